Background: an optimization exercise with open tools, aiming at small area. Do not read the settings as production practice. RTL that was checked went through simulation tests only; none was proved equivalent to the original. The runs stand in the order in which they began. Some may have run side by side, so a run need not build on the results above it, and the first need not be the original design. Not every run is shown, and edits may drop behaviour that the tests do not exercise. Function not checked in runs 3 and 4: the RTL went through the layout flow alone. No driver is modelled on the clock port, so clock power and skew are understated where the tree is cut down; a real chip needs a root buffer or a tree. Power figures rest on the tool's default switching activity, not on a simulated workload.

--- run.sh ---
#!/bin/bash
# synth_recipe.tcl (not shown) runs the flow's synth.tcl, then flattens the netlist and writes it again
# the make line also repeats each setting of config.mk as NAME=value (left out here)
make -C /OpenROAD-flow-scripts/flow DESIGN_CONFIG=/design/flow/config.mk WORK_HOME=/design/flow/orfs CLKGATE_MAP_FILE= SYNTH_SCRIPT=/design/flow/synth_recipe.tcl finish
--- config.mk ---
export PLATFORM = sky130hd
export DESIGN_NAME = smg_display
export DESIGN_NICKNAME = smg_display
export VERILOG_FILES = /design/flow/design.v
export SDC_FILE = /design/flow/constraint.sdc
export NUM_CORES = 4
export LEC_CHECK = 0
export CAP_MARGIN = 20
export CORE_MARGIN = 2
export CORE_UTILIZATION = 40
export SLEW_MARGIN = 20
--- constraint.sdc ---
create_clock -name core_clock -period 10.0 [get_ports {clk}]
set_input_delay 2.0000 -clock core_clock [delete_from_list [all_inputs] [get_ports {clk}]]
set_output_delay 2.0000 -clock core_clock [all_outputs]
set_load 0.01 [all_outputs]
--- design.v ---
`timescale 1ns / 1ps
module smg_display(
input clk,
input rst_n,
input number_en, 
input [19:0] number,
output reg [5:0] an,
output reg [7:0] sseg,
output reg warning
    );
reg [19:0] number_r;
reg [23:0] num;
reg [3:0] num_an;
reg finish;
reg [19:0] count1;
always @(posedge clk or negedge rst_n) begin
    if(!rst_n) begin
            number_r <= 0;
            num <= 0;
            warning <= 0;
            finish <= 0;  
    end
    else begin
        if(number_en == 1) begin
            number_r <= number;
            num <= 0;
            warning <= 0;
            finish <= 0;
        end
        else if(~finish) begin
            if(number_r > 20'b1111_0100_0010_0011_1111) begin 
                number_r <= number_r - 20'b1111_0100_0010_0100_0000;
                warning <= 1;
            end
            else begin
                if(number_r > 20'b0001_1000_0110_1001_1111) begin 
                    number_r <= number_r - 20'b0001_1000_0110_1010_0000; 
                    num[23:20] <= num[23:20] + 4'b1;
                end
                else begin
                    if(number_r > 20'b0000_0010_0111_0000_1111) begin 
                        number_r <= number_r - 20'b0000_0010_0111_0001_0000;
                        num[19:16] <= num[19:16] + 4'b1;
                    end
                    else begin
                        if(number_r > 20'b0000_0000_0011_1110_0111) begin 
                            number_r <= number_r - 20'b0000_0000_0011_1110_1000;
                            num[15:12] <= num[15:12] + 4'b1;
                        end
                        else begin
                            if(number_r > 20'b0000_0000_0000_0110_0011) begin 
                                number_r <= number_r - 20'b0000_0000_0000_0110_0100;
                                num[11:8] <= num[11:8] + 4'b1;
                            end
                            else begin
                                if(number_r > 20'b0000_0000_0000_0000_1001) begin 
                                    number_r <= number_r - 20'b0000_0000_0000_0000_1010;
                                    num[7:4] <= num[7:4] + 4'b1;
                                end
                                else begin
                                    num[3:0] <= number_r[3:0]; 
                                    finish <= 1;
                                end
                            end
                        end
                    end
                end
            end
        end
        else begin
            number_r <= number_r;
            num <= num;
            warning <= warning;
            finish <= finish;
        end
    end
end
always @(posedge clk or negedge rst_n) begin
    if(!rst_n) begin
        an <= 0; 
        count1 <= 0;
        num_an <= 0;
    end
    else begin
        if(count1 == 20'd9_9999) begin 
            an <= 6'b111110;
            num_an <= num[3:0];
            count1 <= count1 + 1;
        end
        else if(count1 == 20'd19_9999) begin
            an <= 6'b111101;
            num_an <= num[7:4];
            count1 <= count1 + 1;
        end
        else if(count1 == 20'd29_9999) begin
            an <= 6'b111011;
            num_an <= num[11:8];
            count1 <= count1 + 1;
        end
        else if(count1 == 20'd39_9999) begin
            an <= 6'b110111;
            num_an <= num[15:12];
            count1 <= count1 + 1;
        end
        else if(count1 == 20'd49_9999) begin
            an <= 6'b101111;
            num_an <= num[19:16];
            count1 <= count1 + 1;
        end
        else if(count1 == 20'd59_9999) begin
            an <= 6'b011111;
            num_an <= num[23:20];
            count1 <= 0;
        end
        else begin
            an <= an;
            num_an <= num_an;
            count1 <= count1 + 1;
        end
    end
end
always @(*) begin
    case(num_an) 
	4'b0000:
	    sseg <= 8'b1100_0000;
	4'b0001:
	    sseg <= 8'b1111_1001;
	4'b0010:
	    sseg <= 8'b1010_0100;				
	4'b0011:
	    sseg <= 8'b1011_0000;
	4'b0100:
	    sseg <= 8'b1001_1001;
	4'b0101:
	    sseg <= 8'b1001_0010;			
	4'b0110:
	    sseg <= 8'b1000_0010;
	4'b0111:
	    sseg <= 8'b1111_1000;
	4'b1000:
	    sseg <= 8'b1000_0000;
	4'b1001:
	    sseg <= 8'b1001_0000;
        default:
            sseg <= 8'b0000_0000; 
    endcase
end
endmodule
==> impl_metrics.json, run 1 <==
{
  "ctsHtreeMaxLevel": 3,
  "synth-adder-area-share_pct": 7.19,
  "insertion_delay_ns": 0.35,
  "antenna_found_initial": 0,
  "r2r-end": "number_r[9]",
  "fin_crit_sh_pct": 39.5,
  "reg2reg_slack_ns": 6.36,
  "dpl-instance-area_um2": 6020,
  "fp.dieArea_um2": 14900,
  "maxCapViolCount": 0,
  "fin_setup_tns_ns": 0,
  "async_flop_share_pct": 100,
  "vias": 5083,
  "cts_setup_buffers": 0,
  "synth_top_flop_cell": "dfrtp_1",
  "hp-class": "flip-flop to flip-flop",
  "synth_xor_area_share_pct": 6.45,
  "num_io_pins": 38,
  "grt_pass1_wl_mm": 25.2,
  "rows": 43,
  "fillers": 1360,
  "p_per_area_nw_per_um2": 213,
  "drt-initial-drc-count": 494,
  "routedWlPerCell_um": 18.1,
  "reg2reg_depth": 10,
  "synth_top_family_by_area": "simple AND/OR/NAND/NOR gates",
  "fin_util_pct": 46.4,
  "ant_nets": 0,
  "critPathBufInv": 2,
  "crit_arrival_ns": 1.95,
  "synth_top_area_share_pct": 34.2,
  "ys_top_cells_by_count": "86 x nor2_1, 76 x dfrtp_1, 51 x nand2_1, 39 x o21ai_0, 37 x a21oi_1",
  "worst_path_max_delay_cell": "clkdlybuf4s50_1",
  "syn_area_per_cell_um2": 8.52,
  "wl_mm": 15.5,
  "crit_path_end": "sseg[3]",
  "ys_seq_area_share_pct": 34.2,
  "leakagePower_nw": 2.66,
  "track_usage_pct": 21.6,
  "ctsRootBufferMaster": "clkbuf_16",
  "diodes": 0,
  "synthMuxAreaShare_pct": 2.83,
  "max_stage_delay_ns": 0.54,
  "clkTransAtPathRegs_ns": 0.06,
  "synth_edf_count": 0,
  "netlist_instances": 653,
  "grt_use_met1_pct": 27.5,
  "multi_input_comb_area_um2": 3440,
  "grt_overflow": 0,
  "areaGrowthSynthToFinish_pct": 14.3,
  "crit_path_start": "num_an[1]",
  "layout.area.seq_um2": 1900,
  "finish.net_count": 726,
  "yosys.area_share.simple_pct": 24.9,
  "final_cells": 856,
  "status": "finished clean",
  "setup_violations": 0,
  "cts_hold_buf": 0,
  "rsz0062_at_grt": "false",
  "ys_ff_latch": 76,
  "port_buffers": 37,
  "ir_worst_vdd_mv": 0.125,
  "synth_area_leaders": "dfrtp_1 34%, ha_1 7.2%, nor2_1 5.8%",
  "syn_nets": 708,
  "syn_area_um2": 5570,
  "die_w_um": 122,
  "start_kind": "flip-flop",
  "crit_cells": 6,
  "design_area_um2": 6360,
  "dp_hpwl_mm": 10.9,
  "holdWs_ns": 0.489,
  "hold_viol_final": 0,
  "cts_sinks": 76,
  "synth_top_cell_by_area": "dfrtp_1",
  "cts_tree": "built",
  "crit_required_ns": 8.00,
  "synth_warnings": 1,
  "routed_via_density": 5.94,
  "r2r_start": "number_r[6]",
  "crit_fanout": 6,
  "drtPass1Iterations": 5,
  "grt_use_met2_pct": 36.6,
  "drive_above_1_share_pct": 7.84,
  "synth_most_common_cell": "nor2_1",
  "fp.dieH_um": 122,
  "critPathKind": "flip-flop to output port",
  "fmax_mhz": 253,
  "grt_max_degree": 77,
  "coreArea_um2": 13700,
  "crit_family": "buffers and inverters",
  "min_period_ns": 3.95,
  "post_cts_resized": 0,
  "clock_path_buffers": 2,
  "report.final.slew_viol_count": 0,
  "grt_pass1_vias": 4995,
  "synth_compound_area_share_pct": 20.3,
  "placedCellCount": 840,
  "busiest_layer": "met2",
  "place_congestion": 0.928,
  "use_met3_pct": 3.32,
  "cts_inserted_buffers": 9,
  "synth_cell_types": 72,
  "worstMarginPinSlew_ns": 1.09,
  "initial_core_util_pct": 40.6,
  "crit_chain": "inv_1, ha_1, nand2_1, o21ai_0, nor2_1, clkdlybuf4s50_1",
  "drc_errors": 0,
  "crit_path_end_kind": "output port",
  "max_slew_margin_pct": 26.9,
  "skew_ns": 0.00673
}
[where the power goes]
| part | total [W] | internal [W] | switching [W] |
|---|---|---|---|
| logic | 0.000526 | 0.000211 | 0.000315 |
| clock network | 0.000370 | 0.000228 | 0.000143 |
| registers | 0.000457 | 0.000349 | 0.000109 |
[routing by layer]
layer | wire length [µm] | vias to the layer above
met5 | 0 | -
met4 | 454 | 0
met3 | 780 | 36
met2 | 7500 | 174
met1 | 6740 | 2439
li1 | - | 2434
[worst min-delay path by stage]
stage,from,end,slack (ns),depth (start not counted)
2_1_floorplan,num[1],num[1],0.45,2
3_3_place_gp,an[2],an[2],0.47,1
3_5_place_dp,count1[4],count1[4],0.49,1
4_1_cts,count1[4],count1[4],0.50,1
5_1_grt,an[2],an[2],0.52,1
6_report,num[2],num[2],0.49,2
[sequential cells by signal (all words and copies together) (netlist names)]
signal / cells
num: 24
count1: 20
number_r: 20
an: 6
num_an: 4
finish: 1
warning: 1
[layout by cell type (no fill, tap or decap), drive strengths merged, types with 6 or more instances in the layout]
cell type / n
a2111oi: 6
clkdlybuf4s50: 35
and3: 9
dfrtp: 76
nor3: 22
a21o: 9
nand3: 30
a31oi: 11
xnor2: 15
xor2: 26
a211oi: 7
buf: 6
a21oi: 37
nand2: 51
nand2b: 6
clkbuf: 10
o21ai: 43
o31ai: 7
ha: 32
nor4: 13
mux2: 6
o211ai: 9
a22oi: 8
or3: 8
nand4: 12
inv: 20
nor2: 86
mux2i: 9
[through the flow]
stage / power (W) / setup WS [ns]
global route: 0.00143 / 5.88
CTS: 0.00135 / 6.04
detailed placement: 0.000973 / 6.22
global placement: 0.000973 / 6.26
finish: 0.00135 / 6.05
floorplan: 0.000836 / 6.84
[tightest hold or removal path, delay by kind of cell (launching register included)]
family	cells	cell delay, ns
simple gates	1	0.05
compound gates	1	0.06
flops	1	0.35
[final cells by class]
class / instances / area share (%)
clock buffer: 10 / 3.76
clock inverter: 6 / 1.48
inverter: 18 / 1.06
multi-input combinational: 525 / 54.0
sequential: 76 / 29.9
tap: 180 / 3.54
timing repair buffer: 41 / 6.24
[kinds of logic after synthesis]
family,count (synthesis)
adders and majority gates,32
buffers and inverters,52
DFF,76
muxes,15
and+or+nand+nor,268
xor gates and xnor gates,41
AOI/OAI and AO/OA,169
==> run 2: changes to the inputs <==
==> design.v (replaced) <==
module smg_display(
input clk,
input rst_n,
input number_en,
input [19:0] number,
output reg [5:0] an,
output reg [7:0] sseg,
output warning
    );
localparam [16:0] SCAN_T = 17'h01a32;
localparam [16:0] SCAN_R = 17'h03464;
reg [24:0] r;
reg [4:0]  c;             
wire busy = ~(c[4] & c[2]);
function [3:0] fix;
    input [3:0] d;
    input       en;
    fix = (en && d >= 4'd5) ? d + 4'd3 : d;
endfunction
wire [24:0] cr;
assign cr[3:0]   = fix(r[3:0],   1'b1);
assign cr[7:4]   = fix(r[7:4],   c[4] | c[3] | c[2]);
assign cr[11:8]  = fix(r[11:8],  c[4] | c[3]);
assign cr[15:12] = fix(r[15:12], c[4] | (c[3] & c[2]));
assign cr[19:16] = fix(r[19:16], c[4]);
assign cr[23:20] = fix(r[23:20], c[4] & c[1] & c[0]);
assign cr[24]    = r[24];
always @(posedge clk or negedge rst_n) begin
    if (!rst_n) begin
        r <= 25'd0;
        c <= 5'd20;
    end else if (number_en) begin
        r <= {number, 5'd0};
        c <= 5'd0;
    end else if (busy) begin
        r <= {cr[23:0], cr[24]};
        c <= c + 5'd1;
    end
end
assign warning = r[24];
reg [16:0] lfsr;
wire step = (lfsr == SCAN_T);
always @(posedge clk or negedge rst_n) begin
    if (!rst_n)
        lfsr <= SCAN_R;
    else
        lfsr <= {lfsr[15:0], lfsr[16] ^ lfsr[11] ^ step};
end
reg [2:0] idx;            
reg [3:0] num_an;
wire [2:0] nidx = (idx == 3'd5 || idx == 3'd7) ? 3'd0 : idx + 3'd1;
reg [3:0] dsel;
always @(*) begin
    case (nidx)
        3'd0: dsel = r[3:0];
        3'd1: dsel = r[7:4];
        3'd2: dsel = r[11:8];
        3'd3: dsel = r[15:12];
        3'd4: dsel = r[19:16];
        default: dsel = r[23:20];
    endcase
end
always @(posedge clk or negedge rst_n) begin
    if (!rst_n) begin
        idx <= 3'd7;
        num_an <= 4'd0;
    end else if (step) begin
        idx <= nidx;
        num_an <= dsel;
    end
end
always @(*) begin
    case (idx)
        3'd0: an = 6'b111110;
        3'd1: an = 6'b111101;
        3'd2: an = 6'b111011;
        3'd3: an = 6'b110111;
        3'd4: an = 6'b101111;
        3'd5: an = 6'b011111;
        default: an = 6'b000000;
    endcase
end
always @(*) begin
    case (num_an)
        4'd0: sseg = 8'hC0;
        4'd1: sseg = 8'hF9;
        4'd2: sseg = 8'hA4;
        4'd3: sseg = 8'hB0;
        4'd4: sseg = 8'h99;
        4'd5: sseg = 8'h92;
        4'd6: sseg = 8'h82;
        4'd7: sseg = 8'hF8;
        4'd8: sseg = 8'h80;
        4'd9: sseg = 8'h90;
        default: sseg = 8'h80;
    endcase
end
endmodule
==> run 2 against run 1 <==
  * Fmax down 6.1%
  * Largest power group is now sequential cells
  * Clock power down 64%
  * Still clean on timing, DRC and antenna
  * Synthesized cell count down 46%
  * Worst hold slack worse by 0.12 ns
  * Total power down 67%
  * Critical path type unchanged
  * Design area down 40%
  * Cell count down 44%
  * Global-route usage down 3.5 points
  * Critical path depth down 2
  * Die area down 40%
  * Via count down 47%
  * Worst setup slack worse by 0.26 ns
==> impl_metrics.json, run 2 <==
{
  "status": "finished clean",
  "routed_via_density": 5.55,
  "routedWlPerCell_um": 15.7,
  "r2r-end": "num_an[1]",
  "finish.net_count": 423,
  "synth_most_common_cell": "dfrtp_1",
  "cts_inserted_buffers": 5,
  "pre_cts_slack_ns": 5.69,
  "min_path_cells": 0,
  "worstMarginPinSlew_ns": 0.701,
  "netlist_instances": 350,
  "regMostFlops": "r",
  "dp_hpwl_mm": 5.37,
  "antenna_found_initial": 0,
  "reg2reg_slack_ns": 7.67,
  "layout.area.seq_um2": 1370,
  "ctsRootBufferMaster": "clkbuf_8",
  "layout_common_cells": "43 x dfrtp_1, 35 x clkdlybuf4s50_1, 28 x nor2_1",
  "max_slew_margin_pct": 53.3,
  "hold_start": "lfsr[3]",
  "crit_path_start": "idx[0]",
  "grt_pass1_vias": 2653,
  "swShare_pct": 29.5,
  "fp.dieArea_um2": 8990,
  "ctsHtreeMaxLevel": 2,
  "maxCapViolCount": 0,
  "hold_viol_final": 0,
  "power_switching_w": 0.000131,
  "grt_max_degree": 55,
  "ant_nets": 0,
  "port_buffers": 36,
  "drc_errors": 0,
  "diodes": 0,
  "syn_area_per_cell_um2": 9.42,
  "cts_sinks": 54,
  "ys_ff_latch": 54,
  "cts_hold_buf": 0,
  "comb_power_share_pct": 14.4,
  "synth_xor_area_share_pct": 1.86,
  "layout_commonest_cell": "dfrtp_1",
  "power.total_w": 0.000443,
  "synth_area_leaders": "dfrtp_1 33%, dfstp_2 8.8%, ha_1 8.7%",
  "crit_fanout": 10,
  "synth-adder-area-share_pct": 8.73,
  "syn_nets": 396,
  "drtPass1Iterations": 4,
  "whs_endpoint": "lfsr[4]",
  "synth_warnings": 1,
  "num_io_pins": 38,
  "cts_tree": "built",
  "areaGrowthSynthToFinish_pct": 15.8,
  "r2r_start": "idx[0]",
  "coreArea_um2": 8090,
  "start_kind": "flip-flop",
  "ir_worst_vdd_mv": 0.0558,
  "crit_arrival_ns": 2.21,
  "ys_seq_area_share_pct": 41.4,
  "synth_compound_area_share_pct": 18.5,
  "leakagePower_nw": 1.57,
  "synth_top_area_share_pct": 32.6,
  "vias": 2680,
  "rsz0062_at_grt": "false",
  "async_flop_share_pct": 100,
  "wl_mm": 7.59,
  "p_seq_share_pct": 55.3,
  "largest_reg_flops": 25,
  "initial_core_util_pct": 40.8,
  "insertion_delay_ns": 0.32,
  "synth_cell_types": 58,
  "reg2reg_depth": 6,
  "setup_ws_ns": 5.79,
  "p_clk_share_pct": 30.4,
  "fin_crit_sh_pct": 42.1,
  "fin_setup_tns_ns": 0,
  "clkTransAtPathRegs_ns": 0.12,
  "fillers": 821,
  "place_congestion": 0.824,
  "setup_violations": 0,
  "synth_edf_count": 0,
  "grt_overflow": 0,
  "synth_top_family_by_area": "compound AO/OA/AOI/OAI gates",
  "skew_ns": 0.0139,
  "die_w_um": 94.8,
  "fmax_mhz": 238,
  "yosys.area_share.simple_pct": 18.4,
  "crit_path_end_kind": "output port",
  "drt-initial-drc-count": 141,
  "drive_above_1_share_pct": 12.2,
  "track_usage_pct": 18.1,
  "p_int_w": 0.000312,
  "ys_top_cells_by_count": "43 x dfrtp_1, 28 x nor2_1, 23 x ha_1, 23 x inv_1, 23 x nand2_1",
  "min_period_ns": 4.21,
  "synthMuxAreaShare_pct": 5.99,
  "top_regs": "r: 25 flops, lfsr: 17 flops, c: 5 flops",
  "rows": 33,
  "multi_input_comb_area_um2": 1770,
  "grt_pass1_wl_mm": 13.0,
  "clock_path_buffers": 2,
  "synth_top_cell_by_area": "dfrtp_1",
  "hp-class": "flip-flop to flip-flop",
  "p_per_area_nw_per_um2": 116,
  "report.final.slew_viol_count": 0,
  "fp.dieH_um": 94.8,
  "crit_required_ns": 8.00,
  "critPathKind": "flip-flop to output port",
  "post_cts_resized": 0,
  "synth_top_flop_cell": "dfrtp_1",
  "syn_area_um2": 3300,
  "cts_setup_buffers": 0
}
## run 2: critical path: stages (launching register included)
cell             delay [ns]
dfstp_2                0.65
inv_1                  0.13
ha_1                   0.27
or3_1                  0.37
clkdlybuf4s50_1        0.48
## run 2: through the flow
stage	std cells	hold slack [ns]	util, %	instance area, µm²
6_report	483	0.364	47.2	3820
5_1_grt	483	0.378	47.2	3820
4_1_cts	483	0.373	47.2	3820
3_5_place_dp	475	0.360	46.0	3720
3_3_place_gp	475	0.358	46.0	3720
2_1_floorplan	350	0.347	-	3300
## run 2: power groups by stage
stage / logic [W] / registers [W] / clock network [W]
2_1_floorplan: 0.0000412 / 0.000242 / 0
3_3_place_gp: 0.0000621 / 0.000248 / 0
3_5_place_dp: 0.0000641 / 0.000249 / 0
4_1_cts: 0.0000645 / 0.000244 / 0.000137
5_1_grt: 0.0000725 / 0.000247 / 0.000147
6_report: 0.0000637 / 0.000245 / 0.000134
## run 2: worst max path at each step
stage                 end  slack, ns
floorplan           an[2]       6.42
global placement    r[14]       5.73
detailed placement   r[6]       5.69
CTS                 an[2]       5.78
finish              an[2]       5.79
global route        an[2]       5.65
## run 2: cell type report
type / count / share of cell area (%)
Inverter: 23 / 2.26
Tap cell: 105 / 3.44
Clock buffer: 5 / 1.80
Sequential cell: 54 / 35.7
Clock inverter: 3 / 0.753
Multi-Input combinational cell: 255 / 46.3
Timing Repair Buffer: 38 / 9.70
## run 2: kinds of logic (layout without fill, tap and decap cells)
family,count (synthesis),in the layout
AND/OR/NAND/NOR,112,112
AO/OA/AOI/OAI,94,94
flip-flops,54,54
buffers and inverters,41,69
adder cells (fa/ha/maj),23,23
multiplexers,18,18
XOR/XNOR,7,7
other,1,1
## run 2: routing by layer
layer	track usage, %	routed length (µm)
met4	3.38	70
met3	2.79	233
met1	25.0	3580
met5	0	0
met2	30.4	3710
==> run 3: changes to the inputs <==
--- a/design.v
+++ b/design.v
@@ -17,3 +17,10 @@
     input       en;
-    fix = (en && d >= 4'd5) ? d + 4'd3 : d;
+    reg         g;
+    begin
+        g = en & (d[3] | d[2] & (d[1] | d[0]));
+        fix[3] = d[3] | g;
+        fix[2] = g ? (d[3] & d[0]) : d[2];
+        fix[1] = g ? (d[1] & d[0] | d[3] & ~d[0]) : d[1];
+        fix[0] = d[0] ^ g;
+    end
 endfunction
==> flow/run.sh (new file) <==
#!/bin/bash
# Standard ORFS layout, but the port buffers are the smallest buffer (buf_1)
# instead of the cell buffer_ports picks by default.
set -euo pipefail
export BUFFER_PORTS_ARGS="-buffer_cell sky130_fd_sc_hd__buf_1"
bash standard.sh > standard.log 2>&1
==> standard.sh (new file) <==
#!/bin/bash
# synth_recipe.tcl (not shown) runs the flow's synth.tcl, then flattens the netlist and writes it again
# the make line also repeats each setting of config.mk as NAME=value (left out here)
make -C /OpenROAD-flow-scripts/flow DESIGN_CONFIG=/design/flow/config.mk WORK_HOME=/design/flow/orfs CLKGATE_MAP_FILE= SYNTH_SCRIPT=/design/flow/synth_recipe.tcl "${@:-finish}"
removed: run.sh
==> run 3 against run 2 <==
  * Sequential cell count unchanged
  * Synthesized cell count is 2.6% higher
  * Clock power grew 7%
  * Sequential share of layout area grew 4.8 points
  * Critical path depth is the same
  * Wire length down 15%
  * Design area is 12% lower
  * Highest routed layer unchanged
==> impl_metrics.json, run 3 <==
{
  "status": "finished clean",
  "top_regs": "r: 25 flops, lfsr: 17 flops, c: 5 flops",
  "whs_endpoint": "lfsr[6]",
  "routed_via_density": 5.32,
  "hold_start": "lfsr[5]",
  "synth_most_common_cell": "nand2_1",
  "antenna_found_initial": 0,
  "syn_area_um2": 3110,
  "synth_edf_count": 0,
  "cts_hold_buf": 0,
  "clkTransAtPathRegs_ns": 0.09,
  "fin_setup_tns_ns": 0,
  "max_slew_margin_pct": 36.2,
  "coreArea_um2": 7650,
  "synth_top_cell_by_area": "dfrtp_1",
  "grt_overflow": 0,
  "areaGrowthSynthToFinish_pct": 8.32,
  "multi_input_comb_area_um2": 1550,
  "skew_ns": 0.00449,
  "grt_use_met2_pct": 25.4,
  "worstMarginPinSlew_ns": 0.954,
  "report.final.slew_viol_count": 0,
  "num_io_pins": 38,
  "regMostFlops": "r",
  "fp.dieArea_um2": 8500,
  "post_cts_resized": 0,
  "wl_mm": 6.49,
  "routedWlPerCell_um": 13.6,
  "reg2reg_slack_ns": 7.56,
  "crit_arrival_ns": 1.85,
  "drt-initial-drc-count": 169,
  "grt_pass1_vias": 2397,
  "hp-class": "flip-flop to flip-flop",
  "ctsHtreeMaxLevel": 2,
  "fin_util_pct": 44.1,
  "layout.area.seq_um2": 1370,
  "synth_top_area_share_pct": 34.6,
  "rsz0062_at_grt": "false",
  "netlist_instances": 359,
  "fin_crit_sh_pct": 38.5,
  "critPathKind": "flip-flop to output port",
  "die_w_um": 92.2,
  "ant_nets": 0,
  "async_flop_share_pct": 100,
  "fmax_mhz": 259,
  "port_buffers": 36,
  "start_kind": "flip-flop",
  "crit_path_start": "idx[0]",
  "leakagePower_nw": 1.39,
  "r2r_start": "idx[1]",
  "use_met3_pct": 3.12,
  "fillers": 788,
  "syn_nets": 394,
  "vias": 2542,
  "place_congestion": 0.752,
  "ctsRootBufferMaster": "clkbuf_8",
  "synth_cell_types": 51,
  "crit_required_ns": 8.00,
  "busiest_layer": "met2",
  "syn_area_per_cell_um2": 8.67,
  "layout_common_cells": "47 x nand2_1, 43 x dfrtp_1, 34 x nor2_1, 34 x o21ai_0, 34 x buf_1",
  "ir_worst_vdd_mv": 0.0550,
  "grt_pass1_wl_mm": 11.2,
  "grt_max_degree": 55,
  "crit_fanout": 10,
  "synth_warnings": 1,
  "min_period_ns": 3.85,
  "setup_violations": 0,
  "fp.dieH_um": 92.2,
  "clock_path_buffers": 2,
  "rows": 32,
  "ys_ff_latch": 54,
  "initial_core_util_pct": 40.7,
  "synth_area_leaders": "dfrtp_1 35%, dfstp_2 9.3%, nand2_1 5.7%",
  "drc_errors": 0,
  "reg2reg_depth": 7,
  "p_per_area_nw_per_um2": 127,
  "ys_seq_area_share_pct": 43.9,
  "power.total_w": 0.000429,
  "track_usage_pct": 16.2,
  "r2r-end": "num_an[3]",
  "largest_reg_flops": 25,
  "cts_inserted_buffers": 5,
  "ys_top_cells_by_count": "47 x nand2_1, 43 x dfrtp_1, 34 x nor2_1, 34 x o21ai_0, 25 x a21oi_1",
  "drtPass1Iterations": 4,
  "cts_setup_buffers": 0,
  "insertion_delay_ns": 0.30,
  "cts_tree": "built",
  "finish.net_count": 410,
  "crit_path_end_kind": "output port",
  "synth_top_flop_cell": "dfrtp_1",
  "dp_hpwl_mm": 4.47,
  "hold_viol_final": 0,
  "grt_use_met1_pct": 22.6,
  "maxCapViolCount": 0,
  "diodes": 0,
  "layout_commonest_cell": "nand2_1",
  "min_path_cells": 0,
  "drive_above_1_share_pct": 8.78,
  "cts_sinks": 54
}
[run 3: cell count changes in the layout (fill, tap and decap cells not counted), moves of 5 or more]
cell             before  now
o21ai_0              21   34
a311oi_1              0    6
nor3_1                9    1
clkdlybuf4s50_1      35    0
nor2b_1               2    9
ha_1                 23   12
nand2_1              23   47
nor2_1               28   34
buf_1                 0   34
nand3_1              13    6
o2bb2ai_1             0    5
mux2_2               14    1
[run 3: cell type report]
| cell class | instances | share of cell area, % |
|---|---|---|
| Multi-Input combinational cell | 258 | 46.1 |
| Sequential cell | 54 | 40.5 |
| Timing Repair Buffer | 37 | 4.31 |
| Tap cell | 102 | 3.79 |
| Inverter | 19 | 2.12 |
| Clock buffer | 5 | 2.04 |
| Clock inverter | 3 | 1.19 |
[run 3: metrics by stage]
| stage | hold WS (ns) | cells | cell area, µm² | setup slack, ns |
|---|---|---|---|---|
| finish | 0.374 | 478 | 3370 | 6.15 |
| floorplan | 0.346 | 359 | 3110 | 6.58 |
| detailed placement | 0.355 | 470 | 3260 | 6.48 |
| CTS | 0.373 | 478 | 3370 | 6.14 |
| global route | 0.378 | 478 | 3370 | 6.04 |
| global placement | 0.355 | 470 | 3260 | 6.53 |
[run 3: how the worst max path moves through the flow]
stage / endpoint / slack, ns / cells after the start
global placement: an[2] / 6.53 / 4
global route: an[2] / 6.04 / 4
floorplan: an[2] / 6.58 / 4
detailed placement: an[2] / 6.48 / 4
CTS: an[2] / 6.14 / 4
finish: an[2] / 6.15 / 4
[run 3: layer usage]
layer	wire length (µm)	vias up	part of all wire [%]
li1	-	1294	-
met1	3200	1189	49
met2	2950	50	45
met3	235	9	3.6
met4	103	0	1.6
met5	0	-	0
[run 3: power by group]
| part | internal (W) | switching [W] |
|---|---|---|
| combinational | 0.0000175 | 0.0000214 |
| clock | 0.0000737 | 0.0000691 |
| sequential | 0.000228 | 0.0000185 |
[run 3: cell families (layout without fill, tap and decap cells)]
group                    Yosys count  in the layout  synth area share [%]
buffers and inverters             47             64                  6.23
other                              1              1                 0.121
AO/OA/AOI/OAI                    119            119                  24.4
AND/OR/NAND/NOR                  119            119                  18.2
flip-flops                        54             54                  43.9
XOR/XNOR                           4              4                  1.13
adder cells (fa/ha/maj)           12             12                  4.82
multiplexers                       3              3                  1.17
[run 3: critical path, cell delays in order (launching register included)]
cell and delay [ns]:
dfstp_2 0.62, inv_1 0.08, ha_1 0.32, or3_1 0.40
buf_1 0.13
==> run 4: changes to the inputs <==
--- a/design.v
+++ b/design.v
@@ -55,35 +55,16 @@
 end
-reg [2:0] idx;            
 reg [3:0] num_an;
-wire [2:0] nidx = (idx == 3'd5 || idx == 3'd7) ? 3'd0 : idx + 3'd1;
-reg [3:0] dsel;
-always @(*) begin
-    case (nidx)
-        3'd0: dsel = r[3:0];
-        3'd1: dsel = r[7:4];
-        3'd2: dsel = r[11:8];
-        3'd3: dsel = r[15:12];
-        3'd4: dsel = r[19:16];
-        default: dsel = r[23:20];
-    endcase
-end
+wire pre = ~(an[0] | an[1]);
+wire [5:0] nan = {an[4:0] | {5{pre}}, an[5]};
+wire [3:0] dsel = ({4{~nan[0]}} & r[3:0])   | ({4{~nan[1]}} & r[7:4])
+                | ({4{~nan[2]}} & r[11:8])  | ({4{~nan[3]}} & r[15:12])
+                | ({4{~nan[4]}} & r[19:16]) | ({4{~nan[5]}} & r[23:20]);
 always @(posedge clk or negedge rst_n) begin
     if (!rst_n) begin
-        idx <= 3'd7;
+        an <= 6'b000000;
         num_an <= 4'd0;
     end else if (step) begin
-        idx <= nidx;
+        an <= nan;
         num_an <= dsel;
     end
-end
-always @(*) begin
-    case (idx)
-        3'd0: an = 6'b111110;
-        3'd1: an = 6'b111101;
-        3'd2: an = 6'b111011;
-        3'd3: an = 6'b110111;
-        3'd4: an = 6'b101111;
-        3'd5: an = 6'b011111;
-        default: an = 6'b000000;
-    endcase
 end
==> flow/run.sh (replaced) <==
#!/bin/bash
# The standard ORFS layout (standard.sh) with two changes:
#  - synthesis maps the logic with an area-oriented ABC script (flow/abc_area.script)
#    in place of ORFS's delay-oriented one; the clock period has ample slack;
#  - the port buffers are the smallest buffer (buf_1).
set -euo pipefail
here=$(pwd)
rm -rf "$here/scripts_own"
cp -r "$FLOW_HOME/scripts" "$here/scripts_own"
cp "$here/flow/abc_area.script" "$here/scripts_own/abc_speed.script"
export BUFFER_PORTS_ARGS="-buffer_cell sky130_fd_sc_hd__buf_1"
bash standard.sh SCRIPTS_DIR="$here/scripts_own" finish > standard.log 2>&1
==> flow/abc_area.script (new file) <==
strash
&get -n
&fraig -x
&put
scorr
dc2
dretime
strash
dch -f
amap
topo
==> run 4 against run 3 <==
  * Sequential power grew 3%
  * Die area fell by 15%
  * Total power up 26%
  * Worst hold slack got worse by 0.0049 ns
  * Global-route usage increased by 3.2 points
  * Largest cell class is now sequential cells
==> impl_metrics.json, run 4 <==
{
  "crit_chain": "buf_1, clkinv_1, nand2_1, clkinv_1, o32a_1",
  "top_regs": "r: 25 flops, lfsr: 17 flops, an: 6 flops",
  "coreArea_um2": 6350,
  "finish.net_count": 356,
  "rows": 29,
  "cts_hold_buf": 0,
  "synth_warnings": 1,
  "post_cts_resized": 0,
  "cts_sinks": 57,
  "ctsHtreeMaxLevel": 3,
  "die_w_um": 85.1,
  "cts_inserted_buffers": 9,
  "synth-adder-area-share_pct": 2.86,
  "max_stage_delay_ns": 0.88,
  "track_usage_pct": 19.4,
  "dp_hpwl_mm": 4.50,
  "place_congestion": 0.876,
  "insertion_delay_ns": 0.34,
  "r2r_start": "lfsr[10]",
  "regMostFlops": "r",
  "worstMarginPinSlew_ns": 0.879,
  "layout_commonest_cell": "dfrtp_1",
  "synth_most_common_cell": "dfrtp_1",
  "fin_crit_sh_pct": 44.1,
  "crit_fanout": 27,
  "crit_path_start": "number_en",
  "synth_top_family_by_area": "compound AO/OA/AOI/OAI gates",
  "largest_reg_flops": 25,
  "yosys.area_share.simple_pct": 13.0,
  "clkTransAtPathRegs_ns": 0.07,
  "syn_area_um2": 2630,
  "async_flop_share_pct": 100,
  "ys_ff_latch": 57,
  "crit_required_ns": 10.22,
  "port_buffers": 36,
  "maxCapViolCount": 0,
  "skew_ns": 0.00794,
  "synth_top_cell_by_area": "dfrtp_1",
  "setup_ws_ns": 5.59,
  "fp.dieArea_um2": 7240,
  "crit_arrival_ns": 4.63,
  "fin_setup_tns_ns": 0,
  "grt_max_degree": 58,
  "synth_cell_types": 32,
  "vias": 2236,
  "synth_xor_area_share_pct": 0,
  "fmax_mhz": 227,
  "grt_pass1_wl_mm": 10.9,
  "ctsRootBufferMaster": "clkbuf_8",
  "ys_seq_area_share_pct": 54.6,
  "syn_nets": 309,
  "synth_top_area_share_pct": 46.6,
  "syn_area_per_cell_um2": 9.39,
  "routedWlPerCell_um": 15.5,
  "status": "finished clean",
  "antenna_found_initial": 0,
  "synth_area_leaders": "dfrtp_1 47%, dfstp_2 8.0%, nor2_1 6.9%",
  "crit_path_end_kind": "flip-flop",
  "max_slew_margin_pct": 41.3,
  "diodes": 0,
  "reg2reg_depth": 5,
  "start_kind": "input port",
  "power.total_w": 0.000538,
  "fillers": 617,
  "drtPass1Iterations": 4,
  "areaGrowthSynthToFinish_pct": 17.6,
  "ant_nets": 0,
  "report.final.slew_viol_count": 0,
  "hold_viol_final": 0,
  "netlist_instances": 280,
  "worst_path_max_delay_cell": "nand2_1",
  "routed_via_density": 5.47,
  "critPathKind": "input port to flip-flop",
  "initial_core_util_pct": 41.4,
  "drive_above_1_share_pct": 8.13,
  "cts_setup_buffers": 0,
  "num_io_pins": 38,
  "grt_pass1_vias": 2201,
  "crit_path_end": "r[23]",
  "drt-initial-drc-count": 198,
  "layout_common_cells": "49 x dfrtp_1, 48 x nor2_1, 35 x buf_1",
  "r2r-end": "num_an[2]",
  "synth_edf_count": 0,
  "synth_top_flop_cell": "dfrtp_1",
  "min_period_ns": 4.41,
  "leakagePower_nw": 1.26,
  "grt_overflow": 0,
  "cts_tree": "built",
  "setup_violations": 0,
  "synthMuxAreaShare_pct": 0,
  "p_per_area_nw_per_um2": 174,
  "wl_mm": 6.33,
  "rsz0062_at_grt": "false",
  "drc_errors": 0,
  "clock_path_buffers": 2,
  "reg2reg_slack_ns": 7.83,
  "crit_top_cell": "clkinv_1",
  "hp-class": "flip-flop to flip-flop",
  "ir_worst_vdd_mv": 0.0871,
  "fp.dieH_um": 85.1,
  "ys_top_cells_by_count": "49 x dfrtp_1, 48 x nor2_1, 34 x clkinv_1, 26 x o21ai_0, 22 x a21oi_1",
  "pre_cts_slack_ns": 5.24,
  "synth_compound_area_share_pct": 23.9
}
## run 4: worst max-delay path: cells and delay by family
| family | cells | cell delay, ns |
|---|---|---|
| AO/OA/AOI/OAI | 1 | 0.43 |
| buffers and inverters | 3 | 1.32 |
| AND/OR/NAND/NOR | 1 | 0.88 |
## run 4: cell families after synthesis
group | after synthesis
fa+ha+maj | 6
other cells | 1
simple gates | 80
flops | 57
buf+inv | 36
compound gates | 100
## run 4: worst min-delay path by stage
stage                  start  slack, ns       end  cells past startpoint
finish              lfsr[12]       0.37  lfsr[13]                      0
global route        lfsr[12]       0.38  lfsr[13]                      0
CTS                 lfsr[12]       0.37  lfsr[13]                      0
detailed placement   lfsr[0]       0.35   lfsr[1]                      0
global placement     lfsr[9]       0.35  lfsr[10]                      0
floorplan            lfsr[0]       0.35   lfsr[1]                      0
## run 4: per-stage QoR
stage	hold slack (ns)	std cells	util, %	area, µm²
floorplan	0.346	280	-	2630
global placement	0.349	393	45.1	2860
detailed placement	0.355	393	45.1	2860
CTS	0.370	409	48.7	3090
global route	0.378	409	48.7	3090
finish	0.369	409	48.7	3090
## run 4: cell type report
cell class,count,area [µm²],area share [%]
tap,77,96.3,3.12
clock inverter,6,91.3,2.96
sequential,57,1440,46.5
multi-input combinational,187,1050,34.0
timing repair buffer,38,151,4.90
inverter,34,128,4.13
clock buffer,10,138,4.45
## run 4: where the power goes
group | leakage [nW] | switching (W) | internal (W) | total, W
Clock | 0.105 | 0.0000981 | 0.000147 | 0.000245
Sequential | 0.711 | 0.0000128 | 0.000241 | 0.000254
Combinational | 0.440 | 0.0000241 | 0.0000150 | 0.0000391
Total | 1.26 | 0.000135 | 0.000403 | 0.000538
## run 4: per-layer routing
layer | global-route usage [%] | wire length, µm | vias to the layer above | part of all wire (%)
met4 | 4.47 | 48 | 0 | 0.76
met1 | 27.5 | 3010 | 1050 | 48
li1 | - | - | 1108 | -
met2 | 28.8 | 2870 | 73 | 45
met3 | 6.81 | 403 | 5 | 6.4
met5 | 0 | 0 | - | 0
==> run 5: changes to the inputs <==
--- a/design.v
+++ b/design.v
@@ -70,16 +70,12 @@
 end
+wire [3:0] d = num_an;
 always @(*) begin
-    case (num_an)
-        4'd0: sseg = 8'hC0;
-        4'd1: sseg = 8'hF9;
-        4'd2: sseg = 8'hA4;
-        4'd3: sseg = 8'hB0;
-        4'd4: sseg = 8'h99;
-        4'd5: sseg = 8'h92;
-        4'd6: sseg = 8'h82;
-        4'd7: sseg = 8'hF8;
-        4'd8: sseg = 8'h80;
-        4'd9: sseg = 8'h90;
-        default: sseg = 8'h80;
-    endcase
+    sseg[7] = 1'b1;
+    sseg[6] = ~d[3] & ~d[2] & ~d[1] | d[2] & d[1] & d[0];
+    sseg[5] = ~d[3] & ~d[2] & d[0] | ~d[2] & d[1] | d[1] & d[0];
+    sseg[4] = d[2] & ~d[1] | d[0];
+    sseg[3] = ~d[3] & ~d[2] & ~d[1] & d[0] | d[2] & ~d[1] & ~d[0] | d[2] & d[1] & d[0];
+    sseg[2] = ~d[2] & d[1] & ~d[0];
+    sseg[1] = d[2] & ~d[1] & d[0] | d[2] & d[1] & ~d[0];
+    sseg[0] = ~d[3] & ~d[2] & ~d[1] & d[0] | d[2] & ~d[1] & ~d[0];
 end
==> flow/run.sh (replaced) <==
#!/bin/bash
# The standard ORFS layout (standard.sh) with these changes:
#  - synthesis maps the logic with an area-oriented ABC script (flow/abc_area.script)
#    in place of ORFS's delay-oriented one; the clock period has ample slack;
#  - the port buffers are the smallest buffer (buf_1);
#  - clock tree synthesis inserts no dummy load cells (CTS_ARGS below).
set -euo pipefail
here=$(pwd)
rm -rf "$here/scripts_own"
cp -r "$FLOW_HOME/scripts" "$here/scripts_own"
cp "$here/flow/abc_area.script" "$here/scripts_own/abc_speed.script"
export BUFFER_PORTS_ARGS="-buffer_cell sky130_fd_sc_hd__buf_1"
export CTS_ARGS="-sink_clustering_enable -repair_clock_nets -dont_use_dummy_load"
bash standard.sh SCRIPTS_DIR="$here/scripts_own" finish > standard.log 2>&1
==> run 5 against run 4 <==
  * Critical path depth unchanged
  * Still clean
  * Highest routed layer unchanged
  * Sequential cell count unchanged
  * Worst setup slack improved by 0.75 ns
  * Count of clock-buffer cells in the layout decreased by 1
  * Largest cell class unchanged
  * Critical path type unchanged
==> impl_metrics.json, run 5 <==
{
  "status": "finished clean",
  "synth_edf_count": 0,
  "hp-class": "flip-flop to flip-flop",
  "skew_ns": 0.0205,
  "ys_ff_latch": 57,
  "finish.net_count": 333,
  "areaGrowthSynthToFinish_pct": 14.0,
  "cts_setup_buffers": 0,
  "dp_hpwl_mm": 4.24,
  "fp.dieH_um": 83.4,
  "r2r_start": "c[2]",
  "drtPass1Iterations": 6,
  "maxCapViolCount": 0,
  "routedWlPerCell_um": 15.6,
  "synth_top_cell_by_area": "dfrtp_1",
  "reg2reg_slack_ns": 7.30,
  "async_flop_share_pct": 100,
  "setup_violations": 0,
  "p_per_area_nw_per_um2": 165,
  "hold_viol_final": 0,
  "synth_warnings": 1,
  "critPathKind": "input port to flip-flop",
  "whs_endpoint": "lfsr[13]",
  "ctsRootBufferMaster": "clkbuf_8",
  "worstMarginPinSlew_ns": 0.702,
  "rows": 28,
  "drive_above_1_share_pct": 6.51,
  "ys_seq_area_share_pct": 56.9,
  "grt_pass1_wl_mm": 9.89,
  "max_slew_margin_pct": 53.2,
  "coreArea_um2": 6030,
  "crit_required_ns": 10.19,
  "synth_top_flop_cell": "dfrtp_1",
  "fin_setup_tns_ns": 0,
  "synth_area_leaders": "dfrtp_1 49%, dfstp_2 8.3%, nor2_1 6.2%",
  "placedCellCount": 373,
  "synth_top_area_share_pct": 48.6,
  "post_cts_resized": 0,
  "drt-initial-drc-count": 161,
  "hold_start": "lfsr[12]",
  "grt_max_degree": 58,
  "port_buffers": 36,
  "r2r-end": "r[24]",
  "insertion_delay_ns": 0.34,
  "cts_sinks": 57,
  "netlist_instances": 262,
  "final_cells": 382,
  "initial_core_util_pct": 41.9,
  "diodes": 0,
  "vias": 2133,
  "largest_reg_flops": 25,
  "antenna_found_initial": 0,
  "crit_arrival_ns": 3.86,
  "top_regs": "r: 25 flops, lfsr: 17 flops, an: 6 flops",
  "multi_input_comb_area_um2": 960,
  "die_w_um": 83.4,
  "fp.dieArea_um2": 6960,
  "grt_overflow": 0,
  "start_kind": "input port",
  "layout_common_cells": "49 x dfrtp_1, 42 x nor2_1, 35 x buf_1",
  "min_period_ns": 3.66,
  "num_io_pins": 38,
  "leakagePower_nw": 1.18,
  "cts_tree": "built",
  "wl_mm": 5.95,
  "syn_area_um2": 2520,
  "synth_cell_types": 35,
  "layout_commonest_cell": "dfrtp_1",
  "fillers": 614,
  "rsz0062_at_grt": "false",
  "crit_path_end_kind": "flip-flop",
  "fmax_mhz": 273,
  "ant_nets": 0,
  "ir_worst_vdd_mv": 0.0873,
  "reg2reg_depth": 7,
  "syn_nets": 286,
  "routed_via_density": 5.58,
  "clock_path_buffers": 2,
  "place_congestion": 0.844,
  "syn_area_per_cell_um2": 9.63,
  "min_path_cells": 0,
  "regMostFlops": "r",
  "layout.area.seq_um2": 1440,
  "grt_pass1_vias": 2022,
  "crit_fanout": 20,
  "cts_hold_buf": 0,
  "synth_most_common_cell": "dfrtp_1",
  "track_usage_pct": 18.0,
  "drc_errors": 0,
  "ctsHtreeMaxLevel": 3,
  "report.final.slew_viol_count": 0,
  "fin_crit_sh_pct": 36.6,
  "cts_inserted_buffers": 9,
  "ys_top_cells_by_count": "49 x dfrtp_1, 42 x nor2_1, 30 x clkinv_1, 22 x o22ai_1",
  "clkTransAtPathRegs_ns": 0.07
}
run 5: worst max-delay path by stage:
stage / slack, ns / end / startpoint
after floorplan: 6.52 / r[18] / number_en
final: 6.34 / r[24] / number_en
after global routing: 6.19 / r[24] / number_en
after global placement: 6.14 / r[18] / number_en
after CTS: 6.37 / r[24] / number_en
after detailed placement: 6.03 / r[24] / number_en
run 5: worst max-delay path, stage by stage:
cell	delay [ns]
buf_1	0.20
nor2_1	0.48
clkinv_1	0.68
o22ai_1	0.42
a21oi_1	0.07
run 5: report_power, final:
part           switching (W)  leakage [nW]  internal [W]  total [W]
registers          0.0000201         0.713      0.000248   0.000268
clock network      0.0000753        0.0647     0.0000795   0.000155
logic              0.0000310         0.405     0.0000226  0.0000536
total               0.000126          1.18      0.000350   0.000476
run 5: logic make-up after synthesis:
kind of cell / count (synthesis) / synth area share [%]
AOI/OAI and AO/OA: 90 / 23.8
adders and majority gates: 1 / 0.496
buffers and inverters: 32 / 5.06
DFF: 57 / 56.9
other: 1 / 0.149
and+or+nand+nor: 81 / 13.6
run 5: per-layer routing:
| layer | track usage [%] | vias to the layer above | wire [µm] |
|---|---|---|---|
| li1 | - | 1050 | - |
| met1 | 27.0 | 999 | 2840 |
| met2 | 24.7 | 76 | 2580 |
| met3 | 6.06 | 8 | 456 |
| met4 | 5.43 | 0 | 70 |
| met5 | 0 | - | 0 |
run 5: final cells by class:
type | instances | share of cell area, %
repair buffers | 38 | 5.26
well taps | 75 | 3.26
clock buffers | 9 | 4.30
inverters | 30 | 3.91
multi-input cells | 173 | 33.3
flip-flops and latches | 57 | 49.9
run 5: per-stage QoR:
step | area (µm²) | worst slack [ns] | utilization, % | hold slack (ns) | total power [W]
global placement | 2750 | 6.14 | 45.7 | 0.351 | 0.000324
detailed placement | 2750 | 6.03 | 45.7 | 0.354 | 0.000325
global route | 2880 | 6.19 | 47.8 | 0.356 | 0.000503
CTS | 2880 | 6.37 | 47.8 | 0.353 | 0.000481
finish | 2880 | 6.34 | 47.8 | 0.351 | 0.000476
floorplan | 2520 | 6.52 | - | 0.346 | 0.000301
==> run 6: changes to the inputs <==
--- a/flow/run.sh
+++ b/flow/run.sh
@@ -12,3 +12,3 @@
 export BUFFER_PORTS_ARGS="-buffer_cell sky130_fd_sc_hd__buf_1"
-export CTS_ARGS="-sink_clustering_enable -repair_clock_nets -dont_use_dummy_load"
+export CTS_ARGS="-sink_clustering_enable -repair_clock_nets -dont_use_dummy_load -buf_list {sky130_fd_sc_hd__clkbuf_2 sky130_fd_sc_hd__clkbuf_4} -sink_clustering_size 20"
 bash standard.sh SCRIPTS_DIR="$here/scripts_own" finish > standard.log 2>&1
==> run 6 against run 5 <==
  * Clock skew grew 0.0076 ns
  * First-iteration DRC count down 2.5%
  * Wire length grew 0.10%
  * Global-route usage rose by 0.084 points
  * Area after synthesis stayed put
  * Register-to-register slack gained 0.02 ns
  * Critical path type unchanged
==> impl_metrics.json, run 6 <==
{
  "drive_above_1_share_pct": 6.51,
  "p_seq_share_pct": 61.7,
  "start_kind": "input port",
  "syn_area_um2": 2520,
  "hold_viol_final": 0,
  "synth_compound_area_share_pct": 23.8,
  "ys_ff_latch": 57,
  "wl_mm": 5.96,
  "ys_seq_area_share_pct": 56.9,
  "critPathKind": "input port to flip-flop",
  "p_clk_share_pct": 25.9,
  "cts_setup_buffers": 0,
  "coreArea_um2": 6030,
  "synth-adder-area-share_pct": 0.496,
  "place_congestion": 0.844,
  "routedWlPerCell_um": 15.6,
  "synth_top_cell_by_area": "dfrtp_1",
  "synth_warnings": 1,
  "drc_errors": 0,
  "num_io_pins": 38,
  "synth_edf_count": 0,
  "leakagePower_nw": 1.16,
  "synth_most_common_cell": "dfrtp_1",
  "setup_violations": 0,
  "synth_top_family_by_area": "compound AO/OA/AOI/OAI gates",
  "finish.net_count": 333,
  "cts_tree": "built",
  "report.final.slew_viol_count": 0,
  "maxCapViolCount": 0,
  "yosys.area_share.simple_pct": 13.6,
  "track_usage_pct": 18.1,
  "synth_cell_types": 35,
  "crit_fanout": 20,
  "layout_common_cells": "49 x dfrtp_1, 42 x nor2_1, 35 x buf_1",
  "grt_pass1_wl_mm": 9.87,
  "regMostFlops": "r",
  "fin_util_pct": 46.8,
  "antenna_found_initial": 0,
  "port_buffers": 36,
  "synth_top_flop_cell": "dfrtp_1",
  "diodes": 0,
  "drt-initial-drc-count": 157,
  "syn_area_per_cell_um2": 9.63,
  "synth_area_leaders": "dfrtp_1 49%, dfstp_2 8.3%, nor2_1 6.2%",
  "hp-class": "flip-flop to flip-flop",
  "async_flop_share_pct": 100,
  "cts_hold_buf": 0,
  "max_slew_margin_pct": 53.4,
  "min_period_ns": 3.55,
  "initial_core_util_pct": 41.9,
  "crit_arrival_ns": 3.81,
  "fp.dieH_um": 83.4,
  "p_int_w": 0.000311,
  "p_per_area_nw_per_um2": 154,
  "drtPass1Iterations": 5,
  "dp_hpwl_mm": 4.24,
  "vias": 2152,
  "top_regs": "r: 25 flops, lfsr: 17 flops, an: 6 flops",
  "insertion_delay_ns": 0.39,
  "cts_inserted_buffers": 9,
  "rsz0062_at_grt": "false",
  "comb_power_share_pct": 12.4,
  "grt_overflow": 0,
  "grt_pass1_vias": 2014,
  "worstMarginPinSlew_ns": 0.700,
  "crit_required_ns": 10.26,
  "fin_setup_tns_ns": 0,
  "ctsRootBufferMaster": "clkbuf_4",
  "post_cts_resized": 0,
  "ir_worst_vdd_mv": 0.0706,
  "netlist_instances": 262,
  "synthMuxAreaShare_pct": 0,
  "ctsHtreeMaxLevel": 3,
  "fmax_mhz": 282,
  "skew_ns": 0.0281,
  "holdWs_ns": 0.349,
  "power.total_w": 0.000433,
  "die_w_um": 83.4,
  "areaGrowthSynthToFinish_pct": 11.8,
  "grt_max_degree": 58,
  "clock_path_buffers": 2,
  "swShare_pct": 28.2,
  "power_switching_w": 0.000122,
  "synth_xor_area_share_pct": 0,
  "fp.dieArea_um2": 6960,
  "cts_sinks": 57,
  "largest_reg_flops": 25,
  "rows": 28,
  "routed_via_density": 5.63,
  "fillers": 617,
  "clkTransAtPathRegs_ns": 0.10,
  "fin_crit_sh_pct": 35.5,
  "ant_nets": 0,
  "ys_top_cells_by_count": "49 x dfrtp_1, 42 x nor2_1, 30 x clkinv_1, 22 x o22ai_1",
  "layout_commonest_cell": "dfrtp_1",
  "synth_top_area_share_pct": 48.6,
  "status": "finished clean",
  "syn_nets": 286,
  "crit_path_end_kind": "flip-flop"
}
## run 6: cell counts after synthesis
Identical to the previous run, type by type.
## run 6: kinds of logic (layout without fill, tap and decap cells)
| logic type | Yosys count | after routing |
|---|---|---|
| other | 1 | 1 |
| AO/OA/AOI/OAI | 90 | 90 |
| buffers and inverters | 32 | 77 |
| AND/OR/NAND/NOR | 81 | 81 |
| flip-flops | 57 | 57 |
| adder cells (fa/ha/maj) | 1 | 1 |
## run 6: per-layer routing
layer | share of wire [%] | track usage, % | up-vias
li1 | - | - | 1056
met2 | 43 | 24.6 | 82
met5 | 0 | 0 | -
met1 | 47 | 26.7 | 1006
met4 | 1.5 | 5.87 | 0
met3 | 9.0 | 6.76 | 8
## run 6: final cells by class
class	instances	area, µm²	share of cell area (%)
multi-input combinational	173	960	34.0
sequential	57	1440	50.9
clock buffer	9	67.6	2.39
timing repair buffer	38	151	5.37
tap	75	93.8	3.33
inverter	30	113	3.99
## run 6: final timing paths
kind	start	endpoint	slack, ns	cells after the start
setup / recovery	number_en	r[24]	6.45	5
hold / removal	lfsr[12]	lfsr[13]	0.35	0
setup reg to reg	c[2]	r[24]	7.32	7
hold reg to reg	lfsr[12]	lfsr[13]	0.35	0
max in group asynchronous	rst_n	r[23]	7.79	2
min in group asynchronous	rst_n	lfsr[8]	1.71	2
## run 6: per-stage QoR
step | std cells | instance area (µm²) | worst slack, ns
floorplan | 262 | 2520 | 6.52
finish | 382 | 2820 | 6.45
detailed placement | 373 | 2750 | 6.03
global route | 382 | 2820 | 6.28
CTS | 382 | 2820 | 6.45
global placement | 373 | 2750 | 6.14
## run 6: power by group through the flow
stage	combinational, W	clock (W)	sequential, W
finish	0.0000536	0.000112	0.000267
global route	0.0000623	0.000128	0.000270
CTS	0.0000544	0.000117	0.000267
detailed placement	0.0000542	0	0.000271
global placement	0.0000530	0	0.000271
floorplan	0.0000371	0	0.000264
## run 6: worst max-delay path: stages
cell      delay [ns]
buf_1           0.20
nor2_1          0.47
clkinv_1        0.66
o22ai_1         0.40
a21oi_1         0.07
==> run 7: changes to the inputs <==
--- a/flow/run.sh
+++ b/flow/run.sh
@@ -12,3 +12,3 @@
 export BUFFER_PORTS_ARGS="-buffer_cell sky130_fd_sc_hd__buf_1"
-export CTS_ARGS="-sink_clustering_enable -repair_clock_nets -dont_use_dummy_load -buf_list {sky130_fd_sc_hd__clkbuf_2 sky130_fd_sc_hd__clkbuf_4} -sink_clustering_size 20"
+export CTS_ARGS="-sink_clustering_enable -repair_clock_nets -dont_use_dummy_load -buf_list {sky130_fd_sc_hd__clkbuf_8 sky130_fd_sc_hd__clkbuf_16} -sink_clustering_size 60 -sink_clustering_max_diameter 300"
 bash standard.sh SCRIPTS_DIR="$here/scripts_own" finish > standard.log 2>&1
==> run 7 against run 6 <==
  * Critical path depth unchanged
  * Worst hold slack improved by 0.0027 ns
  * Clock skew shrank 0.0076 ns
  * Fmax down 3.1%
  * Clock power grew 38%
  * Sequential share of layout area fell by 1.0 points
  * Design area rose by 2.0%
  * Synthesized cell count stayed put
  * Count of clock-buffer cells in the layout is the same
  * Wire length down 0.10%
  * Area after synthesis stayed put
  * Core utilization is 0.93 points higher
  * Critical endpoint unchanged
  * Largest power group unchanged
  * Highest routed layer unchanged
==> impl_metrics.json, run 7 <==
{
  "status": "finished clean",
  "drive_above_1_share_pct": 6.51,
  "cts_hold_buf": 0,
  "synth_top_area_share_pct": 48.6,
  "initial_core_util_pct": 41.9,
  "routedWlPerCell_um": 15.6,
  "rows": 28,
  "worstMarginPinSlew_ns": 0.702,
  "synth_top_cell_by_area": "dfrtp_1",
  "diodes": 0,
  "crit_path_end_kind": "flip-flop",
  "syn_area_per_cell_um2": 9.63,
  "crit_required_ns": 10.19,
  "syn_area_um2": 2520,
  "synth-adder-area-share_pct": 0.496,
  "crit_fanout": 20,
  "synth_edf_count": 0,
  "largest_reg_flops": 25,
  "place_congestion": 0.844,
  "synth_area_leaders": "dfrtp_1 49%, dfstp_2 8.3%, nor2_1 6.2%",
  "synth_xor_area_share_pct": 0,
  "ctsHtreeMaxLevel": 3,
  "ctsRootBufferMaster": "clkbuf_8",
  "clock_path_buffers": 2,
  "setup_violations": 0,
  "drt-initial-drc-count": 161,
  "grt_overflow": 0,
  "ant_nets": 0,
  "hp-class": "flip-flop to flip-flop",
  "critPathKind": "input port to flip-flop",
  "min_period_ns": 3.66,
  "fp.dieArea_um2": 6960,
  "finish.net_count": 333,
  "synth_most_common_cell": "dfrtp_1",
  "ys_top_cells_by_count": "49 x dfrtp_1, 42 x nor2_1, 30 x clkinv_1, 22 x o22ai_1",
  "clkTransAtPathRegs_ns": 0.07,
  "yosys.area_share.simple_pct": 13.6,
  "coreArea_um2": 6030,
  "r2r_start": "c[2]",
  "multi_input_comb_area_um2": 960,
  "start_kind": "input port",
  "routed_via_density": 5.58,
  "fp.dieH_um": 83.4,
  "post_cts_resized": 0,
  "drtPass1Iterations": 6,
  "cts_setup_buffers": 0,
  "skew_ns": 0.0205,
  "leakagePower_nw": 1.18,
  "die_w_um": 83.4,
  "dp_hpwl_mm": 4.24,
  "layout_commonest_cell": "dfrtp_1",
  "regMostFlops": "r",
  "synth_top_flop_cell": "dfrtp_1",
  "max_slew_margin_pct": 53.2,
  "wl_mm": 5.95,
  "synthMuxAreaShare_pct": 0,
  "port_buffers": 36,
  "grt_pass1_vias": 2022,
  "ys_seq_area_share_pct": 56.9,
  "synth_compound_area_share_pct": 23.8,
  "top_regs": "r: 25 flops, lfsr: 17 flops, an: 6 flops",
  "cts_tree": "built",
  "cts_inserted_buffers": 9,
  "insertion_delay_ns": 0.34,
  "synth_top_family_by_area": "compound AO/OA/AOI/OAI gates",
  "track_usage_pct": 18.0,
  "drc_errors": 0,
  "fin_crit_sh_pct": 36.6,
  "ys_ff_latch": 57,
  "num_io_pins": 38,
  "report.final.slew_viol_count": 0,
  "async_flop_share_pct": 100,
  "ir_worst_vdd_mv": 0.0873,
  "synth_warnings": 1,
  "rsz0062_at_grt": "false",
  "p_per_area_nw_per_um2": 165,
  "cts_sinks": 57,
  "maxCapViolCount": 0,
  "synth_cell_types": 35,
  "grt_max_degree": 58,
  "min_path_cells": 0,
  "grt_pass1_wl_mm": 9.89,
  "netlist_instances": 262,
  "layout_common_cells": "49 x dfrtp_1, 42 x nor2_1, 35 x buf_1",
  "fin_util_pct": 47.8,
  "vias": 2133,
  "reg2reg_depth": 7,
  "hold_viol_final": 0,
  "layout.area.seq_um2": 1440,
  "antenna_found_initial": 0,
  "areaGrowthSynthToFinish_pct": 14.0,
  "fmax_mhz": 273,
  "hold_start": "lfsr[12]",
  "syn_nets": 286,
  "holdWs_ns": 0.351,
  "crit_path_start": "number_en",
  "fillers": 614,
  "fin_setup_tns_ns": 0,
  "crit_arrival_ns": 3.86
}
[run 7: layout make-up]
class / count / area share, %
Tap cell: 75 / 3.26
Sequential cell: 57 / 49.9
Multi-Input combinational cell: 173 / 33.3
Inverter: 30 / 3.91
Clock buffer: 9 / 4.30
Timing Repair Buffer: 38 / 5.26
[run 7: where the power goes]
| part | total (W) | switching [W] | internal, W |
|---|---|---|---|
| Combinational | 0.0000536 | 0.0000310 | 0.0000226 |
| Sequential | 0.000268 | 0.0000201 | 0.000248 |
| Clock | 0.000155 | 0.0000753 | 0.0000795 |
| Total | 0.000476 | 0.000126 | 0.000350 |
[run 7: path summary, 6_finish.rpt]
path,endpoint,slack (ns)
setup reg to reg,r[24],7.30
max in group asynchronous,r[2],7.72
hold reg to reg,lfsr[13],0.35
hold / removal,lfsr[13],0.35
min in group asynchronous,lfsr[8],1.79
setup / recovery,r[24],6.34
[run 7: critical path, stage by stage]
cell      delay (ns)
buf_1           0.20
nor2_1          0.48
clkinv_1        0.68
o22ai_1         0.42
a21oi_1         0.07
[run 7: per-stage QoR]
step                      setup WS, ns  cell area (µm²)  instances  power [W]
after detailed placement          6.03             2750        373   0.000325
after CTS                         6.37             2880        382   0.000481
after floorplan                   6.52             2520        262   0.000301
after global placement            6.14             2750        373   0.000324
final                             6.34             2880        382   0.000476
after global routing              6.19             2880        382   0.000503
[run 7: routing by layer]
layer  GRT usage, %  up-vias  part of all wire [%]
met5              0        -                     0
met4           5.43        0                   1.2
met3           6.06        8                   7.7
met2           24.7       76                    43
met1           27.0      999                    48
li1               -     1050                     -
[run 7: kinds of logic (layout without fill, tap and decap cells)]
family                     count (synthesis)  after routing
AOI/OAI and AO/OA                         90             90
adders and majority gates                  1              1
DFF                                       57             57
other                                      1              1
buffers and inverters                     32             77
and+or+nand+nor                           81             81
==> run 8: changes to the inputs <==
--- a/flow/run.sh
+++ b/flow/run.sh
@@ -12,3 +12,3 @@
 export BUFFER_PORTS_ARGS="-buffer_cell sky130_fd_sc_hd__buf_1"
-export CTS_ARGS="-sink_clustering_enable -repair_clock_nets -dont_use_dummy_load -buf_list {sky130_fd_sc_hd__clkbuf_8 sky130_fd_sc_hd__clkbuf_16} -sink_clustering_size 60 -sink_clustering_max_diameter 300"
+export CTS_ARGS="-sink_clustering_enable -repair_clock_nets -dont_use_dummy_load -buf_list {sky130_fd_sc_hd__clkbuf_4 sky130_fd_sc_hd__clkbuf_8} -sink_clustering_size 30 -sink_clustering_max_diameter 200"
 bash standard.sh SCRIPTS_DIR="$here/scripts_own" finish > standard.log 2>&1
==> run 8 against run 7 <==
  * Largest power group unchanged
  * Total power did not move
  * Core utilization did not move
  * Highest routed layer unchanged
  * Sequential cell count did not move
  * Critical path depth did not move
  * Wire length did not move
==> impl_metrics.json, run 8 <==
{
  "layout_commonest_cell": "dfrtp_1",
  "maxCapViolCount": 0,
  "hp-class": "flip-flop to flip-flop",
  "syn_area_um2": 2520,
  "grt_overflow": 0,
  "drc_errors": 0,
  "yosys.area_share.simple_pct": 13.6,
  "routedWlPerCell_um": 15.6,
  "rsz0062_at_grt": "false",
  "fin_crit_sh_pct": 36.6,
  "synth_top_cell_by_area": "dfrtp_1",
  "vias": 2133,
  "synth_top_flop_cell": "dfrtp_1",
  "areaGrowthSynthToFinish_pct": 14.0,
  "post_cts_resized": 0,
  "drt-initial-drc-count": 161,
  "drtPass1Iterations": 6,
  "netlist_instances": 262,
  "synth_xor_area_share_pct": 0,
  "drive_above_1_share_pct": 6.51,
  "synth_warnings": 1,
  "cts_hold_buf": 0,
  "setup_violations": 0,
  "clock_path_buffers": 2,
  "coreArea_um2": 6030,
  "ys_seq_area_share_pct": 56.9,
  "wl_mm": 5.95,
  "design_area_um2": 2880,
  "port_buffers": 36,
  "finish.net_count": 333,
  "cts_sinks": 57,
  "track_usage_pct": 18.0,
  "synth_compound_area_share_pct": 23.8,
  "ys_ff_latch": 57,
  "num_io_pins": 38,
  "ant_nets": 0,
  "dpl-instance-area_um2": 2750,
  "diodes": 0,
  "grt_pass1_wl_mm": 9.89,
  "initial_core_util_pct": 41.9,
  "max_slew_margin_pct": 53.2,
  "crit_required_ns": 10.19,
  "syn_area_per_cell_um2": 9.63,
  "leakagePower_nw": 1.18,
  "antenna_found_initial": 0,
  "top_regs": "r: 25 flops, lfsr: 17 flops, an: 6 flops",
  "skew_ns": 0.0205,
  "critPathKind": "input port to flip-flop",
  "clkTransAtPathRegs_ns": 0.07,
  "synth_area_leaders": "dfrtp_1 49%, dfstp_2 8.3%, nor2_1 6.2%",
  "ir_worst_vdd_mv": 0.0873,
  "start_kind": "input port",
  "syn_nets": 286,
  "dp_hpwl_mm": 4.24,
  "cts_inserted_buffers": 9,
  "crit_path_end_kind": "flip-flop",
  "hold_viol_final": 0,
  "largest_reg_flops": 25,
  "cts_setup_buffers": 0,
  "p_per_area_nw_per_um2": 165,
  "synth_top_family_by_area": "compound AO/OA/AOI/OAI gates",
  "synthMuxAreaShare_pct": 0,
  "fmax_mhz": 273,
  "ys_top_cells_by_count": "49 x dfrtp_1, 42 x nor2_1, 30 x clkinv_1, 22 x o22ai_1",
  "grt_pass1_vias": 2022,
  "async_flop_share_pct": 100,
  "placedCellCount": 373,
  "status": "finished clean",
  "fp.dieArea_um2": 6960,
  "synth_most_common_cell": "dfrtp_1",
  "insertion_delay_ns": 0.34,
  "synth_cell_types": 35,
  "crit_fanout": 20,
  "layout_common_cells": "49 x dfrtp_1, 42 x nor2_1, 35 x buf_1",
  "report.final.slew_viol_count": 0,
  "rows": 28,
  "die_w_um": 83.4,
  "crit_arrival_ns": 3.86,
  "synth_edf_count": 0,
  "regMostFlops": "r",
  "ctsHtreeMaxLevel": 3,
  "final_cells": 382,
  "fp.dieH_um": 83.4,
  "place_congestion": 0.844,
  "synth_top_area_share_pct": 48.6,
  "routed_via_density": 5.58,
  "ctsRootBufferMaster": "clkbuf_8",
  "fin_setup_tns_ns": 0,
  "worstMarginPinSlew_ns": 0.702,
  "synth-adder-area-share_pct": 0.496,
  "min_period_ns": 3.66,
  "grt_max_degree": 58,
  "cts_tree": "built"
}
[run 8: area by class of cell]
cell class	instances	area, µm²
inverters	30	113
clock buffers	9	124
fillers	614	3150
well taps	75	93.8
multi-input cells	173	960
flip-flops and latches	57	1440
repair buffers	38	151
[run 8: per-stage QoR]
stage          util (%)  setup slack [ns]  power [W]  hold WS (ns)
6_report           47.8              6.34   0.000476         0.351
5_1_grt            47.8              6.19   0.000503         0.356
4_1_cts            47.8              6.37   0.000481         0.353
3_5_place_dp       45.7              6.03   0.000325         0.354
3_3_place_gp       45.7              6.14   0.000324         0.351
2_1_floorplan         -              6.52   0.000301         0.346
[run 8: cells by family (layout without fill, tap and decap cells)]
logic type / Yosys count / in the layout
buffers and inverters: 32 / 77
other: 1 / 1
AND/OR/NAND/NOR: 81 / 81
adder cells (fa/ha/maj): 1 / 1
AO/OA/AOI/OAI: 90 / 90
flip-flops: 57 / 57
[run 8: path summary, 6_finish.rpt]
check / startpoint / to / slack, ns / depth (start not counted)
worst max-delay path: number_en / r[24] / 6.34 / 5
worst min-delay path: lfsr[12] / lfsr[13] / 0.35 / 0
worst max register to register: c[2] / r[24] / 7.30 / 7
worst min register to register: lfsr[12] / lfsr[13] / 0.35 / 0
max in group asynchronous: rst_n / r[2] / 7.72 / 2
min in group asynchronous: rst_n / lfsr[8] / 1.79 / 2
[run 8: power breakdown]
group	switching, W	internal (W)	total [W]
clock	0.0000753	0.0000795	0.000155
combinational	0.0000310	0.0000226	0.0000536
sequential	0.0000201	0.000248	0.000268
[run 8: critical path, stage by stage]
cell      delay, ns
buf_1          0.20
nor2_1         0.48
clkinv_1       0.68
o22ai_1        0.42
a21oi_1        0.07
[run 8: metal layers]
metal | vias to the layer above | share of wire (%) | GRT usage, %
li1 | 1050 | - | -
met1 | 999 | 48 | 27.0
met2 | 76 | 43 | 24.7
met3 | 8 | 7.7 | 6.06
met4 | 0 | 1.2 | 5.43
met5 | - | 0 | 0
==> run 9: changes to the inputs <==
==> design.v (replaced) <==
module smg_display(
input clk,
input rst_n,
input number_en,
input [19:0] number,
output reg [5:0] an,
output reg [7:0] sseg,
output warning
    );
localparam [11:0] H_T = 12'h11a;
localparam [11:0] H_R = 12'h235;
localparam [11:0] H_M = 12'h7ff;
reg [24:0] r;
reg        pend;          
reg        conv;          
reg [4:0]  q;
reg [11:0] h;
wire q31 = &q;
wire hcut = ((h & H_M) == (H_T & H_M));
function [3:0] fix;
    input [3:0] d;
    input       en;
    reg         g;
    begin
        g = en & (d[3] | d[2] & (d[1] | d[0]));
        fix[3] = d[3] | g;
        fix[2] = g ? (d[3] & d[0]) : d[2];
        fix[1] = g ? (d[1] & d[0] | d[3] & ~d[0]) : d[1];
        fix[0] = d[0] ^ g;
    end
endfunction
wire [24:0] cr;
assign cr[3:0]   = fix(r[3:0],   1'b1);
assign cr[7:4]   = fix(r[7:4],   q[4] | q[3] | q[2]);
assign cr[11:8]  = fix(r[11:8],  q[4] | q[3]);
assign cr[15:12] = fix(r[15:12], q[4] | (q[3] & q[2]));
assign cr[19:16] = fix(r[19:16], q[4]);
wire g5 = q[4] & q[1] & q[0] & r[22] & r[20];
assign cr[23:20] = {r[23] | g5, r[22] & ~g5, r[21], r[20] & ~g5};
assign cr[24]    = r[24];
always @(posedge clk or negedge rst_n) begin
    if (!rst_n) begin
        r <= 25'd0;
        pend <= 1'b0;
        conv <= 1'b0;
    end else if (number_en) begin
        r <= {number, 5'd0};
        pend <= 1'b1;
        conv <= 1'b0;
    end else begin
        if (q31) begin
            pend <= 1'b0;
            conv <= pend;
        end else if (q == 5'd19) begin
            conv <= 1'b0;
        end
        if (conv)
            r <= {cr[23:0], cr[24]};
    end
end
assign warning = r[24];
always @(posedge clk or negedge rst_n) begin
    if (!rst_n) begin
        q <= 5'd0;
        h <= H_R;
    end else begin
        q <= q + 5'd1;
        h <= {h[10:0], h[11] ^ h[0] ^ hcut};
    end
end
wire step = q31 & hcut;
reg [2:0] jc;
reg       started;
reg [3:0] num_an;
wire s0 = ~jc[2] & ~jc[0];
wire s1 =  jc[0] & ~jc[1];
wire s2 =  jc[1] & ~jc[2];
wire s3 =  jc[2] &  jc[0];
wire s4 =  jc[1] & ~jc[0];
wire s5 =  jc[2] & ~jc[1];
wire [3:0] dsel = ({4{s5}} & r[3:0])   | ({4{s0}} & r[7:4])
                | ({4{s1}} & r[11:8])  | ({4{s2}} & r[15:12])
                | ({4{s3}} & r[19:16]) | ({4{s4}} & r[23:20]);
always @(posedge clk or negedge rst_n) begin
    if (!rst_n) begin
        jc <= 3'b100;
        started <= 1'b0;
        num_an <= 4'd0;
    end else if (step) begin
        jc <= {jc[1:0], ~jc[2]};
        started <= 1'b1;
        num_an <= dsel;
    end
end
always @(*) begin
    an[0] = started & ~s0;
    an[1] = started & ~s1;
    an[2] = started & ~s2;
    an[3] = started & ~s3;
    an[4] = started & ~s4;
    an[5] = started & ~s5;
end
wire [3:0] d = num_an;
always @(*) begin
    sseg[7] = 1'b1;
    sseg[6] = ~d[3] & ~d[2] & ~d[1] | d[2] & d[1] & d[0];
    sseg[5] = ~d[3] & ~d[2] & d[0] | ~d[2] & d[1] | d[1] & d[0];
    sseg[4] = d[2] & ~d[1] | d[0];
    sseg[3] = ~d[3] & ~d[2] & ~d[1] & d[0] | d[2] & ~d[1] & ~d[0] | d[2] & d[1] & d[0];
    sseg[2] = ~d[2] & d[1] & ~d[0];
    sseg[1] = d[2] & ~d[1] & d[0] | d[2] & d[1] & ~d[0];
    sseg[0] = ~d[3] & ~d[2] & ~d[1] & d[0] | d[2] & ~d[1] & ~d[0];
end
endmodule
--- a/flow/run.sh
+++ b/flow/run.sh
@@ -12,3 +12,3 @@
 export BUFFER_PORTS_ARGS="-buffer_cell sky130_fd_sc_hd__buf_1"
-export CTS_ARGS="-sink_clustering_enable -repair_clock_nets -dont_use_dummy_load -buf_list {sky130_fd_sc_hd__clkbuf_4 sky130_fd_sc_hd__clkbuf_8} -sink_clustering_size 30 -sink_clustering_max_diameter 200"
+export CTS_ARGS="-sink_clustering_enable -repair_clock_nets -dont_use_dummy_load -buf_list {sky130_fd_sc_hd__clkbuf_4 sky130_fd_sc_hd__clkbuf_8} -sink_clustering_size 16"
 bash standard.sh SCRIPTS_DIR="$here/scripts_own" finish > standard.log 2>&1
==> run 9 against run 8 <==
  * Die area down 4.4%
  * Critical path depth unchanged
  * Synthesized cell count down 0.38%
  * Worst setup slack worse by 0.55 ns
  * Critical path type unchanged
==> impl_metrics.json, run 9 <==
{
  "status": "finished clean",
  "critPathKind": "input port to flip-flop",
  "grt_pass1_wl_mm": 9.29,
  "crit_required_ns": 10.20,
  "synth_cell_types": 33,
  "placedCellCount": 372,
  "crit_arrival_ns": 4.41,
  "synth_most_common_cell": "dfrtp_1",
  "top_regs": "r: 25 flops, h: 12 flops, q: 5 flops",
  "drtPass1Iterations": 4,
  "max_slew_margin_pct": 37.3,
  "largest_reg_flops": 25,
  "syn_area_um2": 2410,
  "post_cts_resized": 0,
  "clock_path_buffers": 2,
  "regMostFlops": "r",
  "diodes": 0,
  "route.met3.wl_um": 393,
  "ys_ff_latch": 52,
  "p_seq_share_pct": 58.2,
  "rsz0062_at_grt": "false",
  "start_kind": "input port",
  "place_congestion": 0.972,
  "synth_top_area_share_pct": 47.8,
  "min_period_ns": 4.22,
  "top_layer": "met4",
  "synth_top_flop_cell": "dfrtp_1",
  "grt_max_degree": 53,
  "rows": 28,
  "grt_pass1_vias": 1870,
  "synth_edf_count": 0,
  "routed-wl-met2_mm": 2.60,
  "drt-initial-drc-count": 223,
  "p_int_w": 0.000298,
  "routedWlPerCell_um": 15.7,
  "report.final.slew_viol_count": 0,
  "synth_area_leaders": "dfrtp_1 48%, dfstp_2 6.5%, clkinv_1 6.4%",
  "insertion_delay_ns": 0.31,
  "routed_via_density": 5.50,
  "wl_mm": 5.90,
  "grt_overflow": 0,
  "hp-class": "flip-flop to flip-flop",
  "netlist_instances": 261,
  "wl_met1_mm": 2.82,
  "coreArea_um2": 5850,
  "antenna_found_initial": 0,
  "cts_tree": "built",
  "swShare_pct": 29.2,
  "finish.net_count": 329,
  "synth_top_cell_by_area": "dfrtp_1",
  "cts_setup_buffers": 0,
  "hold_viol_final": 0,
  "skew_ns": 0.0176,
  "layout_commonest_cell": "dfrtp_1",
  "leakagePower_nw": 1.08,
  "cts_inserted_buffers": 5,
  "ir_worst_vdd_mv": 0.0661,
  "p_clk_share_pct": 25.5,
  "comb_power_share_pct": 16.3,
  "setup_violations": 0,
  "vias": 2072,
  "power_switching_w": 0.000123,
  "ys_top_cells_by_count": "46 x dfrtp_1, 41 x clkinv_1, 34 x nor2_1, 24 x nand2_1, 24 x o21ai_0",
  "ctsHtreeMaxLevel": 2,
  "num_io_pins": 38,
  "clkTransAtPathRegs_ns": 0.10,
  "ys_seq_area_share_pct": 54.4,
  "crit_path_end_kind": "flip-flop",
  "crit_fanout": 14,
  "final_cells": 377,
  "maxCapViolCount": 0,
  "track_usage_pct": 18.9,
  "fp.dieH_um": 81.6,
  "cts_hold_buf": 0,
  "ctsRootBufferMaster": "clkbuf_8",
  "areaGrowthSynthToFinish_pct": 12.4,
  "layout_common_cells": "46 x dfrtp_1, 41 x clkinv_1, 35 x buf_1",
  "async_flop_share_pct": 100,
  "synth_warnings": 1,
  "drc_errors": 0,
  "syn_area_per_cell_um2": 9.22,
  "die_w_um": 81.6,
  "p_per_area_nw_per_um2": 155,
  "initial_core_util_pct": 41.1,
  "fin_crit_sh_pct": 42.2,
  "syn_nets": 286,
  "fp.dieArea_um2": 6650,
  "cts_sinks": 52,
  "drive_above_1_share_pct": 4.30,
  "fmax_mhz": 237,
  "ant_nets": 0,
  "fin_setup_tns_ns": 0,
  "dp_hpwl_mm": 4.34,
  "worstMarginPinSlew_ns": 0.937,
  "port_buffers": 36
}
==> run 9: area by class of cell <==
class	instances	area, µm²
Sequential cell	52	1310
Clock buffer	5	68.8
Inverter	41	154
Multi-Input combinational cell	167	937
Timing Repair Buffer	37	144
Tap cell	75	93.8
Fill cell	571	3140
==> run 9: routing by layer <==
layer / GRT usage (%) / vias up
li1: - / 1026
met1: 26.8 / 972
met2: 28.5 / 65
met3: 3.96 / 9
met4: 7.17 / 0
met5: 0 / -
==> run 9: power by group through the flow <==
stage | combinational (W) | clock [W] | sequential (W)
after global routing | 0.0000786 | 0.000120 | 0.000246
after global placement | 0.0000680 | 0 | 0.000248
after detailed placement | 0.0000683 | 0 | 0.000248
final | 0.0000687 | 0.000107 | 0.000244
after floorplan | 0.0000484 | 0 | 0.000241
after CTS | 0.0000686 | 0.000112 | 0.000244
==> run 9: critical path, cell delays in order <==
cell and delay, ns:
buf_1 0.48, nor2_1 0.37, nor2_1 0.80, clkinv_1 0.41, o32ai_1 0.35
==> run 9: worst paths after layout <==
kind / from / to / slack, ns / depth (start not counted)
min: h[6] / h[7] / 0.37 / 0
min reg2reg: h[6] / h[7] / 0.37 / 0
max in group asynchronous: rst_n / r[8] / 7.75 / 2
min in group asynchronous: rst_n / h[8] / 1.80 / 2
max reg2reg: conv / r[24] / 7.62 / 4
max: number_en / conv / 5.78 / 5
==> run 9: kinds of logic after synthesis <==
logic type | share of synthesized area [%]
and+or+nand+nor | 12.4
DFF | 54.4
buffers and inverters | 6.70
adders and majority gates | 1.04
AOI/OAI and AO/OA | 25.4
other | 0.156
==> run 9: metrics by stage <==
stage	power (W)	setup slack, ns	util, %	area [µm²]	hold WS, ns
4_1_cts	0.000424	5.79	46.3	2710	0.372
6_report	0.000420	5.78	46.3	2710	0.368
3_3_place_gp	0.000316	5.68	45.1	2640	0.353
3_5_place_dp	0.000316	5.48	45.1	2640	0.356
5_1_grt	0.000445	5.46	46.3	2710	0.387
2_1_floorplan	0.000290	6.59	-	2410	0.345
==> run 10: changes to the inputs <==
==> flow/abc_area.script (replaced) <==
strash
&get -n
&fraig -x
&put
scorr
dc2
dretime
strash
dch -f
amap -m -F 3 -A 20
topo
==> run 10 against run 9 <==
  * Non-clock buffer count increased by 1
  * Wire length fell by 1.2%
  * Clock skew increased by 0.0051 ns
  * Total power hardly changed
  * Fmax grew 6.8%
  * Cell count is 2.7% lower
  * Via count shrank 2.1%
  * Combinational power is 4.7% lower
  * Critical path type unchanged
  * Largest power group unchanged
==> impl_metrics.json, run 10 <==
{
  "worst_path_max_delay_cell": "nor2_1",
  "top_regs": "r: 25 flops, h: 12 flops, q: 5 flops",
  "busiest_layer": "met2",
  "fmax_mhz": 253,
  "use_met3_pct": 3.89,
  "fin_crit_sh_pct": 39.5,
  "vias": 2029,
  "layout.area.seq_um2": 1310,
  "fillers": 598,
  "max_stage_delay_ns": 0.72,
  "netlist_instances": 250,
  "crit_required_ns": 10.21,
  "clock_path_buffers": 2,
  "synth_top_cell_by_area": "dfrtp_1",
  "coreArea_um2": 5820,
  "ir_worst_vdd_mv": 0.0667,
  "drtPass1Iterations": 5,
  "antenna_found_initial": 0,
  "grt_use_met2_pct": 28.3,
  "reg2reg_depth": 6,
  "insertion_delay_ns": 0.31,
  "syn_area_per_cell_um2": 9.51,
  "place_congestion": 0.838,
  "ys_top_cells_by_count": "46 x dfrtp_1, 33 x clkinv_1, 33 x nor2_1, 21 x a21oi_1, 19 x o22ai_1",
  "port_buffers": 36,
  "num_io_pins": 38,
  "fp.dieH_um": 81.1,
  "maxCapViolCount": 0,
  "cts_setup_buffers": 0,
  "crit_cells": 5,
  "p_per_area_nw_per_um2": 157,
  "finish.net_count": 319,
  "fin_setup_tns_ns": 0,
  "grt_use_met1_pct": 28.3,
  "dpl-instance-area_um2": 2620,
  "design_area_um2": 2690,
  "worstMarginPinSlew_ns": 0.902,
  "cts_sinks": 52,
  "ctsRootBufferMaster": "clkbuf_8",
  "synth_top_flop_cell": "dfrtp_1",
  "cts_tree": "built",
  "setup_violations": 0,
  "holdWs_ns": 0.380,
  "fp.dieArea_um2": 6580,
  "hp-class": "flip-flop to flip-flop",
  "synth_most_common_cell": "dfrtp_1",
  "syn_area_um2": 2380,
  "status": "finished clean",
  "synth_edf_count": 0,
  "ys_ff_latch": 52,
  "grt_pass1_wl_mm": 9.43,
  "leakagePower_nw": 1.09,
  "ctsHtreeMaxLevel": 2,
  "ys_seq_area_share_pct": 55.0,
  "routedWlPerCell_um": 15.9,
  "min_period_ns": 3.95,
  "largest_reg_flops": 25,
  "grt_overflow": 0,
  "critPathBufInv": 2,
  "regMostFlops": "r",
  "crit_arrival_ns": 4.16,
  "drt-initial-drc-count": 230,
  "syn_nets": 275,
  "crit_family": "buffers and inverters",
  "drc_errors": 0,
  "rsz0062_at_grt": "false",
  "reg2reg_slack_ns": 7.61,
  "areaGrowthSynthToFinish_pct": 12.9,
  "dp_hpwl_mm": 4.23,
  "synth_top_area_share_pct": 48.4,
  "report.final.slew_viol_count": 0,
  "async_flop_share_pct": 100,
  "rows": 28,
  "drive_above_1_share_pct": 4.79,
  "crit_chain": "buf_1, nor2_1, nor2_1, clkinv_1, o31ai_1",
  "clkTransAtPathRegs_ns": 0.09,
  "die_w_um": 81.1,
  "crit_path_end_kind": "flip-flop",
  "synth_area_leaders": "dfrtp_1 48%, dfstp_2 6.6%, clkinv_1 5.2%",
  "cts_inserted_buffers": 5,
  "track_usage_pct": 19.1,
  "ant_nets": 0,
  "crit_top_cell": "nor2_1",
  "initial_core_util_pct": 40.9,
  "cts_hold_buf": 0,
  "hold_viol_final": 0,
  "routed_via_density": 5.53,
  "wl_mm": 5.83,
  "layout_common_cells": "46 x dfrtp_1, 35 x buf_1, 33 x clkinv_1, 33 x nor2_1, 21 x a21oi_1",
  "min_path_cells": 0,
  "grt_max_degree": 53,
  "layout_commonest_cell": "dfrtp_1",
  "multi_input_comb_area_um2": 938,
  "synth_cell_types": 35,
  "crit_fanout": 15,
  "grt_pass1_vias": 1864,
  "start_kind": "input port",
  "diodes": 0,
  "skew_ns": 0.0227,
  "synth_warnings": 1,
  "critPathKind": "input port to flip-flop",
  "post_cts_resized": 0,
  "max_slew_margin_pct": 39.7
}
run 10: cells by family after synthesis:
family,share of synthesized area [%]
compound gates,26.1
xor+xnor,0.368
fa+ha+maj,1.05
buf+inv,5.52
flops,55.0
other cells,0.158
simple gates,11.8
run 10: power breakdown:
| group | internal (W) | switching, W |
|---|---|---|
| clock | 0.0000453 | 0.0000625 |
| combinational | 0.0000264 | 0.0000390 |
| sequential | 0.000226 | 0.0000215 |
run 10: path summary, 6_finish.rpt:
check	start	end
worst max-delay path	number_en	conv
worst min-delay path	h[2]	h[3]
worst max register to register	h[4]	num_an[0]
worst min register to register	h[2]	h[3]
max in group asynchronous	rst_n	q[4]
min in group asynchronous	rst_n	num_an[1]
run 10: through the flow:
stage / instances / total power (W) / setup slack (ns) / util [%]
after CTS: 367 / 0.000423 / 6.08 / 46.2
final: 367 / 0.000421 / 6.05 / 46.2
after floorplan: 250 / 0.000289 / 6.52 / -
after detailed placement: 362 / 0.000316 / 5.74 / 45.0
after global routing: 367 / 0.000442 / 5.81 / 46.2
after global placement: 362 / 0.000316 / 5.87 / 45.0
run 10: cell type report:
type | instances | share of cell area [%]
repair buffers | 38 | 5.64
multi-input cells | 164 | 34.9
well taps | 75 | 3.49
clock buffers | 5 | 2.56
flip-flops and latches | 52 | 48.7
inverters | 33 | 4.61
run 10: layer usage:
layer	vias to the layer above	wire length, µm
met1	950	2630
met2	70	2700
met5	-	0
li1	1003	-
met4	0	58
met3	6	436
==> run 11: changes to the inputs <==
==> flow/abc_area.script (replaced) <==
strash
&get -n
&fraig -x
&put
scorr
dc2
dretime
strash
dch -f
amap -m
topo
==> run 11 against run 10 <==
  * Sequential cell count did not move
  * Die area grew 0.95%
  * Area after synthesis up 1.0%
  * Worst setup slack got worse by 0.36 ns
  * Register-to-register slack worse by 0.11 ns
  * Design area up 0.61%
  * Count of clock-buffer cells in the layout unchanged
  * Sequential share of layout area is 0.29 points lower
  * Largest power group unchanged
==> impl_metrics.json, run 11 <==
{
  "route.met3.wl_um": 380,
  "crit_required_ns": 10.25,
  "comb_power_share_pct": 16.2,
  "grt_pass1_vias": 2072,
  "routed-wl-met2_mm": 2.86,
  "syn_area_um2": 2400,
  "layout_common_cells": "46 x dfrtp_1, 42 x clkinv_1, 35 x buf_1",
  "wl_met1_mm": 2.69,
  "cts_hold_buf": 0,
  "grt_overflow": 0,
  "clkTransAtPathRegs_ns": 0.10,
  "crit_chain": "buf_1, nor2_1, nor2_1, clkinv_1, nor3_1, a221o_1",
  "largest_reg_flops": 25,
  "top_regs": "r: 25 flops, h: 12 flops, q: 5 flops",
  "swShare_pct": 29.2,
  "fin_setup_tns_ns": 0,
  "cts_sinks": 52,
  "fillers": 593,
  "critPathBufInv": 2,
  "synth_top_area_share_pct": 47.9,
  "ys_seq_area_share_pct": 54.5,
  "routed_via_density": 5.58,
  "worstMarginPinSlew_ns": 0.940,
  "final_cells": 375,
  "ys_top_cells_by_count": "46 x dfrtp_1, 42 x clkinv_1, 33 x nor2_1, 24 x o21ai_0, 23 x nand2_1",
  "async_flop_share_pct": 100,
  "ys_ff_latch": 52,
  "num_io_pins": 38,
  "crit_fanout": 15,
  "insertion_delay_ns": 0.31,
  "p_clk_share_pct": 25.6,
  "skew_ns": 0.0178,
  "crit_family": "simple AND/OR/NAND/NOR gates",
  "layout_commonest_cell": "dfrtp_1",
  "initial_core_util_pct": 41.1,
  "start_kind": "input port",
  "placedCellCount": 370,
  "rows": 28,
  "areaGrowthSynthToFinish_pct": 12.4,
  "netlist_instances": 259,
  "synth_top_flop_cell": "dfrtp_1",
  "track_usage_pct": 20.4,
  "drt-initial-drc-count": 126,
  "fmax_mhz": 232,
  "cts_inserted_buffers": 5,
  "port_buffers": 36,
  "crit_path_end_kind": "flip-flop",
  "syn_nets": 284,
  "dp_hpwl_mm": 4.50,
  "drc_errors": 0,
  "status": "finished clean",
  "synth_warnings": 1,
  "rsz0062_at_grt": "false",
  "ctsRootBufferMaster": "clkbuf_8",
  "drtPass1Iterations": 6,
  "post_cts_resized": 0,
  "grt_max_degree": 53,
  "vias": 2093,
  "p_per_area_nw_per_um2": 155,
  "die_w_um": 81.5,
  "leakagePower_nw": 1.07,
  "synth_edf_count": 0,
  "max_stage_delay_ns": 0.81,
  "routedWlPerCell_um": 16.0,
  "design_area_um2": 2700,
  "p_seq_share_pct": 58.2,
  "dpl-instance-area_um2": 2630,
  "min_period_ns": 4.30,
  "setup_violations": 0,
  "diodes": 0,
  "fp.dieH_um": 81.5,
  "clock_path_buffers": 2,
  "drive_above_1_share_pct": 4.33,
  "synth_area_leaders": "dfrtp_1 48%, dfstp_2 6.6%, clkinv_1 6.6%",
  "crit_top_cell": "nor2_1",
  "power_switching_w": 0.000123,
  "max_slew_margin_pct": 37.1,
  "synth_most_common_cell": "dfrtp_1",
  "report.final.slew_viol_count": 0,
  "wl_mm": 6.02,
  "fp.dieArea_um2": 6640,
  "ant_nets": 0,
  "hold_viol_final": 0,
  "hp-class": "flip-flop to flip-flop",
  "top_layer": "met4",
  "p_int_w": 0.000297,
  "cts_tree": "built",
  "place_congestion": 0.935,
  "regMostFlops": "r",
  "synth_cell_types": 33,
  "fin_crit_sh_pct": 43.0,
  "ctsHtreeMaxLevel": 2,
  "syn_area_per_cell_um2": 9.28,
  "crit_arrival_ns": 4.55,
  "worst_path_max_delay_cell": "nor2_1",
  "maxCapViolCount": 0,
  "finish.net_count": 327,
  "antenna_found_initial": 0,
  "synth_top_cell_by_area": "dfrtp_1",
  "power.total_w": 0.000420,
  "cts_setup_buffers": 0,
  "fin_util_pct": 46.2,
  "grt_pass1_wl_mm": 10.1,
  "critPathKind": "input port to flip-flop",
  "coreArea_um2": 5850,
  "reg2reg_slack_ns": 7.50,
  "ir_worst_vdd_mv": 0.0707
}
==> run 11: changes by cell type in the layout (fill, tap and decap cells not counted), moves of 2 or more <==
cell      before  now
nand2_1       18   23
a32oi_1        1    4
clkinv_1      33   42
a21oi_1       21   10
a31oi_1        3    8
a221oi_1       0    3
a222oi_1      10    6
o21a_1         4    2
o21ai_0       18   24
==> run 11: area by class of cell <==
| cell class | count | area [µm²] | area share (%) |
|---|---|---|---|
| tap | 75 | 93.8 | 3.47 |
| inverter | 42 | 158 | 5.84 |
| multi-input combinational | 164 | 928 | 34.4 |
| clock buffer | 5 | 68.8 | 2.55 |
| sequential | 52 | 1310 | 48.4 |
| timing repair buffer | 37 | 144 | 5.33 |
==> run 11: cells by family after synthesis <==
| logic type | Yosys count | share of synthesized area [%] |
|---|---|---|
| adder cells (fa/ha/maj) | 2 | 1.04 |
| AO/OA/AOI/OAI | 93 | 25.4 |
| other | 1 | 0.156 |
| XOR/XNOR | 1 | 0.365 |
| buffers and inverters | 43 | 6.88 |
| flip-flops | 52 | 54.5 |
| AND/OR/NAND/NOR | 67 | 11.7 |
==> run 11: routing by layer <==
layer  up-vias  track usage, %
li1       1022               -
met1       991            26.7
met2        70            33.2
met3        10            5.38
met4         0            6.61
met5         -               0
==> run 11: worst reg2reg max path: cells and delay by family, from the launching register on <==
family,cells,cell delay [ns]
flops,1,0.36
compound gates,2,0.45
buf+inv,1,0.83
simple gates,1,0.70
==> run 11: power groups by stage <==
stage	clock [W]	combinational [W]	sequential (W)
2_1_floorplan	0	0.0000477	0.000241
3_3_place_gp	0	0.0000671	0.000248
3_5_place_dp	0	0.0000679	0.000248
4_1_cts	0.000111	0.0000683	0.000244
5_1_grt	0.000122	0.0000785	0.000247
6_report	0.000107	0.0000681	0.000244
==> run 11: final timing paths <==
kind                                start  endpoint  cells past startpoint
max in group asynchronous           rst_n     r[14]                      2
worst min-delay path                 h[4]      h[5]                      0
min in group asynchronous           rst_n     h[10]                      2
worst min register to register       h[4]      h[5]                      0
worst max-delay path            number_en     r[23]                      6
worst max register to register       conv     r[24]                      4
==> run 11: metrics by stage <==
step,worst slack [ns],hold WS (ns)
final,5.70,0.367
after global routing,5.35,0.382
after CTS,5.74,0.369
after detailed placement,5.41,0.356
after global placement,5.56,0.356
after floorplan,6.55,0.347
==> run 12: changes to the inputs <==
==> flow/abc_area.script (replaced) <==
strash
&get -n
&fraig -x
&put
scorr
dc2
dretime
strash
dch -f
amap -m -F 3 -A 20
topo
--- a/config.mk
+++ b/config.mk
@@ -7,5 +7,5 @@
 export LEC_CHECK = 0
-export CAP_MARGIN = 20
+export CAP_MARGIN = 0
 export CORE_MARGIN = 2
 export CORE_UTILIZATION = 40
-export SLEW_MARGIN = 20
+export SLEW_MARGIN = 0
==> run 12 against run 11 <==
  * Worst setup slack gained 0.36 ns
  * Design area shrank 0.60%
  * Critical endpoint is now conv
  * Die area fell by 0.94%
  * Sequential share of layout area rose by 0.29 points
  * Combinational power fell by 3.8%
  * Fmax grew 9.0%
  * First-iteration DRC count increased by 83%
  * Count of clock-buffer cells in the layout unchanged
  * Clock power barely moved
  * Worst hold slack better by 0.013 ns
  * Critical path depth decreased by 1
  * Highest routed layer unchanged
==> impl_metrics.json, run 12 <==
{
  "ir_worst_vdd_mv": 0.0667,
  "hp-class": "flip-flop to flip-flop",
  "crit_arrival_ns": 4.16,
  "drt-initial-drc-count": 230,
  "grt_pass1_wl_mm": 9.43,
  "drc_errors": 0,
  "rows": 28,
  "synth_top_flop_cell": "dfrtp_1",
  "ant_nets": 0,
  "min_period_ns": 3.95,
  "setup_violations": 0,
  "crit_required_ns": 10.21,
  "clkTransAtPathRegs_ns": 0.09,
  "netlist_instances": 250,
  "regMostFlops": "r",
  "reg2reg_slack_ns": 7.61,
  "areaGrowthSynthToFinish_pct": 12.9,
  "start_kind": "input port",
  "top_regs": "r: 25 flops, h: 12 flops, q: 5 flops",
  "ctsHtreeMaxLevel": 2,
  "largest_reg_flops": 25,
  "grt_overflow": 0,
  "hold_viol_final": 0,
  "final_cells": 367,
  "synth_edf_count": 0,
  "initial_core_util_pct": 40.9,
  "synth_cell_types": 35,
  "leakagePower_nw": 1.09,
  "synth_top_cell_by_area": "dfrtp_1",
  "fmax_mhz": 253,
  "fillers": 598,
  "cts_tree": "built",
  "syn_nets": 275,
  "vias": 2029,
  "fin_setup_tns_ns": 0,
  "routed_via_density": 5.53,
  "cts_inserted_buffers": 5,
  "crit_fanout": 15,
  "syn_area_um2": 2380,
  "clock_path_buffers": 2,
  "grt_pass1_vias": 1864,
  "post_cts_resized": 0,
  "antenna_found_initial": 0,
  "rsz0062_at_grt": "false",
  "layout_common_cells": "46 x dfrtp_1, 35 x buf_1, 33 x clkinv_1, 33 x nor2_1, 21 x a21oi_1",
  "cts_sinks": 52,
  "cts_setup_buffers": 0,
  "synth_warnings": 1,
  "design_area_um2": 2690,
  "drive_above_1_share_pct": 4.79,
  "layout_commonest_cell": "dfrtp_1",
  "finish.net_count": 319,
  "report.final.slew_viol_count": 0,
  "ctsRootBufferMaster": "clkbuf_8",
  "fin_crit_sh_pct": 39.5,
  "ys_top_cells_by_count": "46 x dfrtp_1, 33 x clkinv_1, 33 x nor2_1, 21 x a21oi_1, 19 x o22ai_1",
  "max_slew_margin_pct": 39.7,
  "synth_most_common_cell": "dfrtp_1",
  "diodes": 0,
  "dp_hpwl_mm": 4.23,
  "cts_hold_buf": 0,
  "port_buffers": 36,
  "worstMarginPinSlew_ns": 0.902,
  "drtPass1Iterations": 5,
  "dpl-instance-area_um2": 2620,
  "routedWlPerCell_um": 15.9,
  "critPathKind": "input port to flip-flop",
  "async_flop_share_pct": 100,
  "placedCellCount": 362,
  "grt_max_degree": 53,
  "maxCapViolCount": 0,
  "status": "finished clean",
  "track_usage_pct": 19.1,
  "synth_area_leaders": "dfrtp_1 48%, dfstp_2 6.6%, clkinv_1 5.2%",
  "skew_ns": 0.0227,
  "fp.dieH_um": 81.1,
  "num_io_pins": 38,
  "synth_top_area_share_pct": 48.4,
  "place_congestion": 0.838,
  "insertion_delay_ns": 0.31,
  "fp.dieArea_um2": 6580,
  "syn_area_per_cell_um2": 9.51,
  "holdWs_ns": 0.380,
  "power.total_w": 0.000421,
  "crit_path_end_kind": "flip-flop",
  "coreArea_um2": 5820,
  "ys_ff_latch": 52,
  "p_per_area_nw_per_um2": 157,
  "ys_seq_area_share_pct": 55.0,
  "wl_mm": 5.83,
  "die_w_um": 81.1
}
==> run 12: per-layer routing <==
| layer | GRT usage, % | vias to the layer above | wire, µm |
|---|---|---|---|
| met5 | 0 | - | 0 |
| met4 | 5.59 | 0 | 58 |
| met3 | 3.89 | 6 | 436 |
| met2 | 28.3 | 70 | 2700 |
| met1 | 28.3 | 950 | 2630 |
| li1 | - | 1003 | - |
==> run 12: final timing paths <==
path / startpoint / end / depth (start not counted)
min reg2reg: h[2] / h[3] / 0
min: h[2] / h[3] / 0
max: number_en / conv / 5
max reg2reg: h[4] / num_an[0] / 6
max in group asynchronous: rst_n / q[4] / 2
min in group asynchronous: rst_n / num_an[1] / 2
==> run 12: worst max-delay path, cell delays in order <==
cell      delay, ns
buf_1          0.51
nor2_1         0.17
nor2_1         0.72
clkinv_1       0.41
o31ai_1        0.34
==> run 12: metrics by stage <==
stage                     setup slack, ns  utilization (%)
final                                6.05             46.2
after global placement               5.87             45.0
after detailed placement             5.74             45.0
after floorplan                      6.52                -
after CTS                            6.08             46.2
after global routing                 5.81             46.2
==> run 12: power by group <==
part            total, W  internal, W  leakage (nW)  switching, W
registers       0.000247     0.000226         0.639     0.0000215
logic          0.0000655    0.0000264         0.419     0.0000390
clock network   0.000108    0.0000453        0.0359     0.0000625
==> run 12: layout make-up <==
type | instances | area, µm² | area share, %
inverter | 33 | 124 | 4.61
tap | 75 | 93.8 | 3.49
clock buffer | 5 | 68.8 | 2.56
multi-input combinational | 164 | 938 | 34.9
sequential | 52 | 1310 | 48.7
timing repair buffer | 38 | 151 | 5.64
==> run 12: logic make-up after synthesis <==
group	Yosys count	share of synthesized area (%)
other cells	1	0.158
simple gates	65	11.8
fa+ha+maj	2	1.05
xor+xnor	1	0.368
flops	52	55.0
buf+inv	34	5.52
compound gates	95	26.1
==> run 13: changes to the inputs <==
--- a/config.mk
+++ b/config.mk
@@ -7,5 +7,5 @@
 export LEC_CHECK = 0
-export CAP_MARGIN = 0
+export CAP_MARGIN = 20
 export CORE_MARGIN = 2
-export CORE_UTILIZATION = 40
-export SLEW_MARGIN = 0
+export CORE_UTILIZATION = 25
+export SLEW_MARGIN = 20
==> run 13 against run 12 <==
  * Global-route usage shrank 6.5 points
  * Synthesized cell count is the same
  * First-iteration DRC count shrank 18%
  * Register-to-register slack lost 0.03 ns
  * Core utilization shrank 16 points
  * Highest routed layer unchanged
==> impl_metrics.json, run 13 <==
{
  "fin_crit_sh_pct": 36.9,
  "max_slew_margin_pct": 31.5,
  "netlist_instances": 250,
  "layout_commonest_cell": "dfrtp_1",
  "synth_cell_types": 35,
  "port_buffers": 36,
  "synth_area_leaders": "dfrtp_1 48%, dfstp_2 6.6%, clkinv_1 5.2%",
  "min_period_ns": 3.69,
  "crit_path_end_kind": "flip-flop",
  "ctsRootBufferMaster": "clkbuf_8",
  "report.final.slew_viol_count": 0,
  "swShare_pct": 29.1,
  "p_seq_share_pct": 58.9,
  "fp.dieH_um": 102,
  "crit_arrival_ns": 3.90,
  "place_congestion": 0.873,
  "regMostFlops": "r",
  "coreArea_um2": 9240,
  "placedCellCount": 417,
  "drc_errors": 0,
  "reg2reg_depth": 6,
  "die_w_um": 102,
  "num_io_pins": 38,
  "grt_pass1_vias": 1976,
  "min_path_cells": 0,
  "routed-wl-met2_mm": 2.59,
  "largest_reg_flops": 25,
  "cts_tree": "built",
  "whs_endpoint": "h[5]",
  "fin_setup_tns_ns": 0,
  "rows": 35,
  "final_cells": 422,
  "r2r-end": "num_an[0]",
  "ant_nets": 0,
  "route.met3.wl_um": 419,
  "synth_warnings": 1,
  "drt-initial-drc-count": 189,
  "hold_start": "h[4]",
  "crit_top_cell": "nor2_1",
  "critPathBufInv": 3,
  "reg2reg_slack_ns": 7.58,
  "synth_top_area_share_pct": 48.4,
  "antenna_found_initial": 0,
  "setup_violations": 0,
  "holdWs_ns": 0.366,
  "finish.net_count": 320,
  "insertion_delay_ns": 0.30,
  "hp-class": "flip-flop to flip-flop",
  "clock_path_buffers": 2,
  "diodes": 0,
  "p_clk_share_pct": 25.4,
  "cts_inserted_buffers": 5,
  "crit_required_ns": 10.21,
  "p_int_w": 0.000298,
  "dp_hpwl_mm": 4.47,
  "ys_seq_area_share_pct": 55.0,
  "grt_max_degree": 53,
  "initial_core_util_pct": 25.7,
  "worst_path_max_delay_cell": "nor2_1",
  "async_flop_share_pct": 100,
  "post_cts_resized": 0,
  "fmax_mhz": 271,
  "ir_worst_vdd_mv": 0.0636,
  "crit_chain": "buf_1, buf_4, nor2_1, nor2_1, clkinv_1, o31ai_1",
  "layout_common_cells": "46 x dfrtp_1, 35 x buf_1, 33 x clkinv_1, 33 x nor2_1, 21 x a21oi_1",
  "cts_setup_buffers": 0,
  "start_kind": "input port",
  "crit_family": "simple AND/OR/NAND/NOR gates",
  "fillers": 970,
  "wl_met1_mm": 3.06,
  "wl_mm": 6.10,
  "drive_above_1_share_pct": 5.12,
  "grt_overflow": 0,
  "worstMarginPinSlew_ns": 1.02,
  "grt_pass1_wl_mm": 10.1,
  "top_regs": "r: 25 flops, h: 12 flops, q: 5 flops",
  "top_layer": "met4",
  "crit_path_start": "number_en",
  "leakagePower_nw": 1.10,
  "cts_sinks": 52,
  "power_switching_w": 0.000122,
  "synth_top_flop_cell": "dfrtp_1",
  "fp.dieArea_um2": 10300,
  "skew_ns": 0.0144,
  "status": "finished clean",
  "ys_top_cells_by_count": "46 x dfrtp_1, 33 x clkinv_1, 33 x nor2_1, 21 x a21oi_1, 19 x o22ai_1",
  "track_usage_pct": 12.6,
  "crit_fanout": 15,
  "synth_most_common_cell": "dfrtp_1",
  "p_per_area_nw_per_um2": 152,
  "syn_nets": 275,
  "r2r_start": "h[4]",
  "comb_power_share_pct": 15.6,
  "ys_ff_latch": 52,
  "max_stage_delay_ns": 0.78,
  "rsz0062_at_grt": "false",
  "cts_hold_buf": 0,
  "maxCapViolCount": 0,
  "routed_via_density": 4.89,
  "routedWlPerCell_um": 14.5,
  "syn_area_per_cell_um2": 9.51,
  "synth_edf_count": 0,
  "areaGrowthSynthToFinish_pct": 16.0,
  "vias": 2065,
  "synth_top_cell_by_area": "dfrtp_1",
  "clkTransAtPathRegs_ns": 0.09,
  "drtPass1Iterations": 5,
  "ctsHtreeMaxLevel": 2,
  "hold_viol_final": 0,
  "syn_area_um2": 2380,
  "critPathKind": "input port to flip-flop"
}
[run 13: changes by cell type in the layout (fill, tap and decap cells not counted)]
cell / before / now
buf_4: 2 / 3
[run 13: cells by family (layout without fill, tap and decap cells)]
kind of cell               count (synthesis)  after routing  share of synthesized area (%)
xor gates and xnor gates                   1              1                          0.368
and+or+nand+nor                           65             65                           11.8
other                                      1              1                          0.158
adders and majority gates                  2              2                           1.05
buffers and inverters                     34             77                           5.52
DFF                                       52             52                           55.0
AOI/OAI and AO/OA                         95             95                           26.1
[run 13: power groups by stage]
stage                     Sequential, W  Combinational (W)  Clock (W)
after floorplan                0.000242          0.0000465          0
after global placement         0.000251          0.0000645          0
after detailed placement       0.000250          0.0000659          0
after CTS                      0.000246          0.0000662   0.000111
after global routing           0.000250          0.0000756   0.000121
final                          0.000247          0.0000656   0.000107
[run 13: layout make-up]
class                           instances  area [µm²]  area share (%)
Clock buffer                            5        68.8            2.49
Timing Repair Buffer                   39         159            5.76
Sequential cell                        52        1310            47.4
Inverter                               33         124            4.49
Multi-Input combinational cell        164         938            34.0
Tap cell                              129         161            5.85
[run 13: metal layers]
metal | global-route usage [%] | vias to the layer above
met5 | 0 | -
met4 | 2.81 | 0
met3 | 2.55 | 4
met2 | 18.1 | 85
met1 | 19.5 | 974
li1 | - | 1002
[run 13: worst register-to-register path, cell delays in order, from the launching register on]
cell and delay [ns]:
dfstp_2 0.53, or4b_1 0.43, nor2_1 0.12, nand3_1 0.13, nor2b_1 0.54, clkinv_1 0.33, a22oi_1 0.26
[run 13: worst max path at each step]
stage	endpoint	slack (ns)	depth (start not counted)
after floorplan	r[20]	6.52	4
after global placement	conv	6.15	6
after detailed placement	conv	6.05	6
after CTS	conv	6.38	6
after global routing	r[16]	6.14	7
final	conv	6.31	6
[run 13: stage by stage]
step | worst slack (ns) | utilization [%] | total power (W) | cell area, µm²
3_5_place_dp | 6.05 | 29.1 | 0.000316 | 2690
5_1_grt | 6.14 | 29.9 | 0.000446 | 2760
4_1_cts | 6.38 | 29.9 | 0.000423 | 2760
3_3_place_gp | 6.15 | 29.1 | 0.000315 | 2690
6_report | 6.31 | 29.9 | 0.000420 | 2760
2_1_floorplan | 6.52 | - | 0.000289 | 2380
==> run 14: changes to the inputs <==
--- a/flow/run.sh
+++ b/flow/run.sh
@@ -12,3 +12,3 @@
 export BUFFER_PORTS_ARGS="-buffer_cell sky130_fd_sc_hd__buf_1"
-export CTS_ARGS="-sink_clustering_enable -repair_clock_nets -dont_use_dummy_load -buf_list {sky130_fd_sc_hd__clkbuf_4 sky130_fd_sc_hd__clkbuf_8} -sink_clustering_size 16"
+export CTS_ARGS="-sink_clustering_enable -repair_clock_nets -dont_use_dummy_load -buf_list {sky130_fd_sc_hd__clkbuf_4} -sink_clustering_size 16"
 bash standard.sh SCRIPTS_DIR="$here/scripts_own" finish > standard.log 2>&1
--- a/config.mk
+++ b/config.mk
@@ -9,3 +9,3 @@
 export CORE_MARGIN = 2
-export CORE_UTILIZATION = 25
+export CORE_UTILIZATION = 85
 export SLEW_MARGIN = 20
==> run 14 against run 13 <==
  * The run now fails in global placement
  * Synthesized cell count is the same
  * Area after synthesis did not move
==> impl_metrics.json, run 14 <==
{
  "status": "aborted with a tool error",
  "lastStage": "global placement",
  "error_line": "[ERROR GPL-0301] Utilization 103.073 % exceeds 100%.",
  "async_flop_share_pct": 100,
  "syn_area_um2": 2380,
  "synth_top_flop_cell": "dfrtp_1",
  "synth_warnings": 1,
  "num_io_pins": 38,
  "syn_area_per_cell_um2": 9.51,
  "synth_edf_count": 0,
  "syn_nets": 275,
  "synth_most_common_cell": "dfrtp_1",
  "die_w_um": 56.9,
  "ys_top_cells_by_count": "46 x dfrtp_1, 33 x clkinv_1, 33 x nor2_1, 21 x a21oi_1, 19 x o22ai_1",
  "ys_ff_latch": 52,
  "synth_area_leaders": "dfrtp_1 48%, dfstp_2 6.6%, clkinv_1 5.2%",
  "ys_seq_area_share_pct": 55.0,
  "fp.dieH_um": 56.9,
  "synth_cell_types": 35,
  "rows": 19,
  "synth_top_area_share_pct": 48.4,
  "initial_core_util_pct": 87.8,
  "netlist_instances": 250,
  "port_buffers": 36,
  "synth_top_cell_by_area": "dfrtp_1"
}
run 14: cells by family after synthesis:
group                    Yosys count  share of synthesized area, %
AO/OA/AOI/OAI                     95                          26.1
adder cells (fa/ha/maj)            2                          1.05
XOR/XNOR                           1                         0.368
flip-flops                        52                          55.0
buffers and inverters             34                          5.52
other                              1                         0.158
AND/OR/NAND/NOR                   65                          11.8
==> run 15: changes to the inputs <==
--- a/flow/run.sh
+++ b/flow/run.sh
@@ -5,3 +5,2 @@
 #  - the port buffers are the smallest buffer (buf_1);
-#  - clock tree synthesis inserts no dummy load cells (CTS_ARGS below).
 set -euo pipefail
@@ -12,3 +11,4 @@
 export BUFFER_PORTS_ARGS="-buffer_cell sky130_fd_sc_hd__buf_1"
-export CTS_ARGS="-sink_clustering_enable -repair_clock_nets -dont_use_dummy_load -buf_list {sky130_fd_sc_hd__clkbuf_4} -sink_clustering_size 16"
+export POST_CTS_TCL="$here/flow/post_cts.tcl"
+export CTS_ARGS="-sink_clustering_enable -repair_clock_nets -dont_use_dummy_load -buf_list {sky130_fd_sc_hd__clkbuf_4 sky130_fd_sc_hd__clkbuf_8} -sink_clustering_size 16"
 bash standard.sh SCRIPTS_DIR="$here/scripts_own" finish > standard.log 2>&1
==> flow/post_cts.tcl (new file) <==
set block [ord::get_db_block]
set root [$block findInst clkbuf_0_clk]
if { $root != "NULL" } {
  set in_net [[$root findITerm A] getNet]
  set out_net [[$root findITerm X] getNet]
  set loads {}
  foreach it [$out_net getITerms] {
    if { [$it getInst] != $root } { lappend loads $it }
  }
  if { [llength $loads] <= 4 && [$in_net getName] == "clk" } {
    puts "post_cts: removing root clock buffer, [llength $loads] leaves on clk"
    foreach it $loads {
      $it disconnect
      $it connect $in_net
    }
    odb::dbInst_destroy $root
    odb::dbNet_destroy $out_net
  } else {
    puts "post_cts: root clock buffer kept ([llength $loads] loads)"
  }
}
--- a/config.mk
+++ b/config.mk
@@ -9,3 +9,3 @@
 export CORE_MARGIN = 2
-export CORE_UTILIZATION = 85
+export CORE_UTILIZATION = 40
 export SLEW_MARGIN = 20
==> run 15 against run 14 <==
  * Now clean on timing, DRC and antenna
  * Synthesized cell count did not move
  * Area after synthesis did not move
==> impl_metrics.json, run 15 <==
{
  "crit_required_ns": 10.06,
  "max_slew_margin_pct": 42.2,
  "synth_area_leaders": "dfrtp_1 48%, dfstp_2 6.6%, clkinv_1 5.2%",
  "crit_family": "buffers and inverters",
  "synth-adder-area-share_pct": 1.05,
  "place_congestion": 0.838,
  "netlist_instances": 250,
  "cts_sinks": 52,
  "grt_use_met1_pct": 28.3,
  "finish.net_count": 318,
  "busiest_layer": "met2",
  "hp-class": "flip-flop to flip-flop",
  "swShare_pct": 28.3,
  "syn_area_um2": 2380,
  "synth_compound_area_share_pct": 26.1,
  "areaGrowthSynthToFinish_pct": 12.3,
  "crit_path_end_kind": "flip-flop",
  "crit_fanout": 15,
  "coreArea_um2": 5820,
  "routed_via_density": 5.60,
  "synth_edf_count": 0,
  "min_path_cells": 0,
  "crit_chain": "buf_1, nor2_1, nor2_1, clkinv_1, o31ai_1",
  "diodes": 0,
  "grt_overflow": 0,
  "synth_warnings": 1,
  "whs_endpoint": "h[3]",
  "p_per_area_nw_per_um2": 151,
  "track_usage_pct": 18.7,
  "ys_top_cells_by_count": "46 x dfrtp_1, 33 x clkinv_1, 33 x nor2_1, 21 x a21oi_1, 19 x o22ai_1",
  "drc_errors": 0,
  "r2r-end": "num_an[0]",
  "hold_start": "h[2]",
  "hold_viol_final": 0,
  "p_clk_share_pct": 22.3,
  "grt_max_degree": 53,
  "crit_arrival_ns": 4.12,
  "ant_nets": 0,
  "port_buffers": 36,
  "start_kind": "input port",
  "routedWlPerCell_um": 15.9,
  "wl_mm": 5.81,
  "largest_reg_flops": 25,
  "fin_crit_sh_pct": 40.6,
  "synth_top_flop_cell": "dfrtp_1",
  "insertion_delay_ns": 0.15,
  "synth_cell_types": 35,
  "drtPass1Iterations": 5,
  "clkTransAtPathRegs_ns": 0.10,
  "max_stage_delay_ns": 0.70,
  "synth_top_family_by_area": "compound AO/OA/AOI/OAI gates",
  "reg2reg_depth": 6,
  "ir_worst_vdd_mv": 0.0674,
  "fp.dieH_um": 81.1,
  "final_cells": 366,
  "grt_pass1_vias": 1854,
  "r2r_start": "h[4]",
  "die_w_um": 81.1,
  "min_period_ns": 4.06,
  "critPathBufInv": 2,
  "yosys.area_share.simple_pct": 11.8,
  "synth_top_area_share_pct": 48.4,
  "worstMarginPinSlew_ns": 0.863,
  "p_seq_share_pct": 61.5,
  "fmax_mhz": 246,
  "vias": 2050,
  "grt_use_met2_pct": 28.3,
  "synth_most_common_cell": "dfrtp_1",
  "syn_area_per_cell_um2": 9.51,
  "leakagePower_nw": 1.09,
  "worst_path_max_delay_cell": "nor2_1",
  "layout_common_cells": "46 x dfrtp_1, 35 x buf_1, 33 x clkinv_1, 33 x nor2_1, 21 x a21oi_1",
  "maxCapViolCount": 0,
  "dp_hpwl_mm": 4.23,
  "placedCellCount": 362,
  "status": "finished clean",
  "reg2reg_slack_ns": 7.59,
  "initial_core_util_pct": 40.9,
  "antenna_found_initial": 0,
  "num_io_pins": 38,
  "critPathKind": "input port to flip-flop",
  "top_regs": "r: 25 flops, h: 12 flops, q: 5 flops",
  "comb_power_share_pct": 16.3,
  "skew_ns": 0.0220,
  "fin_util_pct": 45.9,
  "crit_path_start": "number_en",
  "rsz0062_at_grt": "false",
  "drt-initial-drc-count": 187,
  "power_switching_w": 0.000114,
  "ys_seq_area_share_pct": 55.0,
  "layout_commonest_cell": "dfrtp_1",
  "rows": 28,
  "fp.dieArea_um2": 6580,
  "syn_nets": 275,
  "setup_violations": 0,
  "report.final.slew_viol_count": 0,
  "p_int_w": 0.000289,
  "grt_pass1_wl_mm": 9.38,
  "use_met3_pct": 3.22,
  "async_flop_share_pct": 100,
  "regMostFlops": "r",
  "synth_top_cell_by_area": "dfrtp_1",
  "ys_ff_latch": 52,
  "crit_top_cell": "nor2_1",
  "synth_xor_area_share_pct": 0.368,
  "fin_setup_tns_ns": 0,
  "drive_above_1_share_pct": 4.47,
  "synthMuxAreaShare_pct": 0
}
## run 15: cell counts after synthesis
Identical to the previous run, type by type.
## run 15: power by group through the flow
stage / Clock, W / Combinational (W) / Sequential [W]
finish: 0.0000898 / 0.0000656 / 0.000248
detailed placement: 0 / 0.0000654 / 0.000251
floorplan: 0 / 0.0000465 / 0.000242
global placement: 0 / 0.0000643 / 0.000251
global route: 0.0000994 / 0.0000753 / 0.000249
## run 15: cell type report
class                   instances  area [µm²]
clock buffers                   4        55.1
fillers                       599        3140
inverters                      33         124
multi-input cells             164         938
flip-flops and latches         52        1310
well taps                      75        93.8
repair buffers                 38         151
## run 15: how the worst max path moves through the flow
stage | endpoint | slack, ns | depth (start not counted)
after floorplan | r[20] | 6.52 | 4
after detailed placement | conv | 5.74 | 5
after global placement | conv | 5.87 | 5
after global routing | conv | 5.66 | 5
final | conv | 5.94 | 5
## run 15: through the flow
step	setup slack [ns]	instance area (µm²)	power, W	hold WS (ns)
final	5.94	2670	0.000403	0.380
after global routing	5.66	2670	0.000423	0.372
after detailed placement	5.74	2620	0.000316	0.358
after global placement	5.87	2620	0.000316	0.356
after floorplan	6.52	2380	0.000289	0.347
## run 15: cells by family after synthesis
family          after synthesis
compound gates               95
simple gates                 65
flops                        52
buf+inv                      34
fa+ha+maj                     2
xor+xnor                      1
other cells                   1
## run 15: metal layers
metal | vias up | part of all wire (%)
met1 | 966 | 46
met5 | - | 0
met2 | 78 | 46
li1 | 1001 | -
met4 | 0 | 1.2
met3 | 5 | 7.2
==> run 16: changes to the inputs <==
--- a/config.mk
+++ b/config.mk
@@ -10,2 +10,3 @@
 export CORE_UTILIZATION = 40
+export GPL_TIMING_DRIVEN = 0
 export SLEW_MARGIN = 20
==> run 16 against run 15 <==
  * Still clean on timing, DRC and antenna
  * Clock skew decreased by 0.0023 ns
  * Critical path depth is the same
  * First-iteration DRC count grew 0.53%
  * Clock power barely moved
  * Sequential power about the same
  * Total power is 0.17% higher
  * Fmax down 12%
  * Wire length is 3.5% higher
  * Sequential share of layout area shrank 0.90 points
  * Design area up 1.9%
  * Die area is the same
  * Via count up 0.83%
  * Critical endpoint unchanged
  * Largest cell class unchanged
  * Largest power group unchanged
==> impl_metrics.json, run 16 <==
{
  "critPathKind": "input port to flip-flop",
  "crit_fanout": 15,
  "routed_via_density": 5.63,
  "hold_start": "h[4]",
  "track_usage_pct": 19.7,
  "syn_nets": 275,
  "holdWs_ns": 0.371,
  "synth_top_flop_cell": "dfrtp_1",
  "syn_area_um2": 2380,
  "routedWlPerCell_um": 16.4,
  "die_w_um": 81.1,
  "rsz0062_at_grt": "false",
  "layout_common_cells": "46 x dfrtp_1, 35 x buf_1, 33 x clkinv_1",
  "num_io_pins": 38,
  "skew_ns": 0.0197,
  "drtPass1Iterations": 4,
  "clkTransAtPathRegs_ns": 0.07,
  "r2r_start": "h[4]",
  "p_per_area_nw_per_um2": 148,
  "initial_core_util_pct": 40.9,
  "synth_warnings": 1,
  "min_period_ns": 4.62,
  "leakagePower_nw": 1.11,
  "drive_above_1_share_pct": 5.14,
  "crit_path_start": "number_en",
  "fp.dieArea_um2": 6580,
  "crit_required_ns": 10.05,
  "grt_use_met1_pct": 28.3,
  "drc_errors": 0,
  "synth_most_common_cell": "dfrtp_1",
  "crit_arrival_ns": 4.67,
  "hp-class": "flip-flop to flip-flop",
  "report.final.slew_viol_count": 0,
  "use_met3_pct": 3.00,
  "power.total_w": 0.000404,
  "maxCapViolCount": 0,
  "place_congestion": 0.811,
  "fillers": 592,
  "synth_cell_types": 35,
  "grt_use_met2_pct": 30.1,
  "largest_reg_flops": 25,
  "busiest_layer": "met2",
  "fmax_mhz": 216,
  "rows": 28,
  "diodes": 0,
  "cts_sinks": 52,
  "syn_area_per_cell_um2": 9.51,
  "grt_max_degree": 22,
  "ys_ff_latch": 52,
  "wl_mm": 6.02,
  "status": "finished clean",
  "crit_path_end_kind": "flip-flop",
  "top_regs": "r: 25 flops, h: 12 flops, q: 5 flops",
  "fp.dieH_um": 81.1,
  "worst_path_max_delay_cell": "nor2_1",
  "grt_pass1_wl_mm": 9.78,
  "grt_pass1_vias": 1992,
  "ys_seq_area_share_pct": 55.0,
  "max_stage_delay_ns": 0.87,
  "ys_top_cells_by_count": "46 x dfrtp_1, 33 x clkinv_1, 33 x nor2_1, 21 x a21oi_1, 19 x o22ai_1",
  "worstMarginPinSlew_ns": 1.03,
  "fin_crit_sh_pct": 46.2,
  "crit_chain": "buf_1, nor2_2, nor2_1, clkinv_1, o31ai_1",
  "coreArea_um2": 5820,
  "antenna_found_initial": 0,
  "netlist_instances": 250,
  "setup_violations": 0,
  "async_flop_share_pct": 100,
  "synth_area_leaders": "dfrtp_1 48%, dfstp_2 6.6%, clkinv_1 5.2%",
  "fin_setup_tns_ns": 0,
  "hold_viol_final": 0,
  "synth_edf_count": 0,
  "ant_nets": 0,
  "grt_overflow": 0,
  "regMostFlops": "r",
  "dp_hpwl_mm": 4.41,
  "max_slew_margin_pct": 31.0,
  "vias": 2067,
  "areaGrowthSynthToFinish_pct": 14.4,
  "ir_worst_vdd_mv": 0.0886,
  "finish.net_count": 319,
  "insertion_delay_ns": 0.16,
  "drt-initial-drc-count": 188,
  "synth_top_cell_by_area": "dfrtp_1",
  "synth_top_area_share_pct": 48.4,
  "fin_util_pct": 46.8,
  "layout_commonest_cell": "dfrtp_1",
  "port_buffers": 36,
  "start_kind": "input port"
}
[run 16: cell counts after synthesis]
Identical to the previous run, type by type.
[run 16: cell type report]
| class | count | area [µm²] | share of cell area [%] |
|---|---|---|---|
| sequential | 52 | 1310 | 48.1 |
| multi-input combinational | 164 | 941 | 34.6 |
| timing repair buffer | 38 | 191 | 7.03 |
| inverter | 33 | 124 | 4.55 |
| tap | 75 | 93.8 | 3.45 |
| clock buffer | 4 | 55.1 | 2.02 |
| buffer | 1 | 7.51 | 0.276 |
[run 16: worst max-delay path, delay by kind of cell]
kind	cells	cell delay [ns]
AOI/OAI and AO/OA	1	0.33
and+or+nand+nor	2	1.21
buffers and inverters	2	1.12
[run 16: worst paths after layout]
kind                       depth (start not counted)  slack, ns   endpoint
hold reg to reg                                    0       0.37       h[5]
hold / removal                                     0       0.37       h[5]
setup / recovery                                   5       5.38       conv
setup reg to reg                                   6       7.54  num_an[0]
min in group asynchronous                          1       1.77       r[7]
max in group asynchronous                          3       7.51       h[5]
[run 16: report_power, final]
group | internal [W] | switching, W | total, W
Sequential | 0.000226 | 0.0000196 | 0.000245
Clock | 0.0000368 | 0.0000529 | 0.0000897
Combinational | 0.0000284 | 0.0000405 | 0.0000688
Total | 0.000291 | 0.000113 | 0.000404
[run 16: routing by layer]
| layer | share of wire [%] | up-vias |
|---|---|---|
| met5 | 0 | - |
| met2 | 45 | 56 |
| met1 | 47 | 1000 |
| met3 | 5.8 | 8 |
| li1 | - | 1003 |
| met4 | 1.5 | 0 |
[run 16: metrics by stage]
step	instances	setup WS [ns]	area, µm²
floorplan	250	6.52	2380
global placement	361	5.10	2610
detailed placement	363	5.08	2660
global route	367	5.22	2720
finish	367	5.38	2720
[run 16: cell families after synthesis]
family | share of synthesized area (%)
adder cells (fa/ha/maj) | 1.05
flip-flops | 55.0
AO/OA/AOI/OAI | 26.1
other | 0.158
buffers and inverters | 5.52
XOR/XNOR | 0.368
AND/OR/NAND/NOR | 11.8

## afterwards: timing with drivers on the ports
The results above use ideal ports. As a check the final layouts listed here were re-extracted and re-timed, cells and wires unchanged.
Step 1 sets driving cells, clkbuf_16 on the clock port and buf_2 on the other inputs (assumed; they add their load-dependent delay and slew).
Step 2 moves the port delays by t, midway between the first and last clock arrival at a register: inputs arrive t later, outputs are due t later. That takes back most of the time a late clock gives input paths.
a / b / c = ideal ports / drivers / drivers and shift; a / b = the first two.
| run | shift t [ns] | setup WS [ns] | worst hold slack (ns) | latest minus earliest clock arrival (ns) | pins driven straight from the clock port |
|---|---|---|---|---|---|
| run 1 | 0.383 | 6.050 / 6.011 / 6.227 | 0.489 / 0.489 / 0.489 | 0.008 / 0.008 | 1 |
| run 2 | 0.339 | 5.792 / 5.762 / 5.684 | 0.364 / 0.364 / 0.364 | 0.014 / 0.014 | 1 |
| run 3 | 0.333 | 6.146 / 6.116 / 6.448 | 0.374 / 0.374 / 0.374 | 0.005 / 0.005 | 1 |
| run 4 | 0.366 | 5.588 / 5.593 / 5.227 | 0.369 / 0.369 / 0.369 | 0.008 / 0.008 | 1 |
| run 5 | 0.353 | 6.335 / 6.342 / 5.989 | 0.351 / 0.351 / 0.351 | 0.027 / 0.026 | 1 |
| run 6 | 0.411 | 6.450 / 6.450 / 6.044 | 0.349 / 0.349 / 0.349 | 0.039 / 0.039 | 1 |
| run 7 | 0.353 | 6.335 / 6.342 / 5.989 | 0.351 / 0.351 / 0.351 | 0.027 / 0.026 | 1 |
| run 8 | 0.353 | 6.335 / 6.342 / 5.989 | 0.351 / 0.351 / 0.351 | 0.027 / 0.026 | 1 |
| run 9 | 0.328 | 5.783 / 5.786 / 5.458 | 0.368 / 0.368 / 0.368 | 0.020 / 0.020 | 1 |
| run 10 | 0.327 | 6.053 / 6.056 / 5.730 | 0.380 / 0.380 / 0.380 | 0.023 / 0.023 | 1 |
| run 11 | 0.326 | 5.697 / 5.699 / 5.374 | 0.367 / 0.367 / 0.367 | 0.018 / 0.019 | 1 |
| run 12 | 0.327 | 6.053 / 6.056 / 5.730 | 0.380 / 0.380 / 0.380 | 0.023 / 0.023 | 1 |
| run 13 | 0.323 | 6.309 / 6.316 / 5.993 | 0.366 / 0.366 / 0.366 | 0.014 / 0.014 | 1 |
| run 15 | 0.199 | 5.940 / 5.970 / 5.771 | 0.380 / 0.380 / 0.380 | 0.022 / 0.022 | 4 |
| run 16 | 0.198 | 5.377 / 5.404 / 5.206 | 0.371 / 0.371 / 0.371 | 0.020 / 0.020 | 4 |
After both steps every run listed still meets setup and hold. For run 6, which loses most, drivers alone change the setup slack by 0.000 ns; drivers and shift together by -0.406 ns.
